Source: an optimization exercise on an open RTL-to-GDS flow (aim: small area). Production flows keep margins and buffers that such runs may drop. In this exercise RTL edits were held to simulation tests only and were not proved equivalent to the original. The runs stand in the order in which they began. Some may have run side by side, so a run need not build on the results above it, and the first need not be the original design. The series may have gaps, and a smaller design here may also do less where the tests do not look. Power figures rest on the tool's default switching activity, not on a simulated workload.

### flow/run.sh
#!/bin/bash
# synth_recipe.tcl (not shown) runs the flow's synth.tcl, then flattens the netlist and writes it again
# the make line also repeats each setting of config.mk as NAME=value (left out here)
make -C /OpenROAD-flow-scripts/flow DESIGN_CONFIG=/design/flow/config.mk WORK_HOME=/design/flow/orfs CLKGATE_MAP_FILE= SYNTH_SCRIPT=/design/flow/synth_recipe.tcl finish
### flow/config.mk
export PLATFORM = sky130hd
export DESIGN_NAME = driver
export DESIGN_NICKNAME = driver
export VERILOG_FILES = /design/flow/design.v
export SDC_FILE = /design/flow/constraint.sdc
export NUM_CORES = 4
export LEC_CHECK = 0
export CAP_MARGIN = 20
export CORE_MARGIN = 2
export CORE_UTILIZATION = 40
export SLEW_MARGIN = 20
### flow/constraint.sdc
create_clock -name core_clock -period 4.0 [get_ports {clk}]
set_input_delay 0.8000 -clock core_clock [delete_from_list [all_inputs] [get_ports {clk}]]
set_output_delay 0.8000 -clock core_clock [all_outputs]
set_load 0.01 [all_outputs]
### flow/design.v
`timescale 1ns / 1ps
module driver( 
input clk,
input [31:0] instruction,  
input [1:0]core_sel ,    
input reset,  
input [31:0] input_output_write_data,  
input [31:0] output_addr_data , 
input pc_ready ,  
output reg  output_write_data_pass,  
output reg  output_addr_data_pass,  
output reg [15:0] output_mem_addr, 
output reg [31:0] output_mem_wdata , 
output reg [3:0] output_wstrb,  
output reg pc_valid,
output reg pc_instr,
input [15:0] mem_addr,  
input [31:0] mem_wdata , 
input [3:0] wstrb ,  
input mem_instr ,   
input mem_valid ,  
output reg [31:0] mem_rdata ,  
output reg mem_ready ,  
output reg chip_reset,  
output  [1:0]chip_core  
    );
   reg [31:0] opcode_pc2driver;  
   reg [31:0] i_o_wdata_pc2driver;  
   reg [31:0] i_o_addr_pc2driver;  
    reg [15:0] mem_addr_risc2driver;
    reg [31:0] mem_wdata_risc2driver;
    reg [3:0] wstrb_risc2driver; 
    reg mem_instr_risc2driver;
    reg [3:0] state; 
    reg [3:0] next_state; 
    parameter idle = 0000; 
    parameter write = 0001;
    parameter busy1 = 0010;
    parameter busy2= 0100; 
    parameter idle2 = 0011;
    assign chip_core = core_sel; 
    always@(posedge clk) begin 
    if(reset) begin 
    state <= idle;
    end
    else 
    begin 
    state <= next_state;
    end
    end
    always@(posedge clk) begin 
    case(state)
    idle : begin 
           next_state <= idle2;
          end
    idle2 : begin 
            if(mem_valid) begin
            next_state <= write; 
            end
            else begin 
            next_state <= idle2;
            end
            end
    write :begin 
           if(!mem_valid) begin 
           next_state <= busy1;
           end
           else begin 
           next_state <= write;
           end 
           end
    busy1 : begin
           if(!mem_valid) begin  
           next_state <= busy2;
           end
           else begin 
           next_state <= write; 
           end
           end
    busy2: begin
           if(!mem_valid) begin  
           next_state <= busy2;
           end
            else begin 
            next_state <= write;
            end
           end
    default : begin 
            next_state <= idle;
    end
    endcase
    end
    always@(posedge clk) begin  
    case(state) 
    idle : begin 
    chip_reset <= 1;
    mem_rdata <=0;
    mem_ready <=0 ;
    mem_addr_risc2driver <= 0;
    mem_wdata_risc2driver <=0;
    wstrb_risc2driver<=0; 
    mem_instr_risc2driver <=0; 
    pc_valid <= 0 ; 
    opcode_pc2driver <= 0 ;
    i_o_wdata_pc2driver <= 0 ;
    i_o_addr_pc2driver <= 0 ;
    output_mem_addr <= 0 ; 
    output_mem_wdata <= 0 ;
    output_addr_data_pass <= 0; 
    output_write_data_pass <=0;
    pc_instr <=0;
    output_wstrb <= 0;
           end
    idle2 :begin 
    chip_reset <= 0;
    pc_valid <= 1;
    end
    write : begin 
           mem_rdata <= opcode_pc2driver; 
           mem_ready <=1 ; 
           mem_addr_risc2driver <=mem_addr; 
           mem_wdata_risc2driver <=mem_wdata; 
           wstrb_risc2driver <= wstrb; 
           mem_instr_risc2driver <= mem_instr;  
           pc_valid <=1 ;  
           end
    busy1: begin 
           opcode_pc2driver <= instruction; 
           mem_ready <= 0; 
           i_o_wdata_pc2driver<=input_output_write_data;
           i_o_addr_pc2driver <=output_addr_data;
           output_mem_addr <=mem_addr_risc2driver;
           output_mem_wdata <= mem_wdata_risc2driver;
            output_wstrb <= wstrb_risc2driver ;
           if(mem_addr_risc2driver ==i_o_addr_pc2driver) begin 
           output_addr_data_pass <=1;
           end
           else begin 
            output_addr_data_pass <=0;
           end
           if(mem_wdata_risc2driver==i_o_wdata_pc2driver) begin
           output_write_data_pass <=1 ;
           end
           else begin 
           output_write_data_pass <=0 ;
           end 
           pc_instr <= mem_instr_risc2driver; 
           pc_valid <= 0 ; 
           end
    busy2: begin 
    opcode_pc2driver <= opcode_pc2driver; 
           mem_ready <= mem_ready ; 
           i_o_wdata_pc2driver<=i_o_wdata_pc2driver;
           i_o_addr_pc2driver <=i_o_addr_pc2driver;
           output_mem_addr <= output_mem_addr;
           output_mem_wdata <=  output_mem_wdata;
           if(mem_addr_risc2driver ==i_o_addr_pc2driver) begin 
           output_addr_data_pass <=1;
           end
           else begin 
            output_addr_data_pass <=0;
           end
           if(mem_wdata_risc2driver==i_o_wdata_pc2driver) begin
           output_write_data_pass <=1 ;
           end
           else begin 
           output_write_data_pass <=0 ;
           end 
           pc_instr <= pc_instr; 
           pc_valid <= pc_valid ; 
           end
    default: begin 
    chip_reset <= 0;
    mem_rdata <=0;
    mem_ready <=0 ;
    mem_addr_risc2driver <= 0;
    mem_wdata_risc2driver <=0;
    wstrb_risc2driver<=0; 
    mem_instr_risc2driver <=0; 
    pc_valid <= 1 ; 
    opcode_pc2driver <= 0 ;
    i_o_wdata_pc2driver <= 0 ;
    i_o_addr_pc2driver <= 0 ;
    output_mem_addr <= 0 ; 
    output_mem_wdata <= 0 ;
    output_addr_data_pass <= 0; 
    output_write_data_pass <=0;
    pc_instr <=0;
     output_wstrb <= 0;
            end
    endcase
    end
endmodule
==> flow_metrics.tcl, run 1 <==
set metrics [dict create \
    grt_remaining_overflow 0 \
    ys_top_cells_by_area "edfxtp_1 (75%), and2_1 (15%), xor2_1 (4.0%), dfxtp_1 (1.5%), clkbuf_1 (0.95%)" \
    swShare_pct 23.37 \
    crit_required_ns 4.27 \
    totalWireLength_microns 20020 \
    ios 247 \
    cap_viol_max_count 0 \
    viasPerCell 4.487 \
    setup_viol 0 \
    ant_nets 0 \
    clkTransAtPathRegs_ns 0.06 \
    avgSynthCellArea_sq_um 16.00 \
    tritoncts "done" \
    crit_chain "nand2b_4, nor2_4, buf_4, nor2_1" \
    peakVddDrop_mv 0.3679 \
    p_leak_uw 0.004991 \
    critPathMaxStageDelay_ns 0.61 \
    worst-setup-path-type "register to register" \
    grt_pass1_vias 5602 \
    fin_area_sq_um 13120 \
    p_per_area_nw_per_um2 502.0 \
    cpMaxStageDelayCell "nor2_4" \
    grt_pass1_wl_microns 29920 \
    final_util_pct 56.06 \
    total_power_uw 6586 \
    dpl.hpwl_microns 13230 \
    drt_first_pass_iters 6 \
    initial_utilization_pct 40.69 \
    fmax_mhz 420.4 \
    comb_power_share_pct 14.4 \
    cts.sinks 245 \
    postCtsHoldBufs 0 \
    clock_latency_ns 0.53 \
    cts-root-buf "clkbuf_16" \
    placed_area_sq_um 12310 \
    die_area_sq_um 25060 \
    clock_skew_ns 0.01623 \
    reg2reg_depth 4 \
    die_w_microns 158.3 \
    period_share_pct 59.47 \
    rows 56 \
    antenna_found_initial 1 \
    slew_violations 0 \
    portBuffers 241 \
    yosysWarnings 1 \
    rsz0062_at_grt "false" \
    wire_per_inst_microns 16.89 \
    p_switching_uw 1540 \
    h-tree-depth 1 \
    ys_seq_elements 245 \
    nets 999 \
    vias 5317 \
    cts_buffers 27 \
    final_cells 1185 \
    fillers 1975 \
    ys_seq_area_share_pct 76.52 \
    end_kind "register" \
    reg2reg_slack_ns 1.62 \
    grt_use_total_pct 15.58 \
    worst_slew_pin_slew_ns 0.8848 \
    post-synth-top-area-cell "edfxtp_1" \
    drive_gt1_share_pct 5.903 \
    critical_path.startpoint_type "register" \
    final_hold_viol_count 0 \
    die_h_microns 158.3 \
    worstReg2RegStart "state[0]$_SDFF_PP0_" \
    ys_types 21 \
    coreArea_sq_um 23400 \
    drt-initial-drc-count 297 \
    synth_fp_nets 750 \
    cts_resized 0 \
    synthesis.area_sq_um 9523 \
    seq_power_share_pct 51.5 \
    regToRegEndpoint "chip_reset$_DFFE_PN_" \
    period_needed_ns 2.379 \
    hp-start "next_state[1]$_DFF_P_" \
    synth_top_area_share_pct 75.05 \
    syn_to_final_growth_pct 37.77 \
    crit_arrival_ns 2.65 \
    clockBufferDepth 3 \
    hold_class "register to register" \
    p_clk_share_pct 34.1 \
    cts_post_setup_buffers_inserted 0 \
    gp_congestion 0.7398 \
    placed_cells 1134 \
    grt_start_max_net_pins 128 \
    max_slew_margin_pct 41.01 \
    min_to "state[1]$_SDFF_PP0_" \
    setup_tns_ns 0 \
    holdPathStages 1 \
    internal-power_uw 5047 \
    synth_cells 595 \
    drc 0 \
    status "timing/DRC/antenna clean" \
    critical_path.max_fanout 52 \
]
worst max-delay path by stage:
stage                     cells past startpoint  slack (ns)                             endpoint                 from
after floorplan                               5        0.33  i_o_addr_pc2driver[0]$_SDFFCE_PP0N_  state[2]$_SDFF_PP0_
after global placement                        4        1.57                 chip_reset$_DFFE_PN_  state[0]$_SDFF_PP0_
after detailed placement                      4        1.51                 chip_reset$_DFFE_PN_  state[0]$_SDFF_PP0_
after CTS                                     4        1.48                 chip_reset$_DFFE_PN_  state[0]$_SDFF_PP0_
after global routing                          4        1.33                 chip_reset$_DFFE_PN_  state[0]$_SDFF_PP0_
final                                         4        1.62                 chip_reset$_DFFE_PN_  state[0]$_SDFF_PP0_
worst max-delay path: cells and delay by family, from the launching register on:
family        cells  cell delay [ns]
flops             1             0.50
simple gates      3             1.15
buf+inv           1             0.45
state kept, by name (all words and copies together) (netlist names), 3 cells and up:
name and flops:
state 3, opcode_pc2driver 32, mem_addr_risc2driver 16, i_o_addr_pc2driver 32
output_mem_wdata 32, mem_rdata 32, next_state 3, i_o_wdata_pc2driver 32
output_wstrb 4, output_mem_addr 16, wstrb_risc2driver 4, mem_wdata_risc2driver 32
final cells by class:
type / count / area, sq um / area share, %
Clock inverter: 14 / 67.56 / 0.5150
Multi-Input combinational cell: 323 / 2156 / 16.43
Clock buffer: 35 / 735.7 / 5.607
Antenna cell: 2 / 5.005 / 0.03815
Tap cell: 319 / 399.1 / 3.042
Timing Repair Buffer: 247 / 2470 / 18.83
Sequential cell: 245 / 7287 / 55.54
kinds of logic after synthesis:
| family | count (synthesis) | share of synthesized area (%) |
|---|---|---|
| flip-flops | 245 | 76.52 |
| XOR/XNOR | 49 | 4.507 |
| AO/OA/AOI/OAI | 1 | 0.06574 |
| buffers and inverters | 27 | 1.156 |
| AND/OR/NAND/NOR | 273 | 17.75 |
placed cells by master, fill, tap and decap left out, types with 4 or more instances in the layout:
cell             instances
clkdlybuf4s50_1        241
edfxtp_1               238
and2_1                 234
xor2_1                  43
clkbuf_16               27
nor4_1                  13
clkinv_2                 8
dfxtp_1                  7
nor2_1                   6
xnor2_1                  6
clkbuf_1                 5
clkinv_1                 5
buf_4                    5
nand4_1                  4
synth_stat cells:
cell type,n
clkbuf_1,24
nor4_2,1
or2_2,1
nand3b_1,1
edfxtp_1,238
nor2b_1,3
nor3_1,3
or3b_1,1
dfxtp_1,7
buf_2,1
nor2_1,8
nor4_1,13
nand2_1,1
xnor2_1,6
buf_4,2
xor2_1,43
o22ai_1,1
nand3_1,1
and2_1,234
nand2b_1,2
nand4_1,4
routing by layer:
metal / global-route usage (%) / part of all wire, % / vias up
li1: - / - / 2569
met1: 19.15 / 41 / 2525
met2: 25.69 / 48 / 185
met3: 5.199 / 9.0 / 38
met4: 5.792 / 2.7 / 0
met5: 0 / 0 / -
power by group through the flow:
stage                     Clock (uW)  Sequential (uW)  Combinational (uW)
after CTS                       2310             3400                 972
after global placement             0             3430                 956
final                           2240             3390                 948
after floorplan                    0             3510                 354
after global routing            2410             3430                1040
after detailed placement           0             3450                 966
stage by stage:
stage / setup WS [ns] / hold WS, ns
3_5_place_dp: 1.511 / 0.4411
5_1_grt: 1.334 / 0.4585
6_report: 1.621 / 0.4471
4_1_cts: 1.480 / 0.4528
3_3_place_gp: 1.569 / 0.4199
2_1_floorplan: 0.3329 / 0.4138
==> inputs of run 2 (changes only) <==
==> flow/design.v (replaced) <==
`timescale 1ns / 1ps
module driver(
input clk,
input [31:0] instruction,
input [1:0] core_sel,
input reset,
input [31:0] input_output_write_data,
input [31:0] output_addr_data,
input pc_ready,
output reg output_write_data_pass,
output reg output_addr_data_pass,
output reg [15:0] output_mem_addr,
output reg [31:0] output_mem_wdata,
output reg [3:0] output_wstrb,
output reg pc_valid,
output reg pc_instr,
input [15:0] mem_addr,
input [31:0] mem_wdata,
input [3:0] wstrb,
input mem_instr,
input mem_valid,
output reg [31:0] mem_rdata,
output reg mem_ready,
output reg chip_reset,
output [1:0] chip_core
);
  assign chip_core = core_sel;
  reg [2:0] state;
  reg [2:0] next_state;
  reg [31:0] opcode_pc2driver;
  reg [31:0] i_o_wdata_pc2driver;
  reg [15:0] i_o_addr_lo;
  reg        i_o_addr_hi_nz;        
  reg [15:0] mem_addr_risc2driver;
  reg [31:0] mem_wdata_risc2driver;
  reg [3:0]  wstrb_risc2driver;
  reg        mem_instr_risc2driver;
  wire s_i   = ~state[2] & ~state[1] & ~state[0];
  wire hld_b = state[0];                  
  wire hld_w = state[1];                  
  wire ld_w  = state[0] & ~state[1];      
  wire ld_b  = state[1] & ~state[0];      
  wire [2:0] f;
  assign f[0] = s_i | (state[0] & state[1]) | (mem_valid & (state[0] ^ state[1]));
  assign f[1] = s_i | (state[0] & ~mem_valid);
  assign f[2] = ld_b & ~mem_valid;
  always @(posedge clk) begin
    next_state <= f;
    state <= reset ? 3'b000 : next_state;
  end
  wire a_eq = (mem_addr_risc2driver == i_o_addr_lo) & ~i_o_addr_hi_nz;
  wire d_eq = (mem_wdata_risc2driver == i_o_wdata_pc2driver);
  always @(posedge clk) begin
    mem_rdata             <= ({32{ld_w}} & opcode_pc2driver) | ({32{hld_w}} & mem_rdata);
    mem_addr_risc2driver  <= ({16{ld_w}} & mem_addr)         | ({16{hld_w}} & mem_addr_risc2driver);
    mem_wdata_risc2driver <= ({32{ld_w}} & mem_wdata)        | ({32{hld_w}} & mem_wdata_risc2driver);
    wstrb_risc2driver     <= ({4{ld_w}}  & wstrb)            | ({4{hld_w}}  & wstrb_risc2driver);
    mem_instr_risc2driver <= (ld_w & mem_instr)              | (hld_w & mem_instr_risc2driver);
    opcode_pc2driver      <= ({32{ld_b}} & instruction)             | ({32{hld_b}} & opcode_pc2driver);
    i_o_wdata_pc2driver   <= ({32{ld_b}} & input_output_write_data) | ({32{hld_b}} & i_o_wdata_pc2driver);
    i_o_addr_lo           <= ({16{ld_b}} & output_addr_data[15:0])  | ({16{hld_b}} & i_o_addr_lo);
    i_o_addr_hi_nz        <= (ld_b & (|output_addr_data[31:16]))    | (hld_b & i_o_addr_hi_nz);
    output_mem_addr       <= ({16{ld_b}} & mem_addr_risc2driver)    | ({16{hld_b}} & output_mem_addr);
    output_mem_wdata      <= ({32{ld_b}} & mem_wdata_risc2driver)   | ({32{hld_b}} & output_mem_wdata);
    output_wstrb          <= ({4{ld_b}}  & wstrb_risc2driver)       | ({4{hld_b}}  & output_wstrb);
    pc_instr              <= (ld_b & mem_instr_risc2driver)         | (hld_b & pc_instr);
    output_addr_data_pass <= (ld_b & a_eq)                          | (hld_b & output_addr_data_pass);
    output_write_data_pass<= (ld_b & d_eq)                          | (hld_b & output_write_data_pass);
    mem_ready  <= ld_w | (state[0] & state[1] & mem_ready);
    chip_reset <= s_i | ((state[0] ^ state[1]) & chip_reset);
    pc_valid   <= state[0] | state[2];
  end
endmodule
==> flow_metrics.tcl, run 2 <==
set metrics [dict create \
    drt-initial-drc-count 339 \
    setup_tns_ns 0 \
    dpl.hpwl_microns 12800 \
    synth_fp_nets 749 \
    cts_resized 0 \
    synth_cells 591 \
    worst-setup-path-type "register to primary output" \
    cts_post_setup_buffers_inserted 0 \
    clock_skew_ns 0.01108 \
    ys_seq_area_share_pct 61.77 \
    synth_mux_area_share_pct 0 \
    portBuffers 241 \
    nets 969 \
    crit_family "buffers and inverters" \
    ant_nets 0 \
    synth_top_family_by_area "compound AO/OA/AOI/OAI gates" \
    totalWireLength_microns 20010 \
    crit_buf_inv 1 \
    fmax_mhz 446.1 \
    setup_viol 0 \
    worst_slew_pin_slew_ns 1.100 \
    diodes 0 \
    rsz0062_at_grt "false" \
    crit_arrival_ns 1.44 \
    grt_pass1_wl_microns 31180 \
    vias 5635 \
    holdPathStages 1 \
    synth_commonest_cells "dfxtp_1 (230), a22o_1 (217), clkbuf_1 (31), xor2_1 (27), xnor2_1 (21)" \
    crit_chain "clkdlybuf4s50_1" \
    drt_first_pass_iters 4 \
    clock_latency_ns 0.50 \
    reg2reg_slack_ns 1.97 \
    fin_area_sq_um 10790 \
    period_needed_ns 2.242 \
    crit_required_ns 3.20 \
    p_leak_uw 0.004305 \
    slew_violations 0 \
    cpMaxStageDelayCell "clkdlybuf4s50_1" \
    clockBufferDepth 3 \
    h-tree-depth 1 \
    gp_congestion 0.7786 \
    post_synth_and_or_nand_nor_area_fraction_pct 2.518 \
    wire_per_inst_microns 18.93 \
    async_reset_ff_share_pct 0 \
    critical_path.startpoint_type "register" \
    grt_remaining_overflow 0 \
    synth.most_common_cell "dfxtp_1" \
    synth-main-ff-cell "dfxtp_1" \
    placed_area_sq_um 10010 \
    ys_seq_elements 230 \
    status "timing/DRC/antenna clean" \
    tritoncts "done" \
    cts-root-buf "clkbuf_16" \
    post-synth-top-area-cell "dfxtp_1" \
    hp-start "next_state[0]$_DFF_P_" \
    max_slew_margin_pct 26.66 \
    synth_fa_ha_area_share_pct 0.5035 \
    viasPerCell 5.331 \
    drive_gt1_share_pct 6.039 \
    most-common-layout-cells "clkdlybuf4s50_1 (241), dfxtp_1 (228), a22o_1 (217)" \
    reg2reg_depth 5 \
    yosysWarnings 1 \
    peakVddDrop_mv 0.3531 \
    critPathMaxStageDelay_ns 0.58 \
    syn_to_final_growth_pct 44.73 \
    final_hold_viol_count 0 \
    critical_path.max_fanout 2 \
    rows 49 \
    hold_class "register to register" \
    antenna_found_initial 0 \
    min_to "state[0]$_SDFF_PP0_" \
    synth_compound_area_share_pct 26.40 \
    ios 247 \
    end_kind "primary output" \
    worstReg2RegStart "state[0]$_SDFF_PP0_" \
    cts.sinks 230 \
    clkTransAtPathRegs_ns 0.06 \
    cap_viol_max_count 0 \
    cts_buffers 24 \
    ys_top_cells_by_area "dfxtp_1 (62%), a22o_1 (25%), xor2_1 (3.2%), xnor2_1 (2.5%), clkbuf_1 (1.6%)" \
    synth_top_area_share_pct 61.77 \
    period_share_pct 56.04 \
    coreArea_sq_um 18150 \
    synthesis.area_sq_um 7455 \
    synth-xor-area-share_pct 5.639 \
    die_h_microns 140.5 \
    drc 0 \
    die_w_microns 140.5 \
    regToRegEndpoint "output_write_data_pass$_DFF_P_" \
    grt_use_total_pct 19.49 \
    grt_start_max_net_pins 115 \
    p_per_area_nw_per_um2 589.6 \
    ys_types 26 \
    grt_pass1_vias 5703 \
    die_area_sq_um 19740 \
    initial_utilization_pct 41.08 \
    postCtsHoldBufs 0 \
    layout_commonest_cell "clkdlybuf4s50_1" \
    avgSynthCellArea_sq_um 12.61 \
    synth_edf_count 0 \
]
run 2: changes by cell type after synthesis, moves of 7 or more:
cell      before  now
xor2_1        43   27
xnor2_1        6   21
nor2_1         8    0
dfxtp_1        7  230
and2_1       234    0
edfxtp_1     238    0
buf_2          1   15
a22o_1         0  217
clkbuf_1      24   31
run 2: metrics by stage:
stage / utilization (%) / power (uW) / std cells / hold slack, ns / worst slack [ns]
2_1_floorplan: - / 3637 / 591 / 0.4051 / 2.281
3_3_place_gp: 55.12 / 4194 / 1014 / 0.4203 / 2.000
3_5_place_dp: 55.14 / 4224 / 1014 / 0.4248 / 1.968
4_1_cts: 59.45 / 6427 / 1057 / 0.4419 / 1.735
5_1_grt: 59.45 / 6657 / 1057 / 0.4529 / 1.701
6_report: 59.45 / 6361 / 1057 / 0.4413 / 1.758
run 2: area by class of cell:
type	count	area, sq um
Sequential cell	230	4612
Clock inverter	4	45.04
Fill cell	1468	7358
Multi-Input combinational cell	305	2639
Inverter	4	15.01
Clock buffer	39	738.2
Timing Repair Buffer	246	2454
Tap cell	229	286.5
run 2: how the worst max path moves through the flow:
stage	startpoint	end	slack (ns)	cells after the start
after floorplan	core_sel[0]	chip_core[0]	2.28	1
after CTS	mem_rdata[24]$_DFF_P_	mem_rdata[24]	1.73	1
after detailed placement	output_addr_data[16]	i_o_addr_hi_nz$_DFF_P_	1.97	4
after global placement	output_addr_data[25]	i_o_addr_hi_nz$_DFF_P_	2.00	4
after global routing	output_mem_wdata[31]$_DFF_P_	output_mem_wdata[31]	1.70	1
final	mem_rdata[27]$_DFF_P_	mem_rdata[27]	1.76	1
run 2: routing by layer:
| metal | routed length [microns] | global-route usage (%) | part of all wire, % |
|---|---|---|---|
| met1 | 8924 | 25.86 | 45 |
| met2 | 8806 | 30.08 | 44 |
| met3 | 1618 | 6.256 | 8.1 |
| met4 | 657 | 6.737 | 3.3 |
| met5 | 0 | 0 | 0 |
run 2: cell families after synthesis:
group,after synthesis
xor gates and xnor gates,48
AOI/OAI and AO/OA,225
buffers and inverters,56
adders and majority gates,3
and+or+nand+nor,29
DFF,230
run 2: report_power, final:
group / internal [uW] / switching, uW / leakage, uW
clock network: 1320 / 870 / 0.000387
logic: 675 / 585 / 0.00203
registers: 2650 / 259 / 0.00188
total: 4650 / 1710 / 0.00431
==> inputs of run 3 (changes only) <==
--- a/flow/config.mk
+++ b/flow/config.mk
@@ -6,6 +6,8 @@
 export NUM_CORES = 4
 export LEC_CHECK = 0
+export ABC_AREA = 1
 export CAP_MARGIN = 20
 export CORE_MARGIN = 2
 export CORE_UTILIZATION = 40
+export CTS_BUF_LIST = sky130_fd_sc_hd__clkbuf_4 sky130_fd_sc_hd__clkbuf_8
 export SLEW_MARGIN = 20
==> flow_metrics.tcl, run 3 <==
set metrics [dict create \
    clock_skew_ns 0.02372 \
    grt_start_max_net_pins 82 \
    crit_buf_inv 1 \
    cts_resized 0 \
    min_to "state[2]$_SDFF_PP0_" \
    yosysWarnings 1 \
    globalRouteMet2Util_pct 33.06 \
    totalWireLength_microns 22220 \
    worst_slew_pin_slew_ns 0.9891 \
    die_h_microns 145.3 \
    peakVddDrop_mv 0.3591 \
    p_per_area_nw_per_um2 551.4 \
    synth_fp_nets 1160 \
    grt_busiest_layer "met2" \
    viasPerCell 4.634 \
    grt_use_total_pct 20.74 \
    cpMaxStageDelayCell "clkdlybuf4s50_1" \
    async_reset_ff_share_pct 0 \
    crit_family "buffers and inverters" \
    grt_pass1_wl_microns 35710 \
    synth_commonest_cells "nand2_1 (304), dfxtp_1 (230), o21ai_0 (209), inv_1 (129), clkbuf_1 (42)" \
    ios 247 \
    drt-initial-drc-count 290 \
    h-tree-depth 2 \
    hold_class "register to register" \
    vias 7086 \
    gp_congestion 0.7701 \
    grt_remaining_overflow 0 \
    ant_nets 0 \
    crit_required_ns 3.20 \
    critical_path.startpoint_type "register" \
    rows 51 \
    critical_path.max_fanout 2 \
    setup_tns_ns 0 \
    period_share_pct 56.49 \
    die_w_microns 145.3 \
    worst-setup-path-type "register to primary output" \
    ys_seq_elements 230 \
    cts.sinks 230 \
    layout_commonest_cell "nand2_1" \
    dpl.hpwl_microns 14360 \
    end_kind "primary output" \
    grt_pass1_vias 6943 \
    cap_viol_max_count 0 \
    cts_post_setup_buffers_inserted 0 \
    gr-usage-met1_pct 26.13 \
    p_leak_uw 0.004397 \
    ys_types 23 \
    hp-start "next_state[2]$_DFF_P_" \
    wire_per_inst_microns 14.53 \
    max_slew_margin_pct 33.99 \
    reg2reg_slack_ns 1.93 \
    postCtsHoldBufs 0 \
    synth.most_common_cell "nand2_1" \
    tritoncts "done" \
    avgSynthCellArea_sq_um 7.968 \
    placed_cells 1464 \
    final_cells 1529 \
    syn_to_final_growth_pct 42.66 \
    nets 1398 \
    initial_utilization_pct 40.89 \
    reg2reg_depth 6 \
    ys_top_cells_by_area "dfxtp_1 (58%), nand2_1 (14%), o21ai_0 (13%), inv_1 (6.1%), clkbuf_1 (2.0%)" \
    crit_chain "clkdlybuf4s50_1" \
    critPathMaxStageDelay_ns 0.56 \
    portBuffers 241 \
    fmax_mhz 442.5 \
    rsz0062_at_grt "false" \
    diodes 0 \
    setup_viol 0 \
    fillers 1859 \
    synth_top_area_share_pct 57.67 \
    clkTransAtPathRegs_ns 0.06 \
    drive_gt1_share_pct 6.171 \
    grtUsageMet3_pct 7.579 \
    clockBufferDepth 3 \
    synth-main-ff-cell "dfxtp_1" \
    die_area_sq_um 21110 \
    drt_first_pass_iters 4 \
    synthesis.area_sq_um 7984 \
    regToRegEndpoint "mem_wdata_risc2driver[11]$_DFF_P_" \
    holdPathStages 2 \
    most-common-layout-cells "nand2_1 (304), clkdlybuf4s50_1 (241), dfxtp_1 (229)" \
    cts-root-buf "clkbuf_8" \
    period_needed_ns 2.260 \
    antenna_found_initial 0 \
    synth_cells 1002 \
    whs_ns 0.4017 \
    worstReg2RegStart "state[1]$_SDFF_PP0_" \
    synth_edf_count 0 \
    post-synth-top-area-cell "dfxtp_1" \
    coreArea_sq_um 19530 \
    slew_violations 0 \
    final_hold_viol_count 0 \
    clock_latency_ns 0.51 \
    ys_seq_area_share_pct 57.67 \
    status "timing/DRC/antenna clean" \
    cts_buffers 39 \
    drc 0 \
    crit_arrival_ns 1.46 \
]
-- run 3: cell count changes after synthesis, moves of 24 or more --
| cell | previous run | this run |
|---|---|---|
| o21ai_0 | 2 | 209 |
| xor2_1 | 27 | 3 |
| a22o_1 | 217 | 9 |
| nor2_1 | 0 | 24 |
| nand2_1 | 2 | 304 |
| inv_1 | 4 | 129 |
-- run 3: layout make-up --
type                       instances  area [sq um]  area share [%]
clock buffer                      61         764.5           6.712
clock inverter                     4         45.04          0.3955
inverter                         131         491.7           4.317
multi-input combinational        590          2686           23.59
sequential                       230          4606           40.44
tap                              265         331.6           2.911
timing repair buffer             248          2465           21.64
-- run 3: how the worst max path moves through the flow --
| stage | end | slack, ns | startpoint | depth (start not counted) |
|---|---|---|---|---|
| floorplan | output_write_data_pass$_DFF_P_ | 2.23 | state[0]$_SDFF_PP0_ | 14 |
| global placement | mem_wdata_risc2driver[25]$_DFF_P_ | 1.92 | state[1]$_SDFF_PP0_ | 6 |
| detailed placement | mem_rdata[21]$_DFF_P_ | 1.90 | state[1]$_SDFF_PP0_ | 5 |
| CTS | output_mem_wdata[16] | 1.71 | output_mem_wdata[16]$_DFF_P_ | 1 |
| global route | mem_rdata[24]$_DFF_P_ | 1.69 | state[1]$_SDFF_PP0_ | 5 |
| finish | output_mem_wdata[16] | 1.74 | output_mem_wdata[16]$_DFF_P_ | 1 |
-- run 3: kinds of logic (layout without fill, tap and decap cells) --
| group | after synthesis | after routing | share of synthesized area [%] |
|---|---|---|---|
| buf+inv | 182 | 444 | 8.870 |
| fa+ha+maj | 3 | 3 | 0.4702 |
| compound gates | 227 | 227 | 14.84 |
| simple gates | 349 | 349 | 16.94 |
| xor+xnor | 11 | 11 | 1.207 |
| flops | 230 | 230 | 57.67 |
-- run 3: power breakdown --
| group | leakage (uW) | internal [uW] | switching [uW] |
|---|---|---|---|
| Sequential | 0.00188 | 2650 | 168 |
| Clock | 0.000433 | 1270 | 892 |
| Combinational | 0.00208 | 559 | 745 |
-- run 3: per-stage QoR --
stage / util, % / total power (uW) / worst slack, ns / area [sq um]
6_report: 58.33 / 6280 / 1.740 / 11390
5_1_grt: 58.33 / 6658 / 1.686 / 11390
4_1_cts: 58.33 / 6371 / 1.709 / 11390
3_5_place_dp: 54.18 / 4188 / 1.898 / 10580
3_3_place_gp: 54.18 / 4170 / 1.919 / 10580
2_1_floorplan: - / 3571 / 2.231 / 7984
-- run 3: layer usage --
layer | vias to the layer above | share of wire [%] | wire length [microns]
li1 | 3618 | - | -
met3 | 42 | 8.6 | 1900
met4 | 0 | 2.3 | 510
met5 | - | 0 | 0
met1 | 3207 | 45 | 9995
met2 | 219 | 44 | 9811
==> inputs of run 4 (changes only) <==
--- a/flow/config.mk
+++ b/flow/config.mk
@@ -6,8 +6,9 @@
 export NUM_CORES = 4
 export LEC_CHECK = 0
-export ABC_AREA = 1
 export CAP_MARGIN = 20
 export CORE_MARGIN = 2
 export CORE_UTILIZATION = 40
-export CTS_BUF_LIST = sky130_fd_sc_hd__clkbuf_4 sky130_fd_sc_hd__clkbuf_8
+export CTS_BUF_LIST = sky130_fd_sc_hd__clkbuf_8
+export CTS_CLUSTER_DIAMETER = 60
+export CTS_CLUSTER_SIZE = 20
 export SLEW_MARGIN = 20
==> flow_metrics.tcl, run 4 <==
set metrics [dict create \
    status "timing/DRC/antenna clean" \
    p_leak_uw 0.004102 \
    cts_buffers 16 \
    totalWireLength_microns 19740 \
    ys_seq_area_share_pct 61.77 \
    p_per_area_nw_per_um2 528.5 \
    final_cells 1039 \
    dp_slack_ns 1.968 \
    wire_per_inst_microns 19.00 \
    crit_chain "clkdlybuf4s50_1" \
    rsz0062_at_grt "false" \
    final_hold_viol_count 0 \
    cts_post_setup_buffers_inserted 0 \
    setup_viol 0 \
    fin_area_sq_um 10350 \
    coreArea_sq_um 18150 \
    syn_to_final_growth_pct 38.89 \
    gp_congestion 0.7786 \
    critical_path.startpoint_type "register" \
    crit_buf_inv 1 \
    die_h_microns 140.5 \
    internal-power_uw 3896 \
    portBuffers 241 \
    nets 961 \
    period_needed_ns 2.287 \
    max_slew_margin_pct 26.73 \
    ios 247 \
    synth_fp_nets 749 \
    grt_pass1_wl_microns 30640 \
    fmax_mhz 437.3 \
    post-synth-top-area-cell "dfxtp_1" \
    slew_violations 0 \
    cap_viol_max_count 0 \
    die_w_microns 140.5 \
    drt-initial-drc-count 262 \
    synth-main-ff-cell "dfxtp_1" \
    comb_power_share_pct 23.1 \
    grt_start_max_net_pins 115 \
    reg2reg_slack_ns 1.93 \
    antenna_found_initial 0 \
    hold_class "register to register" \
    synth_commonest_cells "dfxtp_1 (230), a22o_1 (217), clkbuf_1 (31), xor2_1 (27), xnor2_1 (21)" \
    seq_power_share_pct 53.1 \
    min_to "state[0]$_SDFF_PP0_" \
    tritoncts "done" \
    initial_utilization_pct 41.08 \
    drive_gt1_share_pct 4.815 \
    synthesis.area_sq_um 7455 \
    critPathMaxStageDelay_ns 0.59 \
    ys_seq_elements 230 \
    swShare_pct 28.81 \
    synth_cells 591 \
    crit_required_ns 3.20 \
    drc 0 \
    cts-root-buf "clkbuf_8" \
    h-tree-depth 1 \
    hp-start "next_state[0]$_DFF_P_" \
    clock_skew_ns 0.02208 \
    critical_path.max_fanout 2 \
    clkTransAtPathRegs_ns 0.12 \
    layout_commonest_cell "clkdlybuf4s50_1" \
    setup_tns_ns 0 \
    cpMaxStageDelayCell "clkdlybuf4s50_1" \
    period_share_pct 57.17 \
    end_kind "primary output" \
    diodes 0 \
    clockBufferDepth 3 \
    ys_top_cells_by_area "dfxtp_1 (62%), a22o_1 (25%), xor2_1 (3.2%), xnor2_1 (2.5%), clkbuf_1 (1.6%)" \
    grt_pass1_vias 5571 \
    dpl.hpwl_microns 12800 \
    ant_nets 0 \
    synth_edf_count 0 \
    placed_area_sq_um 10010 \
    vias 5525 \
    postCtsHoldBufs 0 \
    crit_arrival_ns 1.49 \
    rows 49 \
    synth_top_area_share_pct 61.77 \
    worst_slew_pin_slew_ns 1.099 \
    setup_slack_ns 1.713 \
    reg2reg_depth 5 \
    die_area_sq_um 19740 \
    synth.most_common_cell "dfxtp_1" \
    holdPathStages 1 \
    p_clk_share_pct 23.8 \
    clock_latency_ns 0.51 \
    most-common-layout-cells "clkdlybuf4s50_1 (241), dfxtp_1 (228), a22o_1 (217)" \
    placed_cells 1014 \
    peakVddDrop_mv 0.2968 \
    cts_resized 0 \
    viasPerCell 5.318 \
    ys_types 26 \
    worst-setup-path-type "register to primary output" \
    drt_first_pass_iters 4 \
    p_switching_uw 1576 \
    cts.sinks 230 \
    regToRegEndpoint "output_write_data_pass$_DFF_P_" \
    grt_use_total_pct 19.14 \
    async_reset_ff_share_pct 0 \
    worstReg2RegStart "state[0]$_SDFF_PP0_" \
    crit_family "buffers and inverters" \
    grt_remaining_overflow 0 \
    avgSynthCellArea_sq_um 12.61 \
    yosysWarnings 1 \
]
==> run 4: changes by cell type in the layout (fill, tap and decap cells not counted), sizes merged, moves of 6 or more <==
cell,change
clkbuf,-42
nand2,-302
xnor2,+13
xor2,+24
inv,-123
nor4,+6
o21ai,-207
a22o,+210
nand3,-6
nor2,-24
==> run 4: worst reg2reg max path, cell delays in order (launching register included) <==
cell	delay, ns
dfxtp_4	0.47
inv_1	0.19
ha_4	0.58
buf_4	0.46
nand4_1	0.16
o21ai_1	0.15
==> run 4: area by class of cell <==
cell class                      count  area [sq um]
Clock buffer                       19         261.5
Multi-Input combinational cell    305          2639
Clock inverter                      6         86.33
Fill cell                        1515          7794
Tap cell                          229         286.5
Sequential cell                   230          4612
Inverter                            4         15.01
Timing Repair Buffer              246          2454
==> run 4: how the worst max path moves through the flow <==
stage	from	end	slack (ns)	cells past startpoint
2_1_floorplan	core_sel[0]	chip_core[0]	2.28	1
3_3_place_gp	output_addr_data[25]	i_o_addr_hi_nz$_DFF_P_	2.00	4
3_5_place_dp	output_addr_data[16]	i_o_addr_hi_nz$_DFF_P_	1.97	4
4_1_cts	mem_rdata[24]$_DFF_P_	mem_rdata[24]	1.69	1
5_1_grt	mem_rdata[24]$_DFF_P_	mem_rdata[24]	1.66	1
6_report	mem_rdata[27]$_DFF_P_	mem_rdata[27]	1.71	1
==> run 4: through the flow <==
step	hold WS, ns	power [uW]	util (%)
global route	0.4628	5761	57.05
floorplan	0.4051	3637	-
global placement	0.4203	4194	55.12
CTS	0.4517	5530	57.05
detailed placement	0.4248	4224	55.14
finish	0.4505	5472	57.05
==> run 4: power groups by stage <==
stage	combinational (uW)	sequential, uW	clock, uW
final	1260	2910	1300
after global placement	1250	2940	0
after global routing	1360	2950	1450
after floorplan	705	2930	0
after detailed placement	1270	2960	0
after CTS	1280	2910	1350
==> run 4: cell families (layout without fill, tap and decap cells) <==
logic type                 after synthesis  after routing  share of synthesized area (%)
AOI/OAI and AO/OA                      225            225                          26.40
and+or+nand+nor                         29             29                          2.517
adders and majority gates                3              3                         0.5036
buffers and inverters                   56            275                          3.172
DFF                                    230            230                          61.77
xor gates and xnor gates                48             48                          5.640
==> run 4: metal layers <==
metal  share of wire [%]  up-vias  track usage (%)
li1                    -     2656                -
met1                  46     2659            25.47
met2                  44      173            29.80
met3                 8.0       37            6.188
met4                 2.6        0            5.842
met5                   0        -                0
==> inputs of run 5 (changes only) <==
==> flow/flow/run.sh (new file) <==
#!/bin/bash
set -euo pipefail
cd "$(dirname "$0")/.."
export BUFFER_PORTS_ARGS="-buffer_cell sky130_fd_sc_hd__buf_1"
bash standard.sh finish > standard_flow.log 2>&1
==> flow/standard.sh (new file) <==
#!/bin/bash
# synth_recipe.tcl (not shown) runs the flow's synth.tcl, then flattens the netlist and writes it again
# the make line also repeats each setting of config.mk as NAME=value (left out here)
make -C /OpenROAD-flow-scripts/flow DESIGN_CONFIG=/design/flow/config.mk WORK_HOME=/design/flow/orfs CLKGATE_MAP_FILE= SYNTH_SCRIPT=/design/flow/synth_recipe.tcl "${@:-finish}"
removed: flow/run.sh
==> flow_metrics.tcl, run 5 <==
set metrics [dict create \
    status "timing/DRC/antenna clean" \
    die_w_microns 140.5 \
    cts_buffers 16 \
    initial_utilization_pct 41.08 \
    critPathMaxStageDelay_ns 0.71 \
    ios 247 \
    tritoncts "done" \
    postCtsHoldBufs 0 \
    drt_first_pass_iters 4 \
    ys_seq_elements 230 \
    ant_nets 0 \
    synth_top_area_share_pct 61.77 \
    end_kind "register" \
    setup_slack_ns 1.922 \
    peakVddDrop_mv 0.2642 \
    layout_commonest_cell "buf_1" \
    grt_remaining_overflow 0 \
    grt_start_max_net_pins 104 \
    clkTransAtPathRegs_ns 0.12 \
    rsz0062_at_grt "false" \
    syn_to_final_growth_pct 17.89 \
    cts-root-buf "clkbuf_8" \
    hold_class "register to register" \
    async_reset_ff_share_pct 0 \
    period_needed_ns 2.078 \
    ys_types 26 \
    drive_gt1_share_pct 4.703 \
    totalWireLength_microns 18890 \
    drt-initial-drc-count 252 \
    cts_resized 0 \
    crit_buf_inv 0 \
    vias 5545 \
    h-tree-depth 1 \
    synthesis.area_sq_um 7455 \
    synth_edf_count 0 \
    cpMaxStageDelayCell "dfxtp_4" \
    critical_path.startpoint_type "register" \
    worst_slew_pin_slew_ns 1.115 \
    fmax_mhz 481.3 \
    viasPerCell 5.347 \
    drc 0 \
    period_share_pct 51.94 \
    diodes 0 \
    clock_skew_ns 0.02659 \
    grt_use_total_pct 18.36 \
    grt_pass1_vias 5654 \
    slew_violations 0 \
    cts_post_setup_buffers_inserted 0 \
    ys_seq_area_share_pct 61.77 \
    max_slew_margin_pct 25.64 \
    die_area_sq_um 19740 \
    synth_fp_nets 749 \
    ys_top_cells_by_area "dfxtp_1 (62%), a22o_1 (25%), xor2_1 (3.2%), xnor2_1 (2.5%), clkbuf_1 (1.6%)" \
    antenna_found_initial 0 \
    avgSynthCellArea_sq_um 12.61 \
    clock_latency_ns 0.52 \
    wire_per_inst_microns 18.21 \
    synth_commonest_cells "dfxtp_1 (230), a22o_1 (217), clkbuf_1 (31), xor2_1 (27), xnor2_1 (21)" \
    nets 961 \
    cap_viol_max_count 0 \
    whs_ns 0.4467 \
    crit_family "flip-flops" \
    yosysWarnings 1 \
    post-synth-top-area-cell "dfxtp_1" \
    fillers 1721 \
    dpl.hpwl_microns 12460 \
    most-common-layout-cells "buf_1 (241), dfxtp_1 (228), a22o_1 (217)" \
    worst-setup-path-type "register to register" \
    die_h_microns 140.5 \
    p_leak_uw 0.003453 \
    rows 49 \
    synth-main-ff-cell "dfxtp_1" \
    clockBufferDepth 3 \
    coreArea_sq_um 18150 \
    p_per_area_nw_per_um2 582.9 \
    gp_congestion 0.7975 \
    setup_viol 0 \
    dp_slack_ns 1.867 \
    grt_pass1_wl_microns 29730 \
    setup_tns_ns 0 \
    synth_cells 591 \
    crit_chain "ha_4, nor4b_2, nand3_1, o41ai_2" \
    final_hold_viol_count 0 \
    crit_arrival_ns 2.50 \
    synth.most_common_cell "dfxtp_1" \
    crit_required_ns 4.42 \
    critical_path.max_fanout 53 \
    portBuffers 241 \
    cts.sinks 230 \
]
run 5: cell type report:
| type | count | area (sq um) | area share, % |
|---|---|---|---|
| clock inverter | 4 | 32.53 | 0.3702 |
| tap | 229 | 286.5 | 3.260 |
| sequential | 230 | 4612 | 52.48 |
| multi-input combinational | 305 | 2639 | 30.03 |
| clock buffer | 19 | 261.5 | 2.976 |
| timing repair buffer | 246 | 942.2 | 10.72 |
| inverter | 4 | 15.01 | 0.1708 |
run 5: final timing paths:
check,cells past startpoint,from,slack (ns),to
worst max-delay path,4,state[1]$_SDFF_PP0_,1.92,output_addr_data_pass$_DFF_P_
worst min register to register,1,next_state[1]$_DFF_P_,0.45,state[1]$_SDFF_PP0_
worst min-delay path,1,next_state[1]$_DFF_P_,0.45,state[1]$_SDFF_PP0_
worst max register to register,4,state[1]$_SDFF_PP0_,1.92,output_addr_data_pass$_DFF_P_
run 5: cells by family after synthesis:
| logic type | share of synthesized area (%) |
|---|---|
| compound gates | 26.40 |
| xor+xnor | 5.640 |
| fa+ha+maj | 0.5036 |
| buf+inv | 3.172 |
| flops | 61.77 |
| simple gates | 2.517 |
run 5: routing by layer:
| layer | track usage [%] | vias to the layer above | part of all wire [%] |
|---|---|---|---|
| met5 | 0 | - | 0 |
| met4 | 5.842 | 0 | 2.7 |
| met3 | 5.060 | 37 | 7.4 |
| met2 | 29.39 | 188 | 44 |
| met1 | 24.24 | 2667 | 46 |
| li1 | - | 2653 | - |
run 5: through the flow:
stage,util [%],instances,area [sq um],total power (uW)
5_1_grt,48.43,1037,8788,5402
6_report,48.43,1037,8788,5123
3_3_place_gp,46.81,1014,8494,3967
4_1_cts,48.43,1037,8788,5179
2_1_floorplan,-,591,7455,3637
3_5_place_dp,46.81,1014,8494,4011
run 5: where the power goes:
group | switching [uW] | leakage, uW | internal, uW
sequential | 301 | 0.00188 | 2650
clock | 728 | 0.000151 | 444
combinational | 539 | 0.00142 | 462
run 5: worst register-to-register path, stage by stage (launching register included):
cell	delay (ns)
dfxtp_4	0.71
ha_4	0.65
nor4b_2	0.33
nand3_1	0.12
o41ai_2	0.20
==> inputs of run 6 (changes only) <==
--- a/flow/config.mk
+++ b/flow/config.mk
@@ -8,5 +8,5 @@
 export CAP_MARGIN = 20
 export CORE_MARGIN = 2
-export CORE_UTILIZATION = 40
+export CORE_UTILIZATION = 70
 export CTS_BUF_LIST = sky130_fd_sc_hd__clkbuf_8
 export CTS_CLUSTER_DIAMETER = 60
==> flow_metrics.tcl, run 6 <==
set metrics [dict create \
    ys_seq_area_share_pct 61.77 \
    grt_pass1_wl_microns 27600 \
    vias 5619 \
    die_h_microns 107.2 \
    fmax_mhz 429.5 \
    diodes 0 \
    max_slew_margin_pct 31.26 \
    drt-initial-drc-count 357 \
    synth_compound_area_share_pct 26.40 \
    p_leak_uw 0.003429 \
    rows 37 \
    cap_viol_max_count 0 \
    drc 0 \
    setup_viol 0 \
    cts.sinks 230 \
    synth_top_area_share_pct 61.77 \
    die_w_microns 107.2 \
    clock_latency_ns 0.48 \
    multi_input_area_sq_um 2639 \
    ys_seq_elements 230 \
    slew_violations 0 \
    postCtsHoldBufs 0 \
    nets 959 \
    synth_commonest_cells "dfxtp_1 (230), a22o_1 (217), clkbuf_1 (31), xor2_1 (27), xnor2_1 (21)" \
    tritoncts "done" \
    drive_gt1_share_pct 3.865 \
    cts-root-buf "clkbuf_8" \
    grt_use_total_pct 29.88 \
    end_kind "register" \
    setup_tns_ns 0 \
    coreArea_sq_um 10320 \
    dpl.hpwl_microns 11750 \
    period_share_pct 58.21 \
    peakVddDrop_mv 0.4493 \
    placed_area_sq_um 8371 \
    synth_top_family_by_area "compound AO/OA/AOI/OAI gates" \
    clkTransAtPathRegs_ns 0.11 \
    clock_skew_ns 0.01227 \
    gp_congestion 0.8051 \
    critical_path.max_fanout 88 \
    synth_fp_nets 749 \
    most-common-layout-cells "buf_1 (241), dfxtp_1 (228), a22o_1 (217)" \
    final_cells 938 \
    synth_edf_count 0 \
    worst_slew_pin_slew_ns 1.031 \
    grt_start_max_net_pins 113 \
    avgSynthCellArea_sq_um 12.61 \
    final_hold_viol_count 0 \
    drt_first_pass_iters 5 \
    synth-xor-area-share_pct 5.639 \
    p_per_area_nw_per_um2 582.7 \
    placed_cells 920 \
    die_area_sq_um 11490 \
    wire_per_inst_microns 18.91 \
    cts_buffers 15 \
    worst-setup-path-type "register to register" \
    post_synth_and_or_nand_nor_area_fraction_pct 2.518 \
    cts_resized 0 \
    rsz0062_at_grt "false" \
    seq_area_sq_um 4612 \
    ios 247 \
    ys_top_cells_by_area "dfxtp_1 (62%), a22o_1 (25%), xor2_1 (3.2%), xnor2_1 (2.5%), clkbuf_1 (1.6%)" \
    grt_remaining_overflow 0 \
    dp_slack_ns 1.660 \
    cts_post_setup_buffers_inserted 0 \
    reg2reg_slack_ns 1.67 \
    synth_mux_area_share_pct 0 \
    critical_path.startpoint_type "register" \
    async_reset_ff_share_pct 0 \
    synth_cells 591 \
    syn_to_final_growth_pct 15.68 \
    initial_utilization_pct 72.21 \
    layout_commonest_cell "buf_1" \
    fillers 634 \
    synth_fa_ha_area_share_pct 0.5035 \
    synthesis.area_sq_um 7455 \
    ant_nets 0 \
    crit_required_ns 4.39 \
    period_needed_ns 2.328 \
    hold_class "register to register" \
    antenna_found_initial 0 \
    crit_arrival_ns 2.72 \
    ys_types 26 \
    yosysWarnings 1 \
    clockBufferDepth 3 \
    setup_slack_ns 1.672 \
    post-synth-top-area-cell "dfxtp_1" \
    grt_pass1_vias 5615 \
    fin_area_sq_um 8623 \
    viasPerCell 5.990 \
    status "timing/DRC/antenna clean" \
    h-tree-depth 1 \
    totalWireLength_microns 17730 \
    synth.most_common_cell "dfxtp_1" \
    portBuffers 241 \
    synth-main-ff-cell "dfxtp_1" \
]
## run 6: through the flow
step                util (%)  total power (uW)  hold slack, ns
floorplan                  -              3637          0.4051
global placement       81.08              3923          0.4182
detailed placement     81.08              3985          0.4293
CTS                    83.49              5032          0.4516
global route           83.53              5249          0.4620
finish                 83.53              5025          0.4560
## run 6: routing by layer
layer	vias up	wire [microns]	GRT usage (%)
li1	2644	-	-
met1	2705	7494	39.50
met2	230	8298	48.64
met3	40	1426	7.173
met4	0	512	9.462
met5	-	0	0
## run 6: area by class of cell
type / instances / area share (%)
flip-flops and latches: 230 / 53.48
multi-input cells: 305 / 30.60
repair buffers: 245 / 10.88
clock buffers: 15 / 2.394
well taps: 136 / 1.973
clock inverters: 3 / 0.4933
inverters: 4 / 0.1741
## run 6: path summary, 6_finish.rpt
path | start | to | cells after the start
setup / recovery | state[1]$_SDFF_PP0_ | mem_addr_risc2driver[15]$_DFF_P_ | 4
hold / removal | next_state[1]$_DFF_P_ | state[1]$_SDFF_PP0_ | 1
setup reg to reg | state[1]$_SDFF_PP0_ | mem_addr_risc2driver[15]$_DFF_P_ | 4
hold reg to reg | next_state[1]$_DFF_P_ | state[1]$_SDFF_PP0_ | 1
## run 6: power breakdown
group | total (uW) | leakage (uW) | internal (uW) | switching, uW
combinational | 1030 | 0.00141 | 464 | 568
clock | 1070 | 0.000131 | 414 | 661
sequential | 2920 | 0.00188 | 2650 | 270
total | 5020 | 0.00343 | 3530 | 1500
## run 6: logic make-up after synthesis
family	after synthesis
buffers and inverters	56
and+or+nand+nor	29
xor gates and xnor gates	48
AOI/OAI and AO/OA	225
adders and majority gates	3
DFF	230
## run 6: critical path, stage by stage, from the launching register on
cell and delay (ns):
dfxtp_4 0.37, buf_4 0.73, inv_1 0.22, ha_4 0.51, a22o_2 0.36
==> inputs of run 7 (changes only) <==
--- a/flow/config.mk
+++ b/flow/config.mk
@@ -9,6 +9,6 @@
 export CORE_MARGIN = 2
 export CORE_UTILIZATION = 70
-export CTS_BUF_LIST = sky130_fd_sc_hd__clkbuf_8
-export CTS_CLUSTER_DIAMETER = 60
-export CTS_CLUSTER_SIZE = 20
+export CTS_BUF_LIST = sky130_fd_sc_hd__clkbuf_16
+export CTS_CLUSTER_DIAMETER = 80
+export CTS_CLUSTER_SIZE = 30
 export SLEW_MARGIN = 20
==> flow_metrics.tcl, run 7 <==
set metrics [dict create \
    final_hold_viol_count 0 \
    period_needed_ns 2.392 \
    wire_per_inst_microns 19.09 \
    crit_required_ns 4.35 \
    synth-main-ff-cell "dfxtp_1" \
    drt_first_pass_iters 5 \
    synth_top_area_share_pct 61.77 \
    slew_violations 0 \
    cts-root-buf "clkbuf_16" \
    async_reset_ff_share_pct 0 \
    rows 37 \
    synth_cells 591 \
    clockBufferDepth 3 \
    rsz0062_at_grt "false" \
    worst-setup-path-type "register to register" \
    drive_gt1_share_pct 3.262 \
    end_kind "register" \
    cap_viol_max_count 0 \
    ys_types 26 \
    clock_skew_ns 0.01172 \
    avgSynthCellArea_sq_um 12.61 \
    ys_seq_elements 230 \
    grt_use_total_pct 30.05 \
    hold_class "register to register" \
    cts_post_setup_buffers_inserted 0 \
    cts.sinks 230 \
    totalWireLength_microns 17810 \
    portBuffers 241 \
    setup_viol 0 \
    gp_congestion 0.8051 \
    nets 955 \
    viasPerCell 5.997 \
    post-synth-top-area-cell "dfxtp_1" \
    layout_commonest_cell "buf_1" \
    syn_to_final_growth_pct 16.23 \
    postCtsHoldBufs 0 \
    synth_commonest_cells "dfxtp_1 (230), a22o_1 (217), clkbuf_1 (31), xor2_1 (27), xnor2_1 (21)" \
    drt-initial-drc-count 443 \
    vias 5595 \
    grt_start_max_net_pins 113 \
    ant_nets 0 \
    initial_utilization_pct 72.21 \
    cts_buffers 11 \
    cts_resized 0 \
    fmax_mhz 418.0 \
    clkTransAtPathRegs_ns 0.11 \
    synth.most_common_cell "dfxtp_1" \
    max_slew_margin_pct 30.79 \
    h-tree-depth 1 \
    antenna_found_initial 0 \
    fillers 608 \
    yosysWarnings 1 \
    ys_seq_area_share_pct 61.77 \
    peakVddDrop_mv 0.4559 \
    critical_path.max_fanout 88 \
    ios 247 \
    die_area_sq_um 11490 \
    p_leak_uw 0.003445 \
    critical_path.startpoint_type "register" \
    dpl.hpwl_microns 11750 \
    tritoncts "done" \
    synthesis.area_sq_um 7455 \
    ys_top_cells_by_area "dfxtp_1 (62%), a22o_1 (25%), xor2_1 (3.2%), xnor2_1 (2.5%), clkbuf_1 (1.6%)" \
    coreArea_sq_um 10320 \
    grt_pass1_vias 5661 \
    die_h_microns 107.2 \
    clock_latency_ns 0.45 \
    diodes 0 \
    synth_edf_count 0 \
    period_share_pct 59.81 \
    status "timing/DRC/antenna clean" \
    drc 0 \
    synth_fp_nets 749 \
    worst_slew_pin_slew_ns 1.038 \
    setup_tns_ns 0 \
    die_w_microns 107.2 \
    p_per_area_nw_per_um2 591.4 \
    grt_remaining_overflow 0 \
    grt_pass1_wl_microns 27740 \
    crit_arrival_ns 2.74 \
    most-common-layout-cells "buf_1 (241), dfxtp_1 (228), a22o_1 (217)" \
    whs_ns 0.4549 \
]
==> run 7: cell type report <==
class	instances	area, sq um	share of cell area, %
clock inverter	2	15.01	0.1733
inverter	4	15.01	0.1733
clock buffer	11	275.3	3.177
tap	136	170.2	1.964
sequential	230	4612	53.23
multi-input combinational	305	2639	30.45
timing repair buffer	245	938.4	10.83
==> run 7: per-layer routing <==
layer	wire (microns)	global-route usage, %	up-vias
li1	-	-	2633
met4	526	9.647	0
met3	1513	7.781	43
met1	7316	38.91	2710
met2	8456	49.37	209
met5	0	0	-
==> run 7: worst paths after layout <==
check,from,to,slack [ns],cells past startpoint
worst max-delay path,state[1]$_SDFF_PP0_,mem_wdata_risc2driver[24]$_DFF_P_,1.61,4
worst max register to register,state[1]$_SDFF_PP0_,mem_wdata_risc2driver[24]$_DFF_P_,1.61,4
worst min register to register,state[2]$_SDFF_PP0_,pc_valid$_DFF_P_,0.45,1
worst min-delay path,state[2]$_SDFF_PP0_,pc_valid$_DFF_P_,0.45,1
==> run 7: cell families after synthesis <==
| group | Yosys count | share of synthesized area (%) |
|---|---|---|
| fa+ha+maj | 3 | 0.5036 |
| xor+xnor | 48 | 5.640 |
| compound gates | 225 | 26.40 |
| flops | 230 | 61.77 |
| simple gates | 29 | 2.517 |
| buf+inv | 56 | 3.172 |
==> run 7: power by group <==
part	total, uW	switching [uW]	internal (uW)
clock network	1170	659	507
logic	1040	574	464
registers	2920	272	2650
==> run 7: stage by stage <==
| stage | instance area, sq um | utilization, % | setup WS [ns] | cells | total power (uW) |
|---|---|---|---|---|---|
| after global routing | 8665 | 83.93 | 1.483 | 933 | 5354 |
| after global placement | 8371 | 81.08 | 1.708 | 920 | 3923 |
| final | 8665 | 83.93 | 1.608 | 933 | 5124 |
| after floorplan | 7455 | - | 2.281 | 591 | 3637 |
| after CTS | 8661 | 83.89 | 1.625 | 933 | 5134 |
| after detailed placement | 8371 | 81.08 | 1.660 | 920 | 3985 |
==> run 7: critical path: stages, from the launching register on <==
cell and delay (ns):
dfxtp_4 0.37, buf_4 0.77, inv_1 0.25, ha_4 0.51, a22o_1 0.35
==> inputs of run 8 (changes only) <==
--- a/flow/config.mk
+++ b/flow/config.mk
@@ -9,6 +9,6 @@
 export CORE_MARGIN = 2
 export CORE_UTILIZATION = 70
-export CTS_BUF_LIST = sky130_fd_sc_hd__clkbuf_16
-export CTS_CLUSTER_DIAMETER = 80
-export CTS_CLUSTER_SIZE = 30
+export CTS_BUF_LIST = sky130_fd_sc_hd__clkbuf_4
+export CTS_CLUSTER_DIAMETER = 40
+export CTS_CLUSTER_SIZE = 10
 export SLEW_MARGIN = 20
==> flow_metrics.tcl, run 8 <==
set metrics [dict create \
    final_util_pct 83.97 \
    cts_buffers 28 \
    p_leak_uw 0.003468 \
    ios 247 \
    syn_to_final_growth_pct 16.28 \
    hp-start "instruction[26]" \
    drive_gt1_share_pct 5.961 \
    gp_congestion 0.8051 \
    period_needed_ns 2.348 \
    status "timing/DRC/antenna clean" \
    cts.sinks 230 \
    drt-initial-drc-count 445 \
    initial_utilization_pct 72.21 \
    cts_post_setup_buffers_inserted 0 \
    p_per_area_nw_per_um2 587.6 \
    ant_nets 0 \
    portBuffers 241 \
    crit_arrival_ns 2.86 \
    fin_area_sq_um 8668 \
    viasPerCell 5.980 \
    nets 972 \
    setup_viol 0 \
    crit_chain "buf_4, inv_1, ha_4, a22o_2" \
    clkTransAtPathRegs_ns 0.10 \
    crit_start "state[1]$_SDFF_PP0_" \
    ys_top_cells_by_area "dfxtp_1 (62%), a22o_1 (25%), xor2_1 (3.2%), xnor2_1 (2.5%), clkbuf_1 (1.6%)" \
    critPathMaxStageDelay_ns 0.74 \
    setup_slack_ns 1.652 \
    synth_commonest_cells "dfxtp_1 (230), a22o_1 (217), clkbuf_1 (31), xor2_1 (27), xnor2_1 (21)" \
    ys_seq_area_share_pct 61.77 \
    coreArea_sq_um 10320 \
    fmax_mhz 425.9 \
    dp_slack_ns 1.660 \
    max_slew_margin_pct 30.54 \
    drc 0 \
    synth.most_common_cell "dfxtp_1" \
    worst-setup-path-type "register to register" \
    cts-root-buf "clkbuf_4" \
    grt_start_max_net_pins 113 \
    diodes 0 \
    fillers 627 \
    placed_cells 920 \
    layout_commonest_cell "buf_1" \
    die_h_microns 107.2 \
    cpMaxStageDelayCell "buf_4" \
    die_w_microns 107.2 \
    yosysWarnings 1 \
    worst_slew_pin_slew_ns 1.042 \
    grt_remaining_overflow 0 \
    most-common-layout-cells "buf_1 (241), dfxtp_1 (228), a22o_1 (217)" \
    final_cells 958 \
    avgSynthCellArea_sq_um 12.61 \
    vias 5729 \
    die_area_sq_um 11490 \
    drt_first_pass_iters 4 \
    synth_edf_count 0 \
    async_reset_ff_share_pct 0 \
    ys_types 26 \
    synthesis.area_sq_um 7455 \
    crit_required_ns 4.51 \
    totalWireLength_microns 17710 \
    clockBufferDepth 3 \
    grt_pass1_wl_microns 27740 \
    synth-main-ff-cell "dfxtp_1" \
    cap_viol_max_count 0 \
    placed_area_sq_um 8371 \
    period_share_pct 58.71 \
    rows 37 \
    synth_cells 591 \
    post-synth-top-area-cell "dfxtp_1" \
    setup_tns_ns 0 \
    synth_top_area_share_pct 61.77 \
    rsz0062_at_grt "false" \
    slew_violations 0 \
    clock_skew_ns 0.01685 \
    peakVddDrop_mv 0.3425 \
    worstReg2RegStart "state[1]$_SDFF_PP0_" \
    h-tree-depth 1 \
    hold_class "primary input to register" \
    cts_resized 0 \
    final_hold_viol_count 0 \
    tritoncts "done" \
    ys_seq_elements 230 \
    critical_path.max_fanout 88 \
    wire_per_inst_microns 18.49 \
    end_kind "register" \
    grt_use_total_pct 29.87 \
    synth_fp_nets 749 \
    antenna_found_initial 0 \
    critical_path.startpoint_type "register" \
    clock_latency_ns 0.62 \
    dpl.hpwl_microns 11750 \
    postCtsHoldBufs 0 \
    grt_pass1_vias 5673 \
]
-- run 8: cell count changes in the layout (fill, tap and decap cells not counted), sizes merged --
cell      before  now
clkinvlp       0    1
clkinv         0    4
bufinv         0    1
clkbuf        11   32
inv            6    4
-- run 8: layer usage --
| layer | vias up | GRT usage (%) | share of wire [%] |
|---|---|---|---|
| met2 | 240 | 48.64 | 46 |
| met3 | 44 | 7.416 | 8.0 |
| met4 | 0 | 9.369 | 2.8 |
| met1 | 2755 | 39.35 | 43 |
| li1 | 2690 | - | - |
| met5 | - | 0 | 0 |
-- run 8: cell families after synthesis --
| group | Yosys count | share of synthesized area [%] |
|---|---|---|
| buffers and inverters | 56 | 3.172 |
| adder cells (fa/ha/maj) | 3 | 0.5036 |
| AND/OR/NAND/NOR | 29 | 2.517 |
| flip-flops | 230 | 61.77 |
| XOR/XNOR | 48 | 5.640 |
| AO/OA/AOI/OAI | 225 | 26.40 |
-- run 8: report_power, final --
group          switching [uW]  internal, uW
sequential                268          2650
clock                     705           439
combinational             570           464
total                    1540          3550
-- run 8: layout make-up --
type | instances | area [sq um] | share of cell area, %
multi-input cells | 305 | 2639 | 30.44
inverters | 4 | 15.01 | 0.1732
well taps | 136 | 170.2 | 1.963
repair buffers | 245 | 938.4 | 10.83
clock inverters | 6 | 53.80 | 0.6207
flip-flops and latches | 230 | 4612 | 53.20
clock buffers | 32 | 240.2 | 2.771
-- run 8: worst paths after layout --
| kind | to | slack [ns] | cells after the start |
|---|---|---|---|
| setup / recovery | mem_addr_risc2driver[15]$_DFF_P_ | 1.65 | 4 |
| hold / removal | opcode_pc2driver[26]$_DFF_P_ | 0.37 | 2 |
| setup reg to reg | mem_addr_risc2driver[15]$_DFF_P_ | 1.65 | 4 |
| hold reg to reg | state[0]$_SDFF_PP0_ | 0.45 | 1 |
-- run 8: per-stage QoR --
stage,total power [uW],hold slack [ns]
after global placement,3923,0.4182
after floorplan,3637,0.4051
after detailed placement,3985,0.4293
after CTS,5112,0.3331
final,5094,0.3745
after global routing,5341,0.3441
-- run 8: worst max-delay path, delay by kind of cell, from the launching register on --
family / cells / cell delay [ns]
compound gates: 1 / 0.36
fa+ha+maj: 1 / 0.53
buf+inv: 2 / 0.96
flops: 1 / 0.37
==> inputs of run 9 (changes only) <==
==> flow/flow/run.sh (replaced) <==
#!/bin/bash
set -euo pipefail
cd "$(dirname "$0")/.."
export BUFFER_PORTS_ARGS="-buffer_cell sky130_fd_sc_hd__buf_1"
export CTS_ARGS="-sink_clustering_enable -repair_clock_nets -dont_use_dummy_load -buf_list sky130_fd_sc_hd__clkbuf_8 -sink_clustering_size 20 -sink_clustering_max_diameter 60"
bash standard.sh finish > standard_flow.log 2>&1
--- a/flow/config.mk
+++ b/flow/config.mk
@@ -9,6 +9,3 @@
 export CORE_MARGIN = 2
 export CORE_UTILIZATION = 70
-export CTS_BUF_LIST = sky130_fd_sc_hd__clkbuf_4
-export CTS_CLUSTER_DIAMETER = 40
-export CTS_CLUSTER_SIZE = 10
 export SLEW_MARGIN = 20
==> flow_metrics.tcl, run 9 <==
set metrics [dict create \
    status "timing/DRC/antenna clean" \
    fmax_mhz 426.6 \
    wire_per_inst_microns 18.92 \
    placed_area_sq_um 8371 \
    regToRegEndpoint "mem_rdata[8]$_DFF_P_" \
    postCtsHoldBufs 0 \
    ys_top_cells_by_area "dfxtp_1 (62%), a22o_1 (25%), xor2_1 (3.2%), xnor2_1 (2.5%), clkbuf_1 (1.6%)" \
    ant_nets 0 \
    grt_start_max_net_pins 113 \
    hp-start "state[2]$_SDFF_PP0_" \
    worst_slew_pin_slew_ns 1.022 \
    cts_post_setup_buffers_inserted 0 \
    period_needed_ns 2.344 \
    rsz0062_at_grt "false" \
    clock_latency_ns 0.49 \
    grt_busiest_layer "met2" \
    grt_use_total_pct 29.67 \
    die_h_microns 107.2 \
    hold_class "register to register" \
    avgSynthCellArea_sq_um 12.61 \
    synth-main-ff-cell "dfxtp_1" \
    worst-setup-path-type "register to register" \
    ys_seq_elements 230 \
    cts_resized 0 \
    dp_slack_ns 1.660 \
    nets 959 \
    ios 247 \
    critical_path.startpoint_type "register" \
    coreArea_sq_um 10320 \
    globalRouteMet2Util_pct 48.10 \
    dpl.hpwl_microns 11750 \
    layout_commonest_cell "buf_1" \
    crit_required_ns 4.34 \
    setup_viol 0 \
    synth_top_area_share_pct 61.77 \
    clock_skew_ns 0.03194 \
    critPathMaxStageDelay_ns 0.75 \
    drc 0 \
    die_area_sq_um 11490 \
    viasPerCell 6.037 \
    whs_ns 0.4453 \
    p_leak_uw 0.003406 \
    drt_first_pass_iters 5 \
    clkTransAtPathRegs_ns 0.11 \
    synth_commonest_cells "dfxtp_1 (230), a22o_1 (217), clkbuf_1 (31), xor2_1 (27), xnor2_1 (21)" \
    reg2reg_depth 4 \
    setup_tns_ns 0 \
    min_to "pc_valid$_DFF_P_" \
    peakVddDrop_mv 0.4312 \
    ys_types 26 \
    synthesis.area_sq_um 7455 \
    holdPathStages 1 \
    grt_pass1_wl_microns 27410 \
    synth_fp_nets 749 \
    cts_buffers 15 \
    gp_congestion 0.8051 \
    cap_viol_max_count 0 \
    ys_seq_area_share_pct 61.77 \
    syn_to_final_growth_pct 15.11 \
    die_w_microns 107.2 \
    grtUsageMet3_pct 7.234 \
    grt_remaining_overflow 0 \
    final_hold_viol_count 0 \
    p_per_area_nw_per_um2 574.6 \
    totalWireLength_microns 17690 \
    reg2reg_slack_ns 1.66 \
    end_kind "register" \
    crit_chain "buf_4, inv_1, ha_4, a22o_1" \
    crit_arrival_ns 2.69 \
    drt-initial-drc-count 411 \
    synth.most_common_cell "dfxtp_1" \
    gr-usage-met1_pct 39.39 \
    clockBufferDepth 3 \
    rows 37 \
    period_share_pct 58.60 \
    grt_pass1_vias 5590 \
    cts.sinks 230 \
    slew_violations 0 \
    synth_edf_count 0 \
    synth_cells 591 \
    tritoncts "done" \
    drive_gt1_share_pct 3.630 \
    portBuffers 241 \
    diodes 0 \
    initial_utilization_pct 72.21 \
    h-tree-depth 1 \
    async_reset_ff_share_pct 0 \
    post-synth-top-area-cell "dfxtp_1" \
    fin_area_sq_um 8581 \
    cpMaxStageDelayCell "buf_4" \
    max_slew_margin_pct 31.86 \
    most-common-layout-cells "buf_1 (241), dfxtp_1 (228), a22o_1 (217)" \
    vias 5645 \
    critical_path.max_fanout 88 \
    setup_slack_ns 1.656 \
    fillers 637 \
    antenna_found_initial 0 \
    yosysWarnings 1 \
    worstReg2RegStart "state[1]$_SDFF_PP0_" \
    cts-root-buf "clkbuf_8" \
]
==> run 9: cell types whose count changed in the layout (fill, tap and decap cells not counted), sizes merged <==
cell and delta:
clkbuf -17, clkinv -4, bufinv -1, clkinvlp -1
==> run 9: cell families after synthesis <==
kind of cell	count (synthesis)	synth area share, %
flip-flops	230	61.77
AO/OA/AOI/OAI	225	26.40
buffers and inverters	56	3.172
XOR/XNOR	48	5.640
AND/OR/NAND/NOR	29	2.517
adder cells (fa/ha/maj)	3	0.5036
==> run 9: worst max-delay path by stage <==
| stage | slack [ns] | start | endpoint |
|---|---|---|---|
| final | 1.66 | state[1]$_SDFF_PP0_ | mem_rdata[8]$_DFF_P_ |
| after global routing | 1.52 | state[1]$_SDFF_PP0_ | mem_rdata[8]$_DFF_P_ |
| after CTS | 1.65 | state[1]$_SDFF_PP0_ | mem_rdata[8]$_DFF_P_ |
| after detailed placement | 1.66 | state[1]$_SDFF_PP0_ | mem_addr_risc2driver[15]$_DFF_P_ |
| after global placement | 1.71 | state[1]$_SDFF_PP0_ | mem_addr_risc2driver[15]$_DFF_P_ |
| after floorplan | 2.28 | core_sel[0] | chip_core[0] |
==> run 9: metal layers <==
metal,wire length [microns],vias to the layer above
met5,0,-
met3,1410,34
met1,7519,2737
li1,-,2642
met2,8276,232
met4,482,0
==> run 9: cell type report <==
type                    instances  area (sq um)  share of cell area [%]
well taps                     136         170.2                   1.983
multi-input cells             305          2639                   30.75
inverters                       4         15.01                  0.1750
repair buffers                245         938.4                   10.94
flip-flops and latches        230          4612                   53.75
clock buffers                  15         206.4                   2.406
==> run 9: worst max-delay path, delay by kind of cell (launching register included) <==
kind,cells,cell delay [ns]
buf+inv,2,0.98
compound gates,1,0.32
flops,1,0.37
fa+ha+maj,1,0.53
==> run 9: power by group <==
| group | internal [uW] | total (uW) | switching [uW] |
|---|---|---|---|
| logic | 463 | 1030 | 569 |
| registers | 2650 | 2920 | 270 |
| clock network | 342 | 980 | 638 |
| total | 3450 | 4930 | 1480 |
==> run 9: per-stage QoR <==
| stage | cells | utilization (%) | power (uW) |
|---|---|---|---|
| finish | 935 | 83.12 | 4931 |
| CTS | 935 | 83.08 | 4940 |
| global route | 935 | 83.12 | 5154 |
| floorplan | 591 | - | 3637 |
| global placement | 920 | 81.08 | 3923 |
| detailed placement | 920 | 81.08 | 3985 |
==> inputs of run 10 (changes only) <==
==> flow/design.v (replaced) <==
`timescale 1ns / 1ps
module driver(
input clk,
input [31:0] instruction,
input [1:0] core_sel,
input reset,
input [31:0] input_output_write_data,
input [31:0] output_addr_data,
input pc_ready,
output reg output_write_data_pass,
output reg output_addr_data_pass,
output reg [15:0] output_mem_addr,
output reg [31:0] output_mem_wdata,
output reg [3:0] output_wstrb,
output reg pc_valid,
output reg pc_instr,
input [15:0] mem_addr,
input [31:0] mem_wdata,
input [3:0] wstrb,
input mem_instr,
input mem_valid,
output reg [31:0] mem_rdata,
output reg mem_ready,
output reg chip_reset,
output [1:0] chip_core
);
  assign chip_core = core_sel;
  reg [2:0] next_state;
  reg st_w, st_b, st_hw, st_hb, st_d;
  reg [31:0] opcode_pc2driver;
  reg [31:0] i_o_wdata_pc2driver;
  reg [15:0] i_o_addr_lo;
  reg        i_o_addr_hi_nz;        
  reg [15:0] mem_addr_risc2driver;
  reg [31:0] mem_wdata_risc2driver;
  reg [3:0]  wstrb_risc2driver;
  reg        mem_instr_risc2driver;
  wire s_i  = ~st_hw & ~st_hb & ~st_d;    
  wire s_i2 = st_hw & st_hb;              
  always @(posedge clk) begin
    next_state[0] <= s_i | s_i2 | (mem_valid & (st_w | st_b));
    next_state[1] <= s_i | (st_hb & ~mem_valid);
    next_state[2] <= st_b & ~mem_valid;
    st_w  <= ~reset & next_state[0] & ~next_state[1];
    st_b  <= ~reset & next_state[1] & ~next_state[0];
    st_hb <= ~reset & next_state[0];
    st_hw <= ~reset & next_state[1];
    st_d  <= ~reset & next_state[2];
  end
  wire a_eq = (mem_addr_risc2driver == i_o_addr_lo) & ~i_o_addr_hi_nz;
  wire d_eq = (mem_wdata_risc2driver == i_o_wdata_pc2driver);
  always @(posedge clk) begin
    mem_rdata             <= ({32{st_w}} & opcode_pc2driver) | ({32{st_hw}} & mem_rdata);
    mem_addr_risc2driver  <= ({16{st_w}} & mem_addr)         | ({16{st_hw}} & mem_addr_risc2driver);
    mem_wdata_risc2driver <= ({32{st_w}} & mem_wdata)        | ({32{st_hw}} & mem_wdata_risc2driver);
    wstrb_risc2driver     <= ({4{st_w}}  & wstrb)            | ({4{st_hw}}  & wstrb_risc2driver);
    mem_instr_risc2driver <= (st_w & mem_instr)              | (st_hw & mem_instr_risc2driver);
    opcode_pc2driver      <= ({32{st_b}} & instruction)             | ({32{st_hb}} & opcode_pc2driver);
    i_o_wdata_pc2driver   <= ({32{st_b}} & input_output_write_data) | ({32{st_hb}} & i_o_wdata_pc2driver);
    i_o_addr_lo           <= ({16{st_b}} & output_addr_data[15:0])  | ({16{st_hb}} & i_o_addr_lo);
    i_o_addr_hi_nz        <= (st_b & (|output_addr_data[31:16]))    | (st_hb & i_o_addr_hi_nz);
    output_mem_addr       <= ({16{st_b}} & mem_addr_risc2driver)    | ({16{st_hb}} & output_mem_addr);
    output_mem_wdata      <= ({32{st_b}} & mem_wdata_risc2driver)   | ({32{st_hb}} & output_mem_wdata);
    output_wstrb          <= ({4{st_b}}  & wstrb_risc2driver)       | ({4{st_hb}}  & output_wstrb);
    pc_instr              <= (st_b & mem_instr_risc2driver)         | (st_hb & pc_instr);
    output_addr_data_pass <= (st_b & a_eq)                          | (st_hb & output_addr_data_pass);
    output_write_data_pass<= (st_b & d_eq)                          | (st_hb & output_write_data_pass);
    mem_ready  <= st_w | (s_i2 & mem_ready);
    chip_reset <= s_i | ((st_w | st_b) & chip_reset);
    pc_valid   <= st_hb | st_d;
  end
endmodule
==> flow_metrics.tcl, run 10 <==
set metrics [dict create \
    status "timing/DRC/antenna clean" \
    worstReg2RegStart "st_w$_DFF_P_" \
    drive_gt1_share_pct 3.745 \
    ios 247 \
    vias 5750 \
    portBuffers 241 \
    hold_class "register to register" \
    die_w_microns 107.4 \
    reg2reg_slack_ns 2.14 \
    avgSynthCellArea_sq_um 12.62 \
    grt_start_max_net_pins 116 \
    p_leak_uw 0.003356 \
    synth.most_common_cell "dfxtp_1" \
    critical_path.startpoint_type "register" \
    synth_top_area_share_pct 62.05 \
    p_clk_share_pct 20.6 \
    synth_cells 593 \
    final_cells 938 \
    synth-main-ff-cell "dfxtp_1" \
    cts.sinks 232 \
    synth_edf_count 0 \
    setup_tns_ns 0 \
    ys_types 23 \
    ys_seq_area_share_pct 62.05 \
    dpl.hpwl_microns 11890 \
    die_h_microns 107.4 \
    fmax_mhz 536.9 \
    grt_pass1_vias 5605 \
    min_to "st_w$_DFF_P_" \
    critical_path.max_fanout 49 \
    crit_required_ns 4.42 \
    p_per_area_nw_per_um2 555.7 \
    period_needed_ns 1.863 \
    antenna_found_initial 0 \
    fin_area_sq_um 8594 \
    synth_fp_nets 748 \
    p_switching_uw 1417 \
    seq_power_share_pct 62.9 \
    clkTransAtPathRegs_ns 0.11 \
    wire_per_inst_microns 19.08 \
    peakVddDrop_mv 0.3833 \
    internal-power_uw 3359 \
    nets 958 \
    h-tree-depth 1 \
    total_power_uw 4776 \
    layout_commonest_cell "buf_1" \
    viasPerCell 6.130 \
    grt_remaining_overflow 0 \
    drt-initial-drc-count 463 \
    crit_start "st_w$_DFF_P_" \
    grt_use_total_pct 29.36 \
    max_slew_margin_pct 31.26 \
    clock_skew_ns 0.01560 \
    regToRegEndpoint "mem_rdata[23]$_DFF_P_" \
    end_kind "register" \
    async_reset_ff_share_pct 0 \
    gp_congestion 0.8019 \
    cts_post_setup_buffers_inserted 0 \
    crit_arrival_ns 2.28 \
    ant_nets 0 \
    period_share_pct 46.57 \
    holdPathStages 1 \
    rsz0062_at_grt "false" \
    synthesis.area_sq_um 7485 \
    ys_seq_elements 232 \
    drc 0 \
    worst_slew_pin_slew_ns 1.031 \
    placed_area_sq_um 8358 \
    rows 37 \
    setup_viol 0 \
    post-synth-top-area-cell "dfxtp_1" \
    die_area_sq_um 11540 \
    coreArea_sq_um 10370 \
    worst-setup-path-type "register to register" \
    postCtsHoldBufs 0 \
    grt_pass1_wl_microns 27520 \
    placed_cells 921 \
    cts-root-buf "clkbuf_8" \
    initial_utilization_pct 72.18 \
    clockBufferDepth 3 \
    final_util_pct 82.88 \
    drt_first_pass_iters 7 \
    syn_to_final_growth_pct 14.83 \
    fillers 624 \
    cts_buffers 15 \
    final_hold_viol_count 0 \
    cap_viol_max_count 0 \
    yosysWarnings 1 \
    hp-start "next_state[1]$_DFF_P_" \
    swShare_pct 29.67 \
    slew_violations 0 \
    clock_latency_ns 0.49 \
    most-common-layout-cells "buf_1 (241), dfxtp_1 (228), a22o_1 (217)" \
    ys_top_cells_by_area "dfxtp_1 (62%), a22o_1 (25%), xor2_1 (3.2%), xnor2_1 (2.5%), buf_2 (1.6%)" \
    totalWireLength_microns 17900 \
    tritoncts "done" \
    synth_commonest_cells "dfxtp_1 (232), a22o_1 (217), xor2_1 (27), buf_2 (24), clkbuf_1 (24)" \
    cts_resized 0 \
    reg2reg_depth 2 \
    comb_power_share_pct 16.4 \
]
run 10: cell count changes in the layout (fill, tap and decap cells not counted), sizes merged, moves of 2 or more:
cell / previous run / this run
ha: 3 / 0
inv: 4 / 1
nand2: 2 / 4
nor2b: 4 / 6
dfxtp: 230 / 232
run 10: final cells by class:
type / instances / area (sq um) / area share, %
diodes: 1 / 2.502 / 0.02912
clock buffers: 15 / 206.4 / 2.402
inverters: 1 / 3.754 / 0.04367
multi-input cells: 307 / 2592 / 30.16
flip-flops and latches: 232 / 4657 / 54.19
well taps: 136 / 170.2 / 1.980
repair buffers: 246 / 962.2 / 11.20
run 10: per-stage QoR:
step | hold slack, ns | setup WS [ns]
after floorplan | 0.3838 | 2.281
after global placement | 0.3813 | 2.120
after detailed placement | 0.3888 | 2.062
after CTS | 0.4061 | 2.026
after global routing | 0.4299 | 2.039
final | 0.4041 | 2.137
run 10: power groups by stage:
stage	clock network [uW]	registers, uW	logic, uW
floorplan	0	2850	676
global placement	0	3060	701
global route	1090	3040	859
detailed placement	0	3090	727
CTS	1000	3040	733
finish	986	3000	786
run 10: worst max-delay path by stage:
stage	end	slack, ns
global route	next_state[0]$_DFF_P_	2.04
global placement	output_addr_data_pass$_DFF_P_	2.12
floorplan	chip_core[0]	2.28
detailed placement	output_addr_data_pass$_DFF_P_	2.06
finish	mem_rdata[23]$_DFF_P_	2.14
CTS	output_addr_data_pass$_DFF_P_	2.03
run 10: kinds of logic (layout without fill, tap and decap cells):
logic type,Yosys count,count (layout),synth area share (%)
buffers and inverters,54,262,3.310
xor gates and xnor gates,48,48,5.617
and+or+nand+nor,34,34,2.758
DFF,232,232,62.05
other,0,1,0
AOI/OAI and AO/OA,225,225,26.26
run 10: metal layers:
| layer | part of all wire (%) | GRT usage (%) |
|---|---|---|
| met5 | 0 | 0 |
| met4 | 2.6 | 8.516 |
| met3 | 9.7 | 7.022 |
| met2 | 47 | 47.02 |
| met1 | 41 | 39.99 |
run 10: worst max-delay path, cell delays in order, from the launching register on:
cell     delay (ns)
dfxtp_2        0.94
buf_4          0.59
a22o_1         0.24
==> inputs of run 11 (changes only) <==
--- a/flow/config.mk
+++ b/flow/config.mk
@@ -8,4 +8,4 @@
 export CAP_MARGIN = 20
 export CORE_MARGIN = 2
-export CORE_UTILIZATION = 70
+export CORE_UTILIZATION = 80
 export SLEW_MARGIN = 20
==> flow_metrics.tcl, run 11 <==
set metrics [dict create \
    final_cells 910 \
    p_leak_uw 0.003339 \
    gp_congestion 0.8279 \
    fmax_mhz 490.3 \
    drc 0 \
    synth.most_common_cell "dfxtp_1" \
    status "timing/DRC/antenna clean" \
    worst-setup-path-type "register to register" \
    h-tree-depth 1 \
    grt_pass1_wl_microns 33150 \
    synth_commonest_cells "dfxtp_1 (232), a22o_1 (217), xor2_1 (27), buf_2 (24), clkbuf_1 (24)" \
    coreArea_sq_um 9153 \
    peakVddDrop_mv 0.4417 \
    multi_input_area_sq_um 2592 \
    p_per_area_nw_per_um2 567.9 \
    tritoncts "done" \
    grt_use_total_pct 41.85 \
    cts.sinks 232 \
    postCtsHoldBufs 0 \
    most-common-layout-cells "buf_1 (241), dfxtp_1 (228), a22o_1 (217)" \
    layout_commonest_cell "buf_1" \
    worst_slew_pin_slew_ns 1.074 \
    totalWireLength_microns 21500 \
    crit_arrival_ns 2.42 \
    antenna_found_initial 1 \
    end_kind "register" \
    crit_required_ns 4.38 \
    nets 956 \
    seq_area_sq_um 4659 \
    clockBufferDepth 3 \
    rows 35 \
    synth-main-ff-cell "dfxtp_1" \
    synthesis.area_sq_um 7485 \
    initial_utilization_pct 81.78 \
    critical_path.startpoint_type "register" \
    synth_edf_count 0 \
    period_share_pct 50.99 \
    fillers 296 \
    yosysWarnings 1 \
    portBuffers 241 \
    syn_to_final_growth_pct 13.94 \
    cts_resized 0 \
    holdPathStages 1 \
    avgSynthCellArea_sq_um 12.62 \
    grt_remaining_overflow 0 \
    ant_nets 0 \
    die_h_microns 100.7 \
    drt-initial-drc-count 454 \
    cts_post_setup_buffers_inserted 0 \
    final_hold_viol_count 0 \
    ys_types 23 \
    setup_tns_ns 0 \
    cap_viol_max_count 0 \
    clock_skew_ns 0.04440 \
    regToRegEndpoint "output_addr_data_pass$_DFF_P_" \
    ys_seq_area_share_pct 62.05 \
    hold_class "register to register" \
    total_power_uw 4843 \
    ys_top_cells_by_area "dfxtp_1 (62%), a22o_1 (25%), xor2_1 (3.2%), xnor2_1 (2.5%), buf_2 (1.6%)" \
    setup_viol 0 \
    clkTransAtPathRegs_ns 0.12 \
    hp-start "next_state[1]$_DFF_P_" \
    cts_buffers 15 \
    synth_fp_nets 748 \
    wire_per_inst_microns 23.62 \
    grt_pass1_vias 6268 \
    reg2reg_slack_ns 1.96 \
    clock_latency_ns 0.51 \
    max_slew_margin_pct 28.38 \
    reg2reg_depth 3 \
    grt_start_max_net_pins 102 \
    diodes 0 \
    synth_top_area_share_pct 62.05 \
    critical_path.max_fanout 101 \
    cts-root-buf "clkbuf_8" \
    rsz0062_at_grt "false" \
    dpl.hpwl_microns 13110 \
    worstReg2RegStart "st_b$_DFF_P_" \
    drt_first_pass_iters 5 \
    viasPerCell 6.691 \
    period_needed_ns 2.040 \
    drive_gt1_share_pct 3.504 \
    post-synth-top-area-cell "dfxtp_1" \
    ios 247 \
    placed_cells 895 \
    min_to "st_w$_DFF_P_" \
    slew_violations 0 \
    async_reset_ff_share_pct 0 \
    die_w_microns 100.7 \
    synth_cells 593 \
    ys_seq_elements 232 \
    vias 6089 \
    die_area_sq_um 10150 \
]
==> run 11: cell counts after synthesis <==
No cell type changed its count.
==> run 11: worst max-delay path: stages (launching register included) <==
cell and delay (ns):
dfxtp_4 1.08, nor4b_2 0.37, nand3_1 0.17, o41ai_2 0.28
==> run 11: layer usage <==
layer	vias up	global-route usage, %	part of all wire [%]
met3	120	9.778	9.9
met2	467	68.97	49
met4	0	24.13	6.7
met5	-	0	0
met1	2858	50.28	35
li1	2644	-	-
==> run 11: through the flow <==
stage | utilization, % | instance area, sq um | hold WS [ns] | setup WS, ns
floorplan | - | 7485 | 0.3838 | 2.281
global placement | 90.92 | 8322 | 0.3804 | 2.200
detailed placement | 90.92 | 8322 | 0.3833 | 2.162
CTS | 93.18 | 8528 | 0.4011 | 2.001
global route | 93.18 | 8528 | 0.4094 | 1.855
finish | 93.18 | 8528 | 0.4026 | 1.960
==> run 11: power by group <==
part	internal (uW)	total (uW)	switching [uW]
logic	392	766	375
clock network	343	1010	665
registers	2620	3070	453
total	3350	4840	1490
==> run 11: cell type report <==
type | instances | area share [%]
Sequential cell | 232 | 54.64
Inverter | 1 | 0.04401
Multi-Input combinational cell | 307 | 30.40
Clock buffer | 15 | 2.421
Tap cell | 111 | 1.629
Timing Repair Buffer | 244 | 10.87
==> run 11: how the worst max path moves through the flow <==
stage	startpoint	end	slack, ns	cells past startpoint
6_report	st_b$_DFF_P_	output_addr_data_pass$_DFF_P_	1.96	3
4_1_cts	st_b$_DFF_P_	output_addr_data_pass$_DFF_P_	2.00	3
5_1_grt	st_b$_DFF_P_	output_addr_data_pass$_DFF_P_	1.85	3
3_3_place_gp	st_b$_DFF_P_	output_mem_addr[2]$_DFF_P_	2.20	2
2_1_floorplan	core_sel[0]	chip_core[0]	2.28	1
3_5_place_dp	st_b$_DFF_P_	output_mem_addr[0]$_DFF_P_	2.16	2
==> run 11: logic make-up (layout without fill, tap and decap cells) <==
family,Yosys count,in the layout,share of synthesized area [%]
AND/OR/NAND/NOR,34,34,2.758
AO/OA/AOI/OAI,225,225,26.26
buffers and inverters,54,260,3.310
XOR/XNOR,48,48,5.617
flip-flops,232,232,62.05
==> inputs of run 12 (changes only) <==
--- a/flow/config.mk
+++ b/flow/config.mk
@@ -8,4 +8,4 @@
 export CAP_MARGIN = 20
 export CORE_MARGIN = 2
-export CORE_UTILIZATION = 80
+export CORE_UTILIZATION = 88
 export SLEW_MARGIN = 20
==> flow_metrics.tcl, run 12 <==
set metrics [dict create \
    initial_utilization_pct 91.09 \
    yosysWarnings 1 \
    async_reset_ff_share_pct 0 \
    portBuffers 241 \
    avgSynthCellArea_sq_um 12.62 \
    post-synth-top-area-cell "dfxtp_1" \
    ys_types 23 \
    synth.most_common_cell "dfxtp_1" \
    synth_fp_nets 748 \
    haltStage "global placement (3_3_place_gp)" \
    ys_seq_area_share_pct 62.05 \
    synthesis.area_sq_um 7485 \
    synth-main-ff-cell "dfxtp_1" \
    ys_top_cells_by_area "dfxtp_1 (62%), a22o_1 (25%), xor2_1 (3.2%), xnor2_1 (2.5%), buf_2 (1.6%)" \
    rows 33 \
    ys_seq_elements 232 \
    ios 247 \
    synth_edf_count 0 \
    status "stopped before the end" \
    error "[ERROR GPL-0301] Utilization 107.233 % exceeds 100%." \
    synth_commonest_cells "dfxtp_1 (232), a22o_1 (217), xor2_1 (27), buf_2 (24), clkbuf_1 (24)" \
    synth_cells 593 \
    die_w_microns 96.23 \
    die_h_microns 96.23 \
    synth_top_area_share_pct 62.05 \
]
[run 12: cell counts after synthesis]
No cell type changed its count.
[run 12: cells by family after synthesis]
group	Yosys count	synth area share (%)
XOR/XNOR	48	5.617
AND/OR/NAND/NOR	34	2.758
buffers and inverters	54	3.310
AO/OA/AOI/OAI	225	26.26
flip-flops	232	62.05
==> inputs of run 13 (changes only) <==
==> flow/flow/run.sh (replaced) <==
#!/bin/bash
set -euo pipefail
cd "$(dirname "$0")/.."
export BUFFER_PORTS_ARGS="-buffer_cell sky130_fd_sc_hd__buf_1"
export CTS_ARGS="-sink_clustering_enable -repair_clock_nets -dont_use_dummy_load -buf_list sky130_fd_sc_hd__clkbuf_8 -root_buf sky130_fd_sc_hd__clkbuf_4 -tree_buf sky130_fd_sc_hd__clkbuf_4 -sink_clustering_buffer sky130_fd_sc_hd__clkbuf_8 -sink_clustering_size 20 -sink_clustering_max_diameter 60"
bash standard.sh finish > standard_flow.log 2>&1
--- a/flow/config.mk
+++ b/flow/config.mk
@@ -8,4 +8,4 @@
 export CAP_MARGIN = 20
 export CORE_MARGIN = 2
-export CORE_UTILIZATION = 88
+export CORE_UTILIZATION = 80
 export SLEW_MARGIN = 20
==> flow_metrics.tcl, run 13 <==
set metrics [dict create \
    status "timing/DRC/antenna clean" \
    comb_power_share_pct 15.8 \
    synth_edf_count 0 \
    worstReg2RegStart "st_b$_DFF_P_" \
    hold_class "primary input to register" \
    crit_chain "buf_1" \
    grt_pass1_wl_microns 31860 \
    crit_arrival_ns 1.19 \
    fmax_mhz 501.5 \
    wl_met1_microns 7584 \
    routed.top_layer "met4" \
    yosysWarnings 1 \
    max_slew_margin_pct 28.93 \
    cts_resized 0 \
    ys_types 23 \
    drt-initial-drc-count 509 \
    totalWireLength_microns 20810 \
    synth.most_common_cell "dfxtp_1" \
    antenna_found_initial 0 \
    synthesis.area_sq_um 7485 \
    wl_met2_microns 10150 \
    rsz0062_at_grt "false" \
    gp_congestion 0.8279 \
    avgSynthCellArea_sq_um 12.62 \
    die_area_sq_um 10150 \
    critical_path.startpoint_type "register" \
    post-synth-top-area-cell "dfxtp_1" \
    dr_wl_met3_microns 1945 \
    cap_viol_max_count 0 \
    clock_latency_ns 0.59 \
    postCtsHoldBufs 0 \
    clock_skew_ns 0.05611 \
    p_leak_uw 0.003331 \
    drive_gt1_share_pct 3.504 \
    final_cells 910 \
    worst_slew_pin_slew_ns 1.066 \
    crit_required_ns 3.20 \
    most-common-layout-cells "buf_1 (241), dfxtp_1 (228), a22o_1 (217)" \
    synth_top_area_share_pct 62.05 \
    setup_viol 0 \
    fin_area_sq_um 8509 \
    critical_path.max_fanout 2 \
    reg2reg_slack_ns 2.04 \
    holdPathStages 2 \
    vias 6018 \
    synth_commonest_cells "dfxtp_1 (232), a22o_1 (217), xor2_1 (27), buf_2 (24), clkbuf_1 (24)" \
    clkTransAtPathRegs_ns 0.12 \
    die_w_microns 100.7 \
    async_reset_ff_share_pct 0 \
    placed_cells 895 \
    grt_start_max_net_pins 102 \
    synth-main-ff-cell "dfxtp_1" \
    initial_utilization_pct 81.78 \
    period_needed_ns 1.994 \
    setup_tns_ns 0 \
    cts.sinks 232 \
    nets 956 \
    cts_post_setup_buffers_inserted 0 \
    ant_nets 0 \
    slew_violations 0 \
    ios 247 \
    diodes 0 \
    period_share_pct 49.85 \
    worst-setup-path-type "register to primary output" \
    hp-start "mem_wdata[27]" \
    grt_remaining_overflow 0 \
    ys_seq_elements 232 \
    final_hold_viol_count 0 \
    p_per_area_nw_per_um2 563.2 \
    syn_to_final_growth_pct 13.69 \
    peakVddDrop_mv 0.4438 \
    viasPerCell 6.613 \
    cpMaxStageDelayCell "dfxtp_1" \
    reg2reg_depth 2 \
    h-tree-depth 1 \
    layout_commonest_cell "buf_1" \
    ys_top_cells_by_area "dfxtp_1 (62%), a22o_1 (25%), xor2_1 (3.2%), xnor2_1 (2.5%), buf_2 (1.6%)" \
    crit_buf_inv 1 \
    fillers 315 \
    rows 35 \
    p_switching_uw 1478 \
    p_clk_share_pct 20.2 \
    critPathMaxStageDelay_ns 0.38 \
    ys_seq_area_share_pct 62.05 \
    tritoncts "done" \
    internal-power_uw 3314 \
    seq_area_sq_um 4659 \
    end_kind "primary output" \
    seq_power_share_pct 63.9 \
    cts-root-buf "clkbuf_4" \
    wire_per_inst_microns 22.87 \
    swShare_pct 30.85 \
    dpl.hpwl_microns 13110 \
    crit_family "flip-flops" \
    coreArea_sq_um 9153 \
    placed_area_sq_um 8322 \
    grt_pass1_vias 6039 \
    grt_use_total_pct 40.18 \
    synth_cells 593 \
    drt_first_pass_iters 5 \
    portBuffers 241 \
    drc 0 \
    multi_input_area_sq_um 2592 \
    min_to "mem_wdata_risc2driver[27]$_DFF_P_" \
    die_h_microns 100.7 \
    cts_buffers 15 \
    regToRegEndpoint "output_mem_addr[0]$_DFF_P_" \
    clockBufferDepth 3 \
    synth_fp_nets 748 \
]
==> run 13: cell type report <==
type,instances,area share [%]
multi-input combinational,307,30.47
clock buffer,15,2.206
inverter,1,0.04411
sequential,232,54.76
tap,111,1.632
timing repair buffer,244,10.90
==> run 13: per-stage QoR <==
step                      worst slack, ns  total power [uW]  hold WS, ns  util (%)
after floorplan                     2.281              3524       0.3838         -
after global placement              2.200              3743       0.3804     90.92
after detailed placement            2.162              3813       0.3833     90.92
after CTS                           1.993              4755       0.3877     92.97
after global routing                1.966              4963       0.3846     92.97
final                               2.006              4792       0.4069     92.97
==> run 13: how the worst max path moves through the flow <==
stage | from | end | slack [ns] | depth (start not counted)
6_report | output_mem_wdata[25]$_DFF_P_ | output_mem_wdata[25] | 2.01 | 1
5_1_grt | st_b$_DFF_P_ | output_mem_addr[3]$_DFF_P_ | 1.97 | 2
4_1_cts | mem_rdata[31]$_DFF_P_ | mem_rdata[31] | 1.99 | 1
3_5_place_dp | st_b$_DFF_P_ | output_mem_addr[0]$_DFF_P_ | 2.16 | 2
3_3_place_gp | st_b$_DFF_P_ | output_mem_addr[2]$_DFF_P_ | 2.20 | 2
2_1_floorplan | core_sel[0] | chip_core[0] | 2.28 | 1
==> run 13: cells by family after synthesis <==
kind of cell,Yosys count,synth area share [%]
simple gates,34,2.758
xor+xnor,48,5.617
buf+inv,54,3.310
compound gates,225,26.26
flops,232,62.05
==> run 13: per-layer routing <==
| layer | vias up | track usage (%) |
|---|---|---|
| met5 | - | 0 |
| met4 | 0 | 20.55 |
| met3 | 100 | 9.986 |
| met2 | 394 | 67.64 |
| met1 | 2875 | 47.77 |
| li1 | 2649 | - |
==> run 13: power groups by stage <==
stage | clock, uW | combinational [uW] | sequential, uW
5_1_grt | 1050 | 815 | 3100
3_5_place_dp | 0 | 729 | 3080
2_1_floorplan | 0 | 676 | 2850
4_1_cts | 961 | 750 | 3040
6_report | 969 | 759 | 3060
3_3_place_gp | 0 | 691 | 3050
==> inputs of run 14 (changes only) <==
==> flow/design.v: back to that of run 2 <==
==> flow/flow/run.sh (replaced) <==
#!/bin/bash
set -euo pipefail
cd "$(dirname "$0")/.."
export BUFFER_PORTS_ARGS="-buffer_cell sky130_fd_sc_hd__buf_1"
export CTS_ARGS="-sink_clustering_enable -repair_clock_nets -dont_use_dummy_load -buf_list sky130_fd_sc_hd__clkbuf_8 -sink_clustering_size 20 -sink_clustering_max_diameter 60"
bash standard.sh finish > standard_flow.log 2>&1
==> flow_metrics.tcl, run 14 <==
set metrics [dict create \
    status "timing/DRC/antenna clean" \
    crit_family "adder cells" \
    totalWireLength_microns 20060 \
    die_h_microns 100.5 \
    wire_per_inst_microns 22.02 \
    clock_skew_ns 0.04990 \
    fillers 305 \
    cts.sinks 230 \
    swShare_pct 30.90 \
    grt_pass1_vias 5985 \
    avgSynthCellArea_sq_um 12.61 \
    grt_use_total_pct 39.00 \
    cpMaxStageDelayCell "ha_4" \
    worst-setup-path-type "register to register" \
    coreArea_sq_um 9153 \
    die_area_sq_um 10110 \
    critPathMaxStageDelay_ns 0.99 \
    crit_required_ns 4.38 \
    drt_first_pass_iters 5 \
    setup_tns_ns 0 \
    yosysWarnings 1 \
    gp_congestion 0.8202 \
    vias 5960 \
    crit_chain "ha_4, nor4b_2, nand3_1, o41ai_2" \
    most-common-layout-cells "buf_1 (241), dfxtp_1 (228), a22o_1 (217)" \
    postCtsHoldBufs 0 \
    viasPerCell 6.542 \
    period_share_pct 72.09 \
    async_reset_ff_share_pct 0 \
    clock_latency_ns 0.50 \
    cts_resized 0 \
    drt-initial-drc-count 295 \
    h-tree-depth 1 \
    cts-root-buf "clkbuf_8" \
    post-synth-top-area-cell "dfxtp_1" \
    portBuffers 241 \
    worstReg2RegStart "state[1]$_SDFF_PP0_" \
    peakVddDrop_mv 0.4398 \
    p_clk_share_pct 19.9 \
    hold_class "register to register" \
    crit_arrival_ns 3.26 \
    ios 247 \
    p_switching_uw 1543 \
    p_per_area_nw_per_um2 585.0 \
    synth_commonest_cells "dfxtp_1 (230), a22o_1 (217), clkbuf_1 (31), xor2_1 (27), xnor2_1 (21)" \
    synth_edf_count 0 \
    comb_power_share_pct 20.4 \
    fin_area_sq_um 8536 \
    grt_start_max_net_pins 103 \
    seq_power_share_pct 59.6 \
    die_w_microns 100.5 \
    ys_seq_area_share_pct 61.77 \
    max_slew_margin_pct 25.09 \
    internal-power_uw 3451 \
    fmax_mhz 346.8 \
    clockBufferDepth 3 \
    dpl.hpwl_microns 13110 \
    slew_violations 0 \
    whs_ns 0.4422 \
    cts_post_setup_buffers_inserted 0 \
    tritoncts "done" \
    synth_top_area_share_pct 61.77 \
    rsz0062_at_grt "false" \
    grt_remaining_overflow 0 \
    ys_top_cells_by_area "dfxtp_1 (62%), a22o_1 (25%), xor2_1 (3.2%), xnor2_1 (2.5%), clkbuf_1 (1.6%)" \
    synth.most_common_cell "dfxtp_1" \
    ys_types 26 \
    worst_slew_pin_slew_ns 1.124 \
    final_hold_viol_count 0 \
    antenna_found_initial 0 \
    nets 959 \
    syn_to_final_growth_pct 14.50 \
    total_power_uw 4994 \
    hp-start "opcode_pc2driver[7]$_DFF_P_" \
    synth-main-ff-cell "dfxtp_1" \
    final_util_pct 93.26 \
    period_needed_ns 2.884 \
    synth_fp_nets 749 \
    clkTransAtPathRegs_ns 0.12 \
    cts_buffers 15 \
    crit_start "state[1]$_SDFF_PP0_" \
    critical_path.startpoint_type "register" \
    rows 35 \
    synthesis.area_sq_um 7455 \
    initial_utilization_pct 81.45 \
    cap_viol_max_count 0 \
    end_kind "register" \
    drc 0 \
    ant_nets 0 \
    drive_gt1_share_pct 3.630 \
    ys_seq_elements 230 \
    synth_cells 591 \
    crit_buf_inv 0 \
    p_leak_uw 0.003403 \
    setup_viol 0 \
    placed_area_sq_um 8327 \
    grt_pass1_wl_microns 30930 \
    critical_path.max_fanout 102 \
    layout_commonest_cell "buf_1" \
]
[run 14: cell count changes after synthesis, moves of 3 or more]
cell      delta
buf_2        -9
clkbuf_1     +7
ha_1         +3
inv_1        +3
[run 14: per-stage QoR]
step | setup WS, ns | cells
global placement | 1.374 | 895
global route | 0.9675 | 910
CTS | 1.191 | 910
finish | 1.116 | 911
floorplan | 2.281 | 591
detailed placement | 1.247 | 895
[run 14: final cells by class]
type	instances	area [sq um]	area share, %
repair buffers	245	934.6	10.95
flip-flops and latches	230	4609	54.00
diodes	1	2.502	0.02932
clock buffers	15	206.4	2.419
multi-input cells	305	2629	30.80
well taps	111	138.9	1.627
inverters	4	15.01	0.1759
[run 14: logic make-up after synthesis]
family / count (synthesis) / share of synthesized area [%]
xor+xnor: 48 / 5.640
fa+ha+maj: 3 / 0.5036
compound gates: 225 / 26.40
simple gates: 29 / 2.517
flops: 230 / 61.77
buf+inv: 56 / 3.172
[run 14: routing by layer]
| layer | GRT usage (%) | wire, microns | vias to the layer above |
|---|---|---|---|
| li1 | - | - | 2641 |
| met1 | 45.39 | 7341 | 2879 |
| met2 | 67.73 | 9930 | 365 |
| met3 | 10.06 | 1784 | 75 |
| met4 | 17.70 | 1004 | 0 |
| met5 | 0 | 0 | - |
[run 14: worst register-to-register path: stages, from the launching register on]
cell	delay [ns]
dfxtp_2	0.93
ha_4	0.99
nor4b_2	0.49
nand3_1	0.15
o41ai_2	0.21
[run 14: power by group through the flow]
| stage | registers [uW] | clock network (uW) | logic (uW) |
|---|---|---|---|
| 4_1_cts | 2970 | 988 | 1010 |
| 5_1_grt | 3020 | 1060 | 1090 |
| 3_5_place_dp | 3000 | 0 | 987 |
| 6_report | 2980 | 996 | 1020 |
| 2_1_floorplan | 2930 | 0 | 705 |
| 3_3_place_gp | 2970 | 0 | 931 |
[run 14: final timing paths]
check | end | slack (ns) | depth (start not counted)
setup reg to reg | output_addr_data_pass$_DFF_P_ | 1.12 | 4
hold reg to reg | mem_rdata[7]$_DFF_P_ | 0.44 | 1
setup / recovery | output_addr_data_pass$_DFF_P_ | 1.12 | 4
hold / removal | mem_rdata[7]$_DFF_P_ | 0.44 | 1
==> inputs of run 15 (changes only) <==
==> flow/design.v: back to that of run 10 <==
==> flow/flow/run.sh (replaced) <==
#!/bin/bash
set -euo pipefail
cd "$(dirname "$0")/.."
export BUFFER_PORTS_ARGS="-buffer_cell sky130_fd_sc_hd__buf_1"
export CTS_ARGS="-sink_clustering_enable -repair_clock_nets -dont_use_dummy_load -buf_list sky130_fd_sc_hd__clkbuf_8 -root_buf sky130_fd_sc_hd__clkbuf_4 -tree_buf sky130_fd_sc_hd__clkbuf_4 -sink_clustering_buffer sky130_fd_sc_hd__clkbuf_8 -sink_clustering_size 20 -sink_clustering_max_diameter 60"
bash standard.sh finish > standard_flow.log 2>&1
==> flow_metrics.tcl, run 15 <==
set metrics [dict create \
    crit_arrival_ns 1.19 \
    die_h_microns 100.7 \
    cts_buffers 15 \
    rows 35 \
    nets 956 \
    worst-setup-path-type "register to primary output" \
    setup_viol 0 \
    async_reset_ff_share_pct 0 \
    status "timing/DRC/antenna clean" \
    max_slew_margin_pct 28.93 \
    ys_types 23 \
    critical_path.max_fanout 2 \
    initial_utilization_pct 81.78 \
    ant_nets 0 \
    slew_violations 0 \
    synth_compound_area_share_pct 26.26 \
    clkTransAtPathRegs_ns 0.12 \
    crit_family "flip-flops" \
    die_w_microns 100.7 \
    synth_fa_ha_area_share_pct 0 \
    grt_start_max_net_pins 102 \
    period_needed_ns 1.994 \
    synth_mux_area_share_pct 0 \
    synth_commonest_cells "dfxtp_1 (232), a22o_1 (217), xor2_1 (27), buf_2 (24), clkbuf_1 (24)" \
    p_leak_uw 0.003331 \
    drt-initial-drc-count 509 \
    holdPathStages 2 \
    fin_area_sq_um 8509 \
    grt_pass1_vias 6039 \
    gp_congestion 0.8279 \
    grt_pass1_wl_microns 31860 \
    layout_commonest_cell "buf_1" \
    tritoncts "done" \
    setup_tns_ns 0 \
    ios 247 \
    fmax_mhz 501.5 \
    critical_path.startpoint_type "register" \
    coreArea_sq_um 9153 \
    crit_required_ns 3.20 \
    cts_post_setup_buffers_inserted 0 \
    synth-xor-area-share_pct 5.617 \
    synth_top_family_by_area "compound AO/OA/AOI/OAI gates" \
    antenna_found_initial 0 \
    drc 0 \
    placed_area_sq_um 8322 \
    avgSynthCellArea_sq_um 12.62 \
    p_per_area_nw_per_um2 563.2 \
    synth.most_common_cell "dfxtp_1" \
    clock_skew_ns 0.05611 \
    drive_gt1_share_pct 3.504 \
    cap_viol_max_count 0 \
    synth_edf_count 0 \
    end_kind "primary output" \
    post_synth_and_or_nand_nor_area_fraction_pct 2.758 \
    post-synth-top-area-cell "dfxtp_1" \
    cpMaxStageDelayCell "dfxtp_1" \
    synth-main-ff-cell "dfxtp_1" \
    viasPerCell 6.613 \
    die_area_sq_um 10150 \
    clock_latency_ns 0.59 \
    totalWireLength_microns 20810 \
    crit_buf_inv 1 \
    rsz0062_at_grt "false" \
    path_depth 1 \
    diodes 0 \
    dpl.hpwl_microns 13110 \
    cts.sinks 232 \
    cts_resized 0 \
    reg2reg_depth 2 \
    most-common-layout-cells "buf_1 (241), dfxtp_1 (228), a22o_1 (217)" \
    synth_top_area_share_pct 62.05 \
    synth_cells 593 \
    critPathMaxStageDelay_ns 0.38 \
    h-tree-depth 1 \
    ys_seq_area_share_pct 62.05 \
    grt_remaining_overflow 0 \
    syn_to_final_growth_pct 13.69 \
    hold_class "primary input to register" \
    portBuffers 241 \
    worst_slew_pin_slew_ns 1.066 \
    cts-root-buf "clkbuf_4" \
    clockBufferDepth 3 \
    yosysWarnings 1 \
    synthesis.area_sq_um 7485 \
    ys_top_cells_by_area "dfxtp_1 (62%), a22o_1 (25%), xor2_1 (3.2%), xnor2_1 (2.5%), buf_2 (1.6%)" \
    drt_first_pass_iters 5 \
    final_hold_viol_count 0 \
    grt_use_total_pct 40.18 \
    period_share_pct 49.85 \
    synth_fp_nets 748 \
    vias 6018 \
    crit_chain "buf_1" \
    postCtsHoldBufs 0 \
    wire_per_inst_microns 22.87 \
    ys_seq_elements 232 \
    peakVddDrop_mv 0.4438 \
]
[run 15: layer usage]
layer	up-vias	track usage [%]	part of all wire, %
met1	2875	47.77	36
met3	100	9.986	9.3
met2	394	67.64	49
li1	2649	-	-
met4	0	20.55	5.4
met5	-	0	0
[run 15: cells by family (layout without fill, tap and decap cells)]
family / after synthesis / after routing
and+or+nand+nor: 34 / 34
DFF: 232 / 232
xor gates and xnor gates: 48 / 48
buffers and inverters: 54 / 260
AOI/OAI and AO/OA: 225 / 225
[run 15: stage by stage]
| step | worst slack, ns | hold slack (ns) | std cells | total power (uW) | util [%] |
|---|---|---|---|---|---|
| after CTS | 1.993 | 0.3877 | 910 | 4755 | 92.97 |
| after detailed placement | 2.162 | 0.3833 | 895 | 3813 | 90.92 |
| after global routing | 1.966 | 0.3846 | 910 | 4963 | 92.97 |
| after global placement | 2.200 | 0.3804 | 895 | 3743 | 90.92 |
| after floorplan | 2.281 | 0.3838 | 593 | 3524 | - |
| final | 2.006 | 0.4069 | 910 | 4792 | 92.97 |
[run 15: report_power, final]
group | total (uW) | switching (uW) | internal (uW)
sequential | 3060 | 448 | 2620
clock | 969 | 663 | 307
combinational | 759 | 368 | 391
total | 4790 | 1480 | 3310
[run 15: worst paths after layout]
kind | start | end | slack, ns
max | output_mem_wdata[25]$_DFF_P_ | output_mem_wdata[25] | 2.01
min | mem_wdata[27] | mem_wdata_risc2driver[27]$_DFF_P_ | 0.41
min reg2reg | next_state[1]$_DFF_P_ | st_w$_DFF_P_ | 0.41
max reg2reg | st_b$_DFF_P_ | output_mem_addr[0]$_DFF_P_ | 2.04
[run 15: cell type report]
class                      count  area, sq um
clock buffer                  15        187.7
multi-input combinational    307         2592
inverter                       1        3.754
tap                          111        138.9
timing repair buffer         244        927.1
fill                         315        643.1
sequential                   232         4659

-- re-timing with driven ports --
The flow's constraints put no driver on any port. The routed layouts listed below were extracted and timed again, unchanged, in two steps. Step 1: set_driving_cell puts a clkbuf_16 on clk and a buf_2 on each other input, an assumption about the parent block. Step 2, shift: input delay + t, output delay - t, t = (earliest + latest rising clock arrival at the registers) / 2. This alone moves slack from input paths to output paths. Three values: no drivers, after step 1, after step 2; two values: the first two.
| run | t (ns) | slack for setup (ns) | clock arrival spread, ns | slew at the worst register clock pin (ns) |
|---|---|---|---|---|
| run 1 | 0.564 | 1.621 / 1.621 / 1.621 | 0.021 / 0.020 | 0.06 / 0.06 |
| run 2 | 0.541 | 1.758 / 1.716 / 1.966 | 0.012 / 0.012 | 0.06 / 0.06 |
| run 3 | 0.546 | 1.740 / 1.698 / 1.925 | 0.032 / 0.032 | 0.06 / 0.06 |
| run 4 | 0.544 | 1.713 / 1.670 / 1.933 | 0.028 / 0.027 | 0.12 / 0.12 |
| run 5 | 0.544 | 1.922 / 1.922 / 1.922 | 0.027 / 0.027 | 0.12 / 0.12 |
| run 6 | 0.516 | 1.672 / 1.672 / 1.672 | 0.016 / 0.017 | 0.12 / 0.12 |
| run 7 | 0.489 | 1.608 / 1.608 / 1.608 | 0.018 / 0.019 | 0.11 / 0.11 |
| run 8 | 0.643 | 1.652 / 1.652 / 1.652 | 0.018 / 0.018 | 0.11 / 0.11 |
| run 9 | 0.504 | 1.656 / 1.656 / 1.656 | 0.040 / 0.040 | 0.12 / 0.12 |
| run 10 | 0.512 | 2.137 / 2.108 / 2.137 | 0.018 / 0.018 | 0.12 / 0.12 |
| run 11 | 0.518 | 1.960 / 1.960 / 1.960 | 0.044 / 0.044 | 0.12 / 0.12 |
| run 13 | 0.592 | 2.006 / 1.974 / 2.039 | 0.060 / 0.060 | 0.12 / 0.12 |
| run 14 | 0.514 | 1.116 / 1.116 / 1.116 | 0.053 / 0.054 | 0.12 / 0.12 |
| run 15 | 0.592 | 2.006 / 1.974 / 2.039 | 0.060 / 0.060 | 0.12 / 0.12 |
After both steps setup and hold are still met in every run listed.
